Source: an optimization exercise on an open RTL-to-GDS flow (aim: a short achievable clock period and few clock cycles). Production flows keep margins and buffers that such runs may drop. Only simulation tests tie the RTL to the original design; equivalence was not proved. Runs are listed by start time; runs that overlapped did not see each other's results, and the first one shown may already differ from the original design. Some runs may be left out. An edit can pass the tests and still lose a function that they never use. Power is estimated from default activity; no workload was simulated.

==> flow/design.v <==
module cpu (
    input  wire        clk_i,
    input  wire        rst_ni,
    input  wire [31:0] rdata_i,
    input  wire        irq_i,
    output wire [31:0] addr_o,
    output wire [31:0] wdata_o,
    output wire        we_o
);
  wire [31:0] instruction_w;
  wire        branch_op_w;
  wire [31:0] imm_w;
  wire        ir_en_w;
  wire        pc_add_imm_w;
  wire        cont_pc_en_w;
  wire        pc_sel_alu_w;
  wire        pc_sel_pc_base_w;
  wire        pc_sel_mtvec_w;
  wire        pc_sel_mepc_w;
  wire        rf_we_w;
  wire        sel_addr_w;
  wire        sel_b_w;
  wire        sel_mem_w;
  wire        sel_pc_w;
  wire        sel_imm_w;
  wire        sel_csr_w;
  wire [ 5:0] alu_op_w;
  wire [31:0] ra_w;
  wire [31:0] rb_w;
  wire [31:0] op_b_w;
  wire [31:0] alu_res_w;
  wire [31:0] next_pc_addr_w;
  wire        pc_en_w;
  wire [31:0] alu_mux_imm_w;
  wire [31:0] pc_mux_rdata_w;
  wire        sel_pc_or_mem_w;
  wire [31:0] alu_pc_res_w;
  wire [31:0] final_mux_w;
  wire        csr_we_w;
  wire        csr_set_w;
  wire        csr_clear_w;
  wire        csr_interrupt_w;
  wire        csr_mret_w;
  wire [31:0] csr_rdata_w;
  wire [31:0] mtvec_w;
  wire [31:0] mepc_w;
  wire        ipending_w;
  ir ir_inst (
      .clk_i   (clk_i),
      .enable_i(ir_en_w),
      .d_i     (rdata_i),
      .q_o     (instruction_w)
  );
  controller controller_inst (
      .clk_i           (clk_i),
      .rst_ni          (rst_ni),
      .instruction_i   (instruction_w),
      .ipending_i      (ipending_w),
      .branch_op_o     (branch_op_w),
      .imm_o           (imm_w),
      .ir_en_o         (ir_en_w),
      .pc_add_imm_o    (pc_add_imm_w),
      .pc_en_o         (cont_pc_en_w),
      .pc_sel_alu_o    (pc_sel_alu_w),
      .pc_sel_pc_base_o(pc_sel_pc_base_w),
      .pc_sel_mtvec_o  (pc_sel_mtvec_w),
      .pc_sel_mepc_o   (pc_sel_mepc_w),
      .rf_we_o         (rf_we_w),
      .sel_addr_o      (sel_addr_w),
      .sel_b_o         (sel_b_w),
      .sel_mem_o       (sel_mem_w),
      .sel_pc_o        (sel_pc_w),
      .sel_imm_o       (sel_imm_w),
      .sel_csr_o       (sel_csr_w),
      .we_o            (we_o),
      .alu_op_o        (alu_op_w),
      .csr_write_o     (csr_we_w),
      .csr_set_o       (csr_set_w),
      .csr_clear_o     (csr_clear_w),
      .csr_interrupt_o (csr_interrupt_w),
      .csr_mret_o      (csr_mret_w)
  );
  register_file rf_inst (
      .clk_i   (clk_i),
      .aa_i    (instruction_w[19:15]),
      .ab_i    (instruction_w[24:20]),
      .aw_i    (instruction_w[11:7]),
      .wren_i  (rf_we_w),
      .wrdata_i(final_mux_w),
      .a_o     (ra_w),
      .b_o     (rb_w)
  );
  mux2x32 mux_inst_imm_rb (
      .a_i  (imm_w),
      .b_i  (rb_w),
      .sel_i(sel_b_w),
      .o_o  (op_b_w)
  );
  alu alu_inst (
      .a_i     (ra_w),
      .b_i     (op_b_w),
      .op_i    (alu_op_w),
      .result_o(alu_res_w)
  );
  assign pc_en_w = (branch_op_w && alu_res_w[0]) || cont_pc_en_w;
  pc pc_inst (
      .clk_i        (clk_i),
      .rst_ni       (rst_ni),
      .en_i         (pc_en_w),
      .sel_alu_i    (pc_sel_alu_w),
      .sel_pc_base_i(pc_sel_pc_base_w),
      .sel_mtvec_i  (pc_sel_mtvec_w),
      .sel_mepc_i   (pc_sel_mepc_w),
      .add_imm_i    (pc_add_imm_w),
      .imm_i        (imm_w),
      .alu_i        (alu_res_w),
      .mtvec_i      (mtvec_w),
      .mepc_i       (mepc_w),
      .addr_o       (next_pc_addr_w)
  );
  mux2x32 mux_inst_alu_imm (
      .a_i  (alu_res_w),
      .b_i  (imm_w),
      .sel_i(sel_imm_w),
      .o_o  (alu_mux_imm_w)
  );
  mux2x32 mux_inst_mem_pc (
      .a_i  (next_pc_addr_w),
      .b_i  (rdata_i),
      .sel_i(sel_mem_w),
      .o_o  (pc_mux_rdata_w)
  );
  assign sel_pc_or_mem_w = sel_pc_w || sel_mem_w;
  mux2x32 mux_inst_alu_pc (
      .a_i  (alu_mux_imm_w),
      .b_i  (pc_mux_rdata_w),
      .sel_i(sel_pc_or_mem_w),
      .o_o  (alu_pc_res_w)
  );
  mux2x32 mux_inst_final (
      .a_i  (alu_pc_res_w),
      .b_i  (csr_rdata_w),
      .sel_i(sel_csr_w),
      .o_o  (final_mux_w)
  );
  mux2x32 mux_inst_mem_addr (
      .a_i  (next_pc_addr_w),
      .b_i  (alu_res_w),
      .sel_i(sel_addr_w),
      .o_o  (addr_o)
  );
  wire [31:0] imm_csr_w;
  mux2x32 mux_inst_imm_csr (
      .a_i  (ra_w),
      .b_i  (imm_w),
      .sel_i(sel_imm_w),
      .o_o  (imm_csr_w)
  );
  csr csr_inst (
      .clk_i      (clk_i),
      .rst_ni     (rst_ni),
      .addr_i     (instruction_w[31:20]),
      .wdata_i    (imm_csr_w),
      .irq_i      (irq_i),
      .pc_i       (next_pc_addr_w),
      .write_i    (csr_we_w),
      .set_i      (csr_set_w),
      .clear_i    (csr_clear_w),
      .interrupt_i(csr_interrupt_w),
      .mret_i     (csr_mret_w),
      .rdata_o    (csr_rdata_w),
      .mtvec_o    (mtvec_w),
      .mepc_o     (mepc_w),
      .ipending_o (ipending_w)
  );
  assign wdata_o = rb_w;
endmodule
module controller (
    input wire clk_i,
    input wire rst_ni,
    input wire [31:0] instruction_i,
    input wire ipending_i,
    output reg branch_op_o,
    output reg [31:0] imm_o,
    output reg ir_en_o,
    output reg pc_add_imm_o,
    output reg pc_en_o,
    output reg pc_sel_alu_o,
    output reg pc_sel_pc_base_o,
    output reg pc_sel_mtvec_o,
    output reg pc_sel_mepc_o,
    output reg rf_we_o,
    output reg sel_addr_o,
    output reg sel_b_o,
    output reg sel_mem_o,
    output reg sel_pc_o,
    output reg sel_imm_o,
    output reg sel_csr_o,
    output reg we_o,
    output reg csr_write_o,
    output reg csr_set_o,
    output reg csr_clear_o,
    output reg csr_interrupt_o,
    output reg csr_mret_o,
    output reg [5:0] alu_op_o
);
    reg [3:0]   current_state_r;
    reg [3:0]   next_state_r;
    reg  [1:0]  bits_5_and_4_alu_op_r;
    reg         special_bit_alu_op_r;
    reg  [2:0]  last_3_bits_alu_op_r;
    wire [ 2:0] func3_w;
    wire [ 6:0] func7_w;
    wire [11:0] imm_w;
    wire [ 6:0] op_code_w;
    assign func3_w   = instruction_i[14:12];
    assign func7_w   = instruction_i[31:25];
    assign imm_w     = instruction_i[31:20];
    assign op_code_w = instruction_i[ 6: 0];
    localparam FETCH_1            = 4'b0000;
    localparam FETCH_2            = 4'B0001;
    localparam DECODE             = 4'b0010;
    localparam U_TYPE_S           = 4'b0011;
    localparam R_TYPE_S           = 4'b0100;
    localparam S_TYPE_S           = 4'b0101;
    localparam I_TYPE_S           = 4'b0110;
    localparam BREAK_S            = 4'b0111;
    localparam B_TYPE_S           = 4'b1000;
    localparam J_TYPE_S           = 4'b1001;
    localparam JALR_S             = 4'b1010;
    localparam LOAD_1             = 4'b1011;
    localparam LOAD_2             = 4'b1100;
    localparam CSR_S              = 4'b1101;
    localparam INTERRUPT_RETURN_S = 4'b1110;
    localparam R_TYPE_OP = 7'b0110011;
    localparam I_TYPE_OP = 7'b0010011;
    localparam U_TYPE_OP = 7'b0110111;
    localparam S_TYPE_OP = 7'b0100011;
    localparam LOAD_OP   = 7'b0000011;
    localparam SYSTEM_OP = 7'b1110011;
    localparam B_TYPE_OP = 7'b1100011;
    localparam J_TYPE_OP = 7'b1101111;
    localparam JALR_OP   = 7'b1100111;
    always @(*) begin
        next_state_r = FETCH_1;
        case (current_state_r)
            FETCH_1: next_state_r = FETCH_2;
            FETCH_2: begin
                if (ipending_i) begin
                    next_state_r = FETCH_1;
                end else begin
                    next_state_r = DECODE;
                end
            end
            DECODE: begin
                case (op_code_w)
                    I_TYPE_OP: next_state_r = I_TYPE_S;
                    R_TYPE_OP: next_state_r = R_TYPE_S;
                    U_TYPE_OP: next_state_r = U_TYPE_S;
                    S_TYPE_OP: next_state_r = S_TYPE_S;
                    LOAD_OP:   next_state_r = LOAD_1;
                    SYSTEM_OP:  begin
                        if (imm_w == 1 && func3_w == 3'b0) begin
                            next_state_r = BREAK_S;
                        end else if (imm_w == 12'h302 && func3_w == 3'b0) begin
                            next_state_r = INTERRUPT_RETURN_S;
                        end else begin
                            next_state_r = CSR_S;
                        end
                    end
                    B_TYPE_OP: next_state_r = B_TYPE_S;
                    J_TYPE_OP: next_state_r = J_TYPE_S;
                    JALR_OP:   next_state_r = JALR_S;
                    default:   next_state_r = FETCH_1;
                endcase
            end
            I_TYPE_S: next_state_r = FETCH_2;
            R_TYPE_S: next_state_r = FETCH_2;
            U_TYPE_S: next_state_r = FETCH_2;
            LOAD_1:   next_state_r = LOAD_2;
            LOAD_2:   next_state_r = FETCH_1;
            S_TYPE_S: next_state_r = FETCH_1;
            BREAK_S:  next_state_r = BREAK_S;
            B_TYPE_S: next_state_r = FETCH_1;
            J_TYPE_S: next_state_r = FETCH_1;
            JALR_S:   next_state_r = FETCH_1;
            CSR_S:    next_state_r = FETCH_2;
            INTERRUPT_RETURN_S: next_state_r = FETCH_1;
            default:  next_state_r = FETCH_1;
        endcase
    end
    always @(posedge clk_i) begin
        if (!rst_ni) begin
            current_state_r <= FETCH_1;
        end else begin
            current_state_r <= next_state_r;
        end
    end
    always @(*) begin
        imm_o            = 32'b0;
        branch_op_o      = 1'b0;
        ir_en_o          = 1'b0;
        pc_add_imm_o     = 1'b0;
        pc_en_o          = 1'b0;
        pc_sel_alu_o     = 1'b0;
        pc_sel_pc_base_o = 1'b0;
        rf_we_o          = 1'b0;
        sel_addr_o       = 1'b0;
        sel_b_o          = 1'b0;
        sel_mem_o        = 1'b0;
        sel_pc_o         = 1'b0;
        sel_imm_o        = 1'b0;
        we_o             = 1'b0;
        sel_csr_o        = 1'b0;
        pc_sel_mepc_o    = 1'b0;
        pc_sel_mtvec_o   = 1'b0;
        csr_write_o      = 1'b0;
        csr_set_o        = 1'b0;
        csr_clear_o      = 1'b0;
        csr_interrupt_o  = 1'b0;
        csr_mret_o       = 1'b0;
        case (current_state_r)
            FETCH_1: begin
                we_o = 1'b0;
            end
            FETCH_2: begin
                pc_en_o = 1'b1;
                if (ipending_i) begin
                    csr_interrupt_o = 1'b1;
                    pc_sel_mtvec_o  = 1'b1;
                end else begin
                    ir_en_o = 1'b1;
                end
            end
            I_TYPE_S: begin
                imm_o   = { {20{imm_w[11]}}, imm_w };
                rf_we_o = 1'b1;
            end
            R_TYPE_S: begin
                rf_we_o = 1'b1;
                sel_b_o = 1'b1;
            end
            U_TYPE_S: begin
                imm_o     = instruction_i[31:12] << 12;
                rf_we_o   = 1'b1;
                sel_imm_o = 1'b1;
            end
            LOAD_1: begin
                imm_o = { {20{imm_w[11]}}, imm_w };
                sel_addr_o = 1'b1;
                we_o       = 1'b0;
            end
            LOAD_2: begin
                imm_o = { {20{imm_w[11]}}, imm_w };
                sel_addr_o = 1'b1;
                sel_mem_o  = 1'b1;
                rf_we_o    = 1'b1;
            end
            S_TYPE_S: begin
                imm_o = $signed({
                    {20{instruction_i[31]}},
                    instruction_i[31:25],
                    instruction_i[11: 7]
                });
                we_o       = 1'b1;
                sel_addr_o = 1'b1;
            end
            B_TYPE_S: begin
                imm_o = $signed({
                    {19{instruction_i[31]}},
                    instruction_i[31],
                    instruction_i[7],
                    instruction_i[30:25],
                    instruction_i[11:8],
                    1'b0
                });
                sel_b_o          = 1'b1;
                branch_op_o      = 1'b1;
                pc_add_imm_o     = 1'b1;
                pc_sel_pc_base_o = 1'b1;
            end
            J_TYPE_S: begin
                imm_o = $signed({
                    {11{instruction_i[31]}},
                    instruction_i[31],
                    instruction_i[19:12],
                    instruction_i[20],
                    instruction_i[30:21],
                    1'b0
                });
                rf_we_o          = 1'b1;
                sel_pc_o         = 1'b1;
                pc_en_o          = 1'b1;
                pc_add_imm_o     = 1'b1;
                pc_sel_pc_base_o = 1'b1;
            end
            JALR_S: begin
                imm_o = { {20{imm_w[11]}}, imm_w };
                pc_en_o      = 1'b1;
                pc_sel_alu_o = 1'b1;
                sel_pc_o     = 1'b1;
                rf_we_o      = 1'b1;
            end
            CSR_S: begin
                sel_csr_o = 1'b1;
                rf_we_o   = 1'b1;
                case (func3_w)
                    3'b001, 3'b101: csr_write_o = 1'b1;
                    3'b010, 3'b110: csr_set_o   = 1'b1;
                    3'b011, 3'b111: csr_clear_o = 1'b1;
                    default: begin
                    end
                endcase
                if (func3_w[2]) begin
                    sel_imm_o = 1'b1;
                    imm_o     = { 27'b0, instruction_i[19:15] };
                end else begin
                    sel_imm_o = 1'b0;
                    imm_o     = 32'b0;
                end
            end
            INTERRUPT_RETURN_S: begin
                csr_mret_o    = 1'b1;
                pc_sel_mepc_o = 1'b1;
                pc_en_o       = 1'b1;
            end
            default: begin
                imm_o            = 32'b0;
                branch_op_o      = 1'b0;
                ir_en_o          = 1'b0;
                pc_add_imm_o     = 1'b0;
                pc_en_o          = 1'b0;
                pc_sel_alu_o     = 1'b0;
                pc_sel_pc_base_o = 1'b0;
                rf_we_o          = 1'b0;
                sel_addr_o       = 1'b0;
                sel_b_o          = 1'b0;
                sel_mem_o        = 1'b0;
                sel_pc_o         = 1'b0;
                sel_imm_o        = 1'b0;
                we_o             = 1'b0;
                sel_csr_o        = 1'b0;
                pc_sel_mepc_o    = 1'b0;
                pc_sel_mtvec_o   = 1'b0;
                csr_write_o      = 1'b0;
                csr_set_o        = 1'b0;
                csr_clear_o      = 1'b0;
                csr_interrupt_o  = 1'b0;
                csr_mret_o       = 1'b0;
            end
        endcase
    end
    always @(*) begin
        bits_5_and_4_alu_op_r = 2'b0;
        special_bit_alu_op_r  = 1'b0;
        last_3_bits_alu_op_r  = 3'b0;
        case (op_code_w)
            R_TYPE_OP, I_TYPE_OP: begin
                case (func3_w)
                    3'b000:                 bits_5_and_4_alu_op_r = 2'b00;
                    3'b010, 3'b011:         bits_5_and_4_alu_op_r = 2'b01;
                    3'b100, 3'b110, 3'b111: bits_5_and_4_alu_op_r = 2'b10;
                    3'b001, 3'b101:         bits_5_and_4_alu_op_r = 2'b11;
                    default:                bits_5_and_4_alu_op_r = 2'b00;
                endcase
                if (func3_w == 3'b010 || func3_w == 3'b011) begin
                    last_3_bits_alu_op_r = func3_w << 1;
                end else begin
                    last_3_bits_alu_op_r = func3_w;
                end
                if (op_code_w == I_TYPE_OP && func3_w == 0) begin
                    special_bit_alu_op_r = 1'b0;
                end else if (func7_w == 7'h20) begin
                    special_bit_alu_op_r = 1'b1;
                end else if (bits_5_and_4_alu_op_r == 2'b01) begin
                    special_bit_alu_op_r = 1'b1;
                end else begin
                    special_bit_alu_op_r = 1'b0;
                end
            end
            B_TYPE_OP: begin
                bits_5_and_4_alu_op_r = 2'b01;
                special_bit_alu_op_r  = 1'b1;
                last_3_bits_alu_op_r  = func3_w;
            end
            default: begin
                bits_5_and_4_alu_op_r = 2'b00;
                special_bit_alu_op_r  = 1'b0;
                last_3_bits_alu_op_r  = 3'b000;
            end
        endcase
        alu_op_o = {
            bits_5_and_4_alu_op_r,
            special_bit_alu_op_r,
            last_3_bits_alu_op_r
        };
    end
endmodule
module ir (
    input  wire        clk_i,
    input  wire        enable_i,
    input  wire [31:0] d_i,
    output reg  [31:0] q_o
);
    always @(posedge clk_i) begin
        if (enable_i) begin
            q_o <= d_i;
        end
    end
endmodule
module register_file (
    input  wire        clk_i,
    input  wire [ 4:0] aa_i,
    input  wire [ 4:0] ab_i,
    input  wire [ 4:0] aw_i,
    input  wire        wren_i,
    input  wire [31:0] wrdata_i,
    output wire [31:0] a_o,
    output wire [31:0] b_o
);
  reg [31:0] reg_array_r[32];
  assign a_o = (aa_i == 5'b0) ? 32'b0 : reg_array_r[aa_i];
  assign b_o = (ab_i == 5'b0) ? 32'b0 : reg_array_r[ab_i];
  always @(posedge clk_i) begin
    if (wren_i && aw_i != 5'b0) begin
      reg_array_r[aw_i] <= wrdata_i;
    end
  end
endmodule
module mux2x32 (
    input  wire [31:0] a_i,
    input  wire [31:0] b_i,
    input  wire        sel_i,
    output reg  [31:0] o_o
);
    always @(*) begin
        o_o = 32'b0;
        if (sel_i) begin
            o_o = b_i;
        end else begin
            o_o = a_i;
        end
    end
endmodule
module mux4x32 (
    input  wire [31:0] a_i,
    input  wire [31:0] b_i,
    input  wire [31:0] c_i,
    input  wire [31:0] d_i,
    input  wire [ 1:0] sel_i,
    output wire [31:0] o_o
);
    assign o_o = (sel_i == 2'b00) ? a_i :
                 (sel_i == 2'b01) ? b_i :
                 (sel_i == 2'b10) ? c_i :
                 (sel_i == 2'b11) ? d_i :
                 32'b0;
endmodule
module alu (
    input  wire [31:0] a_i,
    input  wire [31:0] b_i,
    input  wire [ 5:0] op_i,
    output wire [31:0] result_o
);
  wire [31:0] addsub_result_w;
  wire        carry_w;
  wire        zero_w;
  wire        sub_w;
  assign sub_w = op_i[3];
  add_sub add_sub_unit (
      .a_i    (a_i),
      .b_i    (b_i),
      .sub_i  (sub_w),
      .carry_o(carry_w),
      .zero_o (zero_w),
      .r_o    (addsub_result_w)
  );
  wire comp_result_w;
  comparator comp_unit (
      .carry_i  (carry_w),
      .zero_i   (zero_w),
      .a_31_i   (a_i[31]),
      .b_31_i   (b_i[31]),
      .diff_31_i(addsub_result_w[31]),
      .op_i     (op_i[2:0]),
      .r_o      (comp_result_w)
  );
  wire [31:0] logic_result_w;
  logic_unit logic_unit (
      .a_i (a_i),
      .b_i (b_i),
      .op_i(op_i[2:0]),
      .r_o (logic_result_w)
  );
  wire [31:0] shift_result_w;
  wire        arithmetic_shift_w;
  assign arithmetic_shift_w = op_i[3];
  shift_unit shift_unit (
      .a_i         (a_i),
      .b_i         (b_i),
      .op_i        (op_i[2:0]),
      .arithmetic_i(arithmetic_shift_w),
      .r_o         (shift_result_w)
  );
  wire [31:0] comp_result_extended_w;
  assign comp_result_extended_w = {31'b0, comp_result_w};
  mux4x32 result_mux (
      .a_i  (addsub_result_w),
      .b_i  (comp_result_extended_w),
      .c_i  (logic_result_w),
      .d_i  (shift_result_w),
      .sel_i(op_i[5:4]),
      .o_o  (result_o)
  );
endmodule
module add_sub (
    input  wire [31:0] a_i,
    input  wire [31:0] b_i,
    input  wire        sub_i,
    output reg         carry_o,
    output reg         zero_o,
    output reg  [31:0] r_o
);
    wire [31:0] b_xor_w = b_i ^ {32{sub_i}};
    assign {carry_o, r_o} = {1'b0, a_i} + {1'b0, b_xor_w} + {32'b0, sub_i};
    assign zero_o = (r_o == 32'b0);
endmodule
module comparator (
    input  wire       a_31_i,
    input  wire       b_31_i,
    input  wire       diff_31_i,
    input  wire       carry_i,
    input  wire       zero_i,
    input  wire [2:0] op_i,
    output wire       r_o
);
    assign r_o = (op_i == 3'b000) ? zero_i  :
                 (op_i == 3'b001) ? ~zero_i :
                 (op_i == 3'b100) ? (( a_31_i & ~b_31_i) |
                                        ((a_31_i ~^ b_31_i)) &  diff_31_i) :
                 (op_i == 3'b101) ? ((~a_31_i &  b_31_i) |
                                        ((a_31_i ~^ b_31_i)) & ~diff_31_i) :
                 (op_i == 3'b110) ? (~carry_i & ~zero_i) :
                 (op_i == 3'b111) ? ( carry_i |  zero_i) :
                 1'b0;
endmodule
module logic_unit (
    input  wire [31:0] a_i,
    input  wire [31:0] b_i,
    input  wire [ 2:0] op_i,
    output reg [31:0] r_o
);
    assign r_o = (op_i == 3'b100) ? (a_i ^ b_i) :
                 (op_i == 3'b110) ? (a_i | b_i) :
                 (op_i == 3'b111) ? (a_i & b_i) :
                 32'b0;
endmodule
module shift_unit (
    input  wire [31:0] a_i,
    input  wire [31:0] b_i,
    input  wire [ 2:0] op_i,
    input  wire        arithmetic_i,
    output wire [31:0] r_o
);
    assign r_o = (op_i == 3'b001)                  ? (a_i << b_i[4:0]) :
                 (op_i == 3'b101 && ~arithmetic_i) ? (a_i >> b_i[4:0]) :
                 (op_i == 3'b101 &&  arithmetic_i) ? $signed(($signed(a_i) >>> b_i[4:0])) :
                 32'b0;
endmodule
module pc (
    input  wire        clk_i,
    input  wire        rst_ni,
    input  wire        en_i,
    input  wire        sel_alu_i,
    input  wire        sel_pc_base_i,
    input  wire        sel_mtvec_i,
    input  wire        sel_mepc_i,
    input  wire        add_imm_i,
    input  wire [31:0] imm_i,
    input  wire [31:0] alu_i,
    input  wire [31:0] mtvec_i,
    input  wire [31:0] mepc_i,
    output wire [31:0] addr_o
);
    reg [31:0] current_address_r;
    reg [31:0] next_address_r;
    localparam RESET_VALUE        = 32'h80000000;
    localparam MASK_LAST_TWO_BITS = 32'hfffffffc;
    always @(*) begin
        next_address_r = current_address_r;
        if (add_imm_i) begin
            next_address_r = current_address_r + imm_i;
        end else begin
            next_address_r = current_address_r + 4;
        end
    end
    always @(posedge clk_i) begin
        if (!rst_ni) begin
            current_address_r <= RESET_VALUE;
        end else if (en_i) begin
            if (sel_pc_base_i) begin
                current_address_r <= next_address_r - 4;
            end else if (sel_alu_i) begin
                current_address_r <= (alu_i & MASK_LAST_TWO_BITS);
            end else if (sel_mtvec_i) begin
                current_address_r <= (mtvec_i & MASK_LAST_TWO_BITS);
            end else if (sel_mepc_i) begin
                current_address_r <= mepc_i;
            end else begin
                current_address_r <= next_address_r;
            end
        end
    end
    assign addr_o = current_address_r;
endmodule
module csr (
    input  wire        clk_i,
    input  wire        rst_ni,
    input  wire [11:0] addr_i,
    input  wire [31:0] wdata_i,
    input  wire        irq_i,
    input  wire [31:0] pc_i,
    input  wire        write_i,
    input  wire        set_i,
    input  wire        clear_i,
    input  wire        interrupt_i,
    input  wire        mret_i,
    output wire [31:0] rdata_o,
    output wire [31:0] mtvec_o,
    output wire [31:0] mepc_o,
    output wire        ipending_o
);
  reg [31:0] mstatus_r, mie_r, mtvec_r, mepc_r, mcause_r, mip_r;
  reg [31:0] next_mstatus_r;
  reg [31:0] next_mie_r;
  reg [31:0] next_mtvec_r;
  reg [31:0] next_mepc_r;
  reg [31:0] next_mcause_r;
  reg [31:0] next_mip_r;
  localparam MSTATUS_ADDR = 12'h300;
  localparam MIE_ADDR     = 12'h304;
  localparam MTVEC_ADDR   = 12'h305;
  localparam MEPC_ADDR    = 12'h341;
  localparam MCAUSE_ADDR  = 12'h342;
  localparam MIP_ADDR     = 12'h344;
  localparam MSTATUS_MASK = 32'h00001888;
  localparam MIE_MASK     = 32'h00000800;
  localparam MCASUE_MASK  = 32'h80000800;
  localparam MIP_MASK     = 32'h00000800;
  localparam MSTATUS_RST  = 32'h00001800;
  always @(*) begin
    next_mstatus_r = mstatus_r;
    next_mie_r     = mie_r;
    next_mtvec_r   = mtvec_r;
    next_mepc_r    = mepc_r;
    next_mcause_r  = mcause_r;
    next_mip_r     = mip_r;
    if (write_i && !set_i && !clear_i) begin
      case (addr_i)
        MSTATUS_ADDR: begin
          next_mstatus_r = (wdata_i | MSTATUS_RST);
        end
        MIE_ADDR: begin
          next_mie_r = (wdata_i & MIE_MASK);
        end
        MTVEC_ADDR: begin
          next_mtvec_r = wdata_i;
        end
        MEPC_ADDR: begin
          next_mepc_r = wdata_i;
        end
        MCAUSE_ADDR: begin
          next_mcause_r = (wdata_i & MCASUE_MASK);
        end
        MIP_ADDR: begin
          next_mip_r = (wdata_i & MIP_MASK);
        end
        default: begin
        end
      endcase
    end else if (!write_i && set_i && !clear_i) begin
      case (addr_i)
        MSTATUS_ADDR: begin
          next_mstatus_r = ((wdata_i | mstatus_r) & MSTATUS_MASK);
        end
        MIE_ADDR: begin
          next_mie_r = ((wdata_i | mie_r) & MIE_MASK);
        end
        MTVEC_ADDR: begin
          next_mtvec_r = (wdata_i | mtvec_r);
        end
        MEPC_ADDR: begin
          next_mepc_r = (wdata_i | mepc_r);
        end
        MCAUSE_ADDR: begin
          next_mcause_r = ((wdata_i | mcause_r) & MCASUE_MASK);
        end
        MIP_ADDR: begin
          next_mip_r = ((wdata_i | mip_r) & MIP_MASK);
        end
        default: begin
        end
      endcase
    end else if (!write_i && !set_i && clear_i) begin
      case (addr_i)
        MSTATUS_ADDR: begin
          next_mstatus_r = ((mstatus_r & ~wdata_i) & MSTATUS_MASK);
        end
        MIE_ADDR: begin
          next_mie_r = ((mie_r & ~wdata_i) & MIE_MASK);
        end
        MTVEC_ADDR: begin
          next_mtvec_r = (mtvec_r & ~wdata_i);
        end
        MEPC_ADDR: begin
          next_mepc_r = (mepc_r & ~wdata_i);
        end
        MCAUSE_ADDR: begin
          next_mcause_r = ((mcause_r & ~wdata_i) & MCASUE_MASK);
        end
        MIP_ADDR: begin
          next_mip_r = ((mip_r & ~wdata_i) & MIP_MASK);
        end
        default: begin
        end
      endcase
    end
    if (irq_i) begin
      next_mip_r[11] = mstatus_r[3] & mie_r[11];
    end
    if (interrupt_i) begin
      next_mepc_r = pc_i;
      next_mstatus_r[7] = mstatus_r[3];
      next_mstatus_r[3] = 1'b0;
      next_mcause_r[31] = 1'b1;
      next_mcause_r[11] = 1'b1;
      next_mip_r[11]    = 1'b0;
    end
    if (mret_i) begin
      next_mstatus_r[3] = mstatus_r[7];
    end
  end
  always @(posedge clk_i) begin
    if (!rst_ni) begin
      mstatus_r <= MSTATUS_RST;
      mie_r     <= 32'h0;
      mtvec_r   <= 32'h0;
      mepc_r    <= 32'h0;
      mcause_r  <= 32'h0;
      mip_r     <= 32'h0;
    end else begin
      mstatus_r <= next_mstatus_r;
      mie_r     <= next_mie_r;
      mtvec_r   <= next_mtvec_r;
      mepc_r    <= next_mepc_r;
      mcause_r  <= next_mcause_r;
      mip_r     <= next_mip_r;
    end
  end
  assign rdata_o =
    addr_i == MSTATUS_ADDR ? mstatus_r :
    addr_i == MIE_ADDR     ? mie_r :
    addr_i == MTVEC_ADDR   ? mtvec_r :
    addr_i == MEPC_ADDR    ? mepc_r :
    addr_i == MCAUSE_ADDR  ? mcause_r :
    addr_i == MIP_ADDR     ? mip_r :
    32'h0;
  assign mtvec_o = mtvec_r;
  assign mepc_o  = mepc_r;
  assign ipending_o = mip_r != 32'b0;
endmodule
==> flow/run.sh <==
#!/bin/bash
# synth_recipe.tcl (not shown) runs the flow's synth.tcl, then flattens the netlist and writes it again
# the make line also repeats each setting of config.mk as NAME=value (left out here)
make -C /OpenROAD-flow-scripts/flow DESIGN_CONFIG=/design/flow/config.mk WORK_HOME=/design/flow/orfs CLKGATE_MAP_FILE= SYNTH_SCRIPT=/design/flow/synth_recipe.tcl finish
==> flow/config.mk <==
export PLATFORM = sky130hd
export DESIGN_NAME = cpu
export DESIGN_NICKNAME = cpu
export VERILOG_FILES = /design/flow/design.v
export SDC_FILE = /design/flow/constraint.sdc
export NUM_CORES = 4
export LEC_CHECK = 0
export CAP_MARGIN = 20
export CORE_MARGIN = 2
export CORE_UTILIZATION = 40
export PLACE_DENSITY = 0.6
export SLEW_MARGIN = 20
export SYNTH_MEMORY_MAX_BITS = 4096
==> flow/constraint.sdc <==
create_clock -name core_clock -period 11.0 [get_ports {clk_i}]
set_input_delay 2.2000 -clock core_clock [delete_from_list [all_inputs] [get_ports {clk_i}]]
set_output_delay 2.2000 -clock core_clock [all_outputs]
set_load 0.01 [all_outputs]
==> results.json, run 1 <==
{
  "hold_viol": 0,
  "die_w_um": 427,
  "post_cts_buffers": 0,
  "cts_tree": "done",
  "period_minus_slack_ns": 10.72,
  "overflow": 0,
  "netlist_top_cells_area": "edfxtp_1, mux4_2, dfxtp_1, mux2i_1, a21oi_1",
  "synth.ff_latch_count": 1204,
  "clk_pin_slew_ns": 0.06,
  "insertion_delay_ns": 0.79,
  "synth.top_cell.area_share": 0.443,
  "post-route-period-util": 0.975,
  "start_util": 0.402,
  "ant_nets": 0,
  "cts-buffers-inserted": 136,
  "netSwitchingPower_w": 0.00493,
  "cp-start-kind": "flop",
  "internal-power_w": 0.00951,
  "arrival_ns": 8.52,
  "synth_commonest_cells": "edfxtp_1, mux4_2, nor2_1",
  "vdd_drop_max_mv": 0.110,
  "dp.final_hpwl_um": 216000,
  "via_per_inst": 6.89,
  "gp_congestion": 1.07,
  "worst_slack_ns": 0.279,
  "portBuffers": 99,
  "syn_area_per_cell_sq_um": 12.5,
  "finalSetupTns_ns": 0,
  "core_area_sq_mm": 0.178,
  "hold_path_class": "flop to flop",
  "netlist_instances": 5719,
  "async_flop_share": 0,
  "cts.path.max_buffers": 3,
  "finalMaxSlewViolations": 0,
  "synth.distinct_cells": 107,
  "fill_cells": 15900,
  "syn2layout_area_growth_pct": 13.8,
  "dieArea_sq_mm": 0.183,
  "gr-usage-all-layers": 0.338,
  "grt_pass1_wl_um": 433000,
  "yosysMostFrequentCell": "edfxtp_1",
  "worstSetupPathType": "flop to output pin",
  "drt-total-wl_um": 313000,
  "seq_area_frac_synth": 0.484,
  "ys_warn_count": 8,
  "ios": 100,
  "synth-edff-count": 1056,
  "slew_headroom": 0.167,
  "drive_gt1_frac": 0.223,
  "fin_skew_ns": 0.0542,
  "drc_errors": 0,
  "drtIter0Drc": 9178,
  "seqPwrFrac": 0.386,
  "wl_per_cell_um": 37.5,
  "antenna_found_initial": 13,
  "drt_first_pass_iters": 8,
  "path_max_fanout": 32,
  "pre_cts_slack_ns": 1.04,
  "p_comb_frac": 0.301,
  "layout.nets": 6044,
  "required_ns": 8.80,
  "drv_cap": 0,
  "worstMarginPinSlew_ns": 1.24,
  "netSwitchingFraction": 0.341,
  "p_leak_nw": 27.7,
  "grt_pass1_vias": 54700,
  "pwr-share-clk": 0.313,
  "rsz0062_at_grt": "yes",
  "yosysTopAreaCell": "edfxtp_1",
  "setup_violations": 0,
  "ys.flop_type": "edfxtp_1",
  "critPathCaptureType": "output pin",
  "rows": 155,
  "power_per_cell_area_mw_per_mm2": 177,
  "grt_start_max_net_pins": 97,
  "outcome": "finished clean",
  "fmaxAchievable_mhz": 93.3,
  "cts_max_level": 4,
  "die_y_um": 427,
  "cts_sinks": 1204,
  "syn_area_sq_mm": 0.0717,
  "cts_root_buffer": "clkbuf_16",
  "num_vias": 57500
}
[kinds of logic (layout without fill, tap and decap cells)]
family	count (synthesis)	count (layout)	share of synthesized area
mux	857	857	0.222
flops	1204	1204	0.484
fa+ha+maj	133	133	0.0234
other cells	1	43	0.0000523
simple gates	1354	1354	0.0855
buf+inv	574	804	0.0341
xor+xnor	122	122	0.0149
compound gates	1474	1474	0.136
[what timing repair did]
action | in CTS | in global routing
gates resized for setup | 0 | 13
setup endpoints to repair | 0 | 2
hold buffers | 0 | 0
[routing by layer]
| layer | GRT usage | vias to the layer above | wire length, um |
|---|---|---|---|
| li1 | - | 23200 | - |
| met1 | 0.458 | 29400 | 120000 |
| met2 | 0.499 | 4054 | 136000 |
| met3 | 0.0724 | 814 | 34300 |
| met4 | 0.204 | 2 | 22500 |
| met5 | 0 | - | 9 |
[cells in the final DEF (no fill, tap or decap), types with 111 or more instances in the layout]
| cell | instances |
|---|---|
| mux2i_1 | 231 |
| dfxtp_1 | 139 |
| nand2_1 | 442 |
| inv_1 | 113 |
| clkbuf_16 | 140 |
| mux4_2 | 580 |
| nor2_1 | 413 |
| o21ai_0 | 334 |
| edfxtp_1 | 1056 |
| a22oi_1 | 111 |
| ha_1 | 131 |
| buf_4 | 319 |
| a21oi_1 | 347 |
[stage by stage]
step,area (sq um),instances,total power (W),hold WS (ns),utilization
after global routing,81500,8338,0.0148,0.513,0.457
after detailed placement,77100,8093,0.00986,0.476,0.433
after global placement,77100,8091,0.00984,0.460,0.432
final,81600,8346,0.0144,0.484,0.458
after floorplan,71800,5750,0.00789,0.449,-
after CTS,81500,8335,0.0144,0.485,0.457
[worst max-delay path, cell delays in order (launching register included)]
cell and delay [ns]:
dfxtp_4 0.48, buf_12 0.28, buf_12 0.26, mux4_2 0.54, mux4_2 0.47, mux2i_1 0.78
o21ai_0 0.17, o21ai_0 0.21, xnor2_1 0.12, ha_1 0.43, a21o_1 0.22, a21oi_1 0.17
o21ai_0 0.22, or4b_2 0.68, o21ai_0 0.41, buf_4 0.22, xnor2_1 0.17, nor3b_1 0.23
o2111ai_1 0.25, a2111o_1 0.40, o211ai_4 0.15, nor2_1 0.10, nor2_1 0.13, clkdlybuf4s50_1 0.55
[state kept, by name (all words and copies together), names as in the netlist, named ones only]
name and count:
rf_inst.reg_array_r 1024, ir_inst.q_o 32, pc_inst.current_address_r 32, controller_inst.current_state_r 4
csr_inst.mcause_r 2, csr_inst.mstatus_r 31
[path summary, 6_finish.rpt]
path | startpoint | to | slack [ns] | depth (start not counted)
setup / recovery | flop | addr_o[0] | 0.28 | 23
hold / removal | flop | flop | 0.48 | 2
setup reg to reg | flop | rf_inst.reg_array_r[3][0]$_DFFE_PP_ | 2.36 | 23
hold reg to reg | flop | flop | 0.48 | 2
[power by group through the flow]
stage,combinational (W),sequential [W],clock (W)
after global placement,0.00417,0.00567,0
after global routing,0.00445,0.00558,0.00474
after floorplan,0.00229,0.00561,0
final,0.00435,0.00558,0.00452
after detailed placement,0.00419,0.00567,0
after CTS,0.00421,0.00557,0.00457
[cell type report]
class / count / area (sq um) / share of cell area
Antenna cell: 11 / 27.5 / 0.000338
Tap cell: 2355 / 2950 / 0.0361
Clock inverter: 70 / 703 / 0.00862
Sequential cell: 1204 / 34700 / 0.425
Clock buffer: 172 / 3670 / 0.0450
Multi-Input combinational cell: 3972 / 35300 / 0.433
Inverter: 125 / 473 / 0.00580
Timing Repair Buffer: 437 / 3740 / 0.0458
Testbench counts, summed over its fixed seeds: cycles 200,740.
==> inputs of run 2 (changes only) <==
--- a/flow/design.v
+++ b/flow/design.v
@@ -8,171 +8,349 @@
     output wire        we_o
 );
-  wire [31:0] instruction_w;
-  wire        branch_op_w;
-  wire [31:0] imm_w;
-  wire        ir_en_w;
-  wire        pc_add_imm_w;
-  wire        cont_pc_en_w;
-  wire        pc_sel_alu_w;
-  wire        pc_sel_pc_base_w;
-  wire        pc_sel_mtvec_w;
-  wire        pc_sel_mepc_w;
-  wire        rf_we_w;
-  wire        sel_addr_w;
-  wire        sel_b_w;
-  wire        sel_mem_w;
-  wire        sel_pc_w;
-  wire        sel_imm_w;
-  wire        sel_csr_w;
-  wire [ 5:0] alu_op_w;
-  wire [31:0] ra_w;
-  wire [31:0] rb_w;
-  wire [31:0] op_b_w;
-  wire [31:0] alu_res_w;
-  wire [31:0] next_pc_addr_w;
-  wire        pc_en_w;
-  wire [31:0] alu_mux_imm_w;
-  wire [31:0] pc_mux_rdata_w;
-  wire        sel_pc_or_mem_w;
-  wire [31:0] alu_pc_res_w;
-  wire [31:0] final_mux_w;
-  wire        csr_we_w;
-  wire        csr_set_w;
-  wire        csr_clear_w;
-  wire        csr_interrupt_w;
-  wire        csr_mret_w;
-  wire [31:0] csr_rdata_w;
-  wire [31:0] mtvec_w;
-  wire [31:0] mepc_w;
-  wire        ipending_w;
-  ir ir_inst (
-      .clk_i   (clk_i),
-      .enable_i(ir_en_w),
-      .d_i     (rdata_i),
-      .q_o     (instruction_w)
-  );
-  controller controller_inst (
-      .clk_i           (clk_i),
-      .rst_ni          (rst_ni),
-      .instruction_i   (instruction_w),
-      .ipending_i      (ipending_w),
-      .branch_op_o     (branch_op_w),
-      .imm_o           (imm_w),
-      .ir_en_o         (ir_en_w),
-      .pc_add_imm_o    (pc_add_imm_w),
-      .pc_en_o         (cont_pc_en_w),
-      .pc_sel_alu_o    (pc_sel_alu_w),
-      .pc_sel_pc_base_o(pc_sel_pc_base_w),
-      .pc_sel_mtvec_o  (pc_sel_mtvec_w),
-      .pc_sel_mepc_o   (pc_sel_mepc_w),
-      .rf_we_o         (rf_we_w),
-      .sel_addr_o      (sel_addr_w),
-      .sel_b_o         (sel_b_w),
-      .sel_mem_o       (sel_mem_w),
-      .sel_pc_o        (sel_pc_w),
-      .sel_imm_o       (sel_imm_w),
-      .sel_csr_o       (sel_csr_w),
-      .we_o            (we_o),
-      .alu_op_o        (alu_op_w),
-      .csr_write_o     (csr_we_w),
-      .csr_set_o       (csr_set_w),
-      .csr_clear_o     (csr_clear_w),
-      .csr_interrupt_o (csr_interrupt_w),
-      .csr_mret_o      (csr_mret_w)
-  );
-  register_file rf_inst (
-      .clk_i   (clk_i),
-      .aa_i    (instruction_w[19:15]),
-      .ab_i    (instruction_w[24:20]),
-      .aw_i    (instruction_w[11:7]),
-      .wren_i  (rf_we_w),
-      .wrdata_i(final_mux_w),
-      .a_o     (ra_w),
-      .b_o     (rb_w)
-  );
-  mux2x32 mux_inst_imm_rb (
-      .a_i  (imm_w),
-      .b_i  (rb_w),
-      .sel_i(sel_b_w),
-      .o_o  (op_b_w)
-  );
-  alu alu_inst (
-      .a_i     (ra_w),
-      .b_i     (op_b_w),
-      .op_i    (alu_op_w),
-      .result_o(alu_res_w)
-  );
-  assign pc_en_w = (branch_op_w && alu_res_w[0]) || cont_pc_en_w;
-  pc pc_inst (
-      .clk_i        (clk_i),
-      .rst_ni       (rst_ni),
-      .en_i         (pc_en_w),
-      .sel_alu_i    (pc_sel_alu_w),
-      .sel_pc_base_i(pc_sel_pc_base_w),
-      .sel_mtvec_i  (pc_sel_mtvec_w),
-      .sel_mepc_i   (pc_sel_mepc_w),
-      .add_imm_i    (pc_add_imm_w),
-      .imm_i        (imm_w),
-      .alu_i        (alu_res_w),
-      .mtvec_i      (mtvec_w),
-      .mepc_i       (mepc_w),
-      .addr_o       (next_pc_addr_w)
-  );
-  mux2x32 mux_inst_alu_imm (
-      .a_i  (alu_res_w),
-      .b_i  (imm_w),
-      .sel_i(sel_imm_w),
-      .o_o  (alu_mux_imm_w)
-  );
-  mux2x32 mux_inst_mem_pc (
-      .a_i  (next_pc_addr_w),
-      .b_i  (rdata_i),
-      .sel_i(sel_mem_w),
-      .o_o  (pc_mux_rdata_w)
-  );
-  assign sel_pc_or_mem_w = sel_pc_w || sel_mem_w;
-  mux2x32 mux_inst_alu_pc (
-      .a_i  (alu_mux_imm_w),
-      .b_i  (pc_mux_rdata_w),
-      .sel_i(sel_pc_or_mem_w),
-      .o_o  (alu_pc_res_w)
-  );
-  mux2x32 mux_inst_final (
-      .a_i  (alu_pc_res_w),
-      .b_i  (csr_rdata_w),
-      .sel_i(sel_csr_w),
-      .o_o  (final_mux_w)
-  );
-  mux2x32 mux_inst_mem_addr (
-      .a_i  (next_pc_addr_w),
-      .b_i  (alu_res_w),
-      .sel_i(sel_addr_w),
-      .o_o  (addr_o)
-  );
-  wire [31:0] imm_csr_w;
-  mux2x32 mux_inst_imm_csr (
-      .a_i  (ra_w),
-      .b_i  (imm_w),
-      .sel_i(sel_imm_w),
-      .o_o  (imm_csr_w)
-  );
-  csr csr_inst (
-      .clk_i      (clk_i),
-      .rst_ni     (rst_ni),
-      .addr_i     (instruction_w[31:20]),
-      .wdata_i    (imm_csr_w),
-      .irq_i      (irq_i),
-      .pc_i       (next_pc_addr_w),
-      .write_i    (csr_we_w),
-      .set_i      (csr_set_w),
-      .clear_i    (csr_clear_w),
-      .interrupt_i(csr_interrupt_w),
-      .mret_i     (csr_mret_w),
-      .rdata_o    (csr_rdata_w),
-      .mtvec_o    (mtvec_w),
-      .mepc_o     (mepc_w),
-      .ipending_o (ipending_w)
-  );
-  assign wdata_o = rb_w;
+  localparam [31:0] RESET_PC = 32'h80000000;
+  reg  [31:0] addr_q;
+  reg         we_q;
+  reg  [31:0] wdata_q;
+  reg         fetch_q;      
+  reg         load_q;       
+  reg  [ 4:0] m_rd_q;
+  reg  [31:0] fp_q;         
+  reg         halt_q;
+  assign addr_o  = addr_q;
+  assign we_o    = we_q;
+  assign wdata_o = wdata_q;
+  reg         d_v_q;
+  reg  [31:0] d_pc_q;
+  reg         d_pred_q;     
+  reg         m_wen_q;      
+  reg         l_wen_q;      
+  reg  [ 4:0] l_rd_q;
+  reg         wl_v_q;
+  reg  [ 4:0] wl_rd_q;
+  reg  [31:0] ldq;
+  reg         wx_v_q;
+  reg  [ 4:0] wx_rd_q;
+  reg  [31:0] wb_q;         
+  wire [31:0] rfv [0:31];
+  assign rfv[0] = 32'b0;
+  genvar gi;
+  generate
+    for (gi = 1; gi < 32; gi = gi + 1) begin : g_rf
+      reg [31:0] r;
+      always @(posedge clk_i) begin
+        if (wx_v_q && wx_rd_q == gi) r <= wb_q;
+        else if (wl_v_q && wl_rd_q == gi) r <= ldq;
+      end
+      assign rfv[gi] = r;
+    end
+  endgenerate
+  reg  [31:0] mstatus_q, mtvec_q, mepc_q;
+  reg         mie_q, mcause31_q, mcause11_q, mip_q;
+  reg         x_v_q;
+  reg         x_pred_q;
+  reg  [31:0] x_pc_q;
+  reg  [ 4:0] x_rd_q;
+  reg         x_wr_q;        
+  reg         x_ld_q, x_st_q, x_br_q, x_jal_q, x_jalr_q, x_mret_q, x_ebreak_q;
+  reg  [31:0] opa_q, opb_q, sd_q;
+  reg         x_sub_q, x_sra_q;
+  reg         sel_add_q, sel_slt_q, sel_sltu_q, sel_xor_q, sel_or_q, sel_and_q;
+  reg         sel_sll_q, sel_sr_q, sel_csr_q, sel_fix_q;
+  reg  [31:0] fix_q;         
+  reg  [31:0] ximm_q;        
+  reg  [31:0] link_q;        
+  reg  [ 5:0] csr_sel_q;     
+  reg         csr_w_q, csr_s_q, csr_c_q;
+  wire        r_v    = d_v_q;
+  wire [31:0] ir     = rdata_i;
+  wire [31:0] r_pc   = d_pc_q;
+  wire        r_pred = d_pred_q;
+  wire [ 6:0] opc   = ir[6:0];
+  wire [ 4:0] r_rd  = ir[11:7];
+  wire [ 2:0] r_f3  = ir[14:12];
+  wire [ 4:0] r_rs1 = ir[19:15];
+  wire [ 4:0] r_rs2 = ir[24:20];
+  wire [ 6:0] r_f7  = ir[31:25];
+  wire is_op   = opc == 7'b0110011;
+  wire is_opi  = opc == 7'b0010011;
+  wire is_lui  = opc == 7'b0110111;
+  wire is_ld   = opc == 7'b0000011;
+  wire is_st   = opc == 7'b0100011;
+  wire is_br   = opc == 7'b1100011;
+  wire is_jal  = opc == 7'b1101111;
+  wire is_jalr = opc == 7'b1100111;
+  wire is_sys  = opc == 7'b1110011;
+  wire is_ebreak = is_sys && ir[31:20] == 12'h001 && r_f3 == 3'b000;
+  wire is_mret   = is_sys && ir[31:20] == 12'h302 && r_f3 == 3'b000;
+  wire is_csr    = is_sys && !is_ebreak && !is_mret;
+  wire is_alu    = is_op | is_opi;
+  wire use_rs1 = is_alu | is_ld | is_st | is_br | is_jalr | (is_csr & ~r_f3[2]);
+  wire use_rs2 = is_op | is_st | is_br;
+  wire wr_rd   = (is_alu | is_lui | is_ld | is_jal | is_jalr | is_csr) && r_rd != 5'd0;
+  wire [31:0] imm_i = {{20{ir[31]}}, ir[31:20]};
+  wire [31:0] imm_s = {{20{ir[31]}}, ir[31:25], ir[11:7]};
+  wire [31:0] imm_b = {{19{ir[31]}}, ir[31], ir[7], ir[30:25], ir[11:8], 1'b0};
+  wire [31:0] imm_j = {{11{ir[31]}}, ir[31], ir[19:12], ir[20], ir[30:21], 1'b0};
+  wire [31:0] imm_u = {ir[31:12], 12'b0};
+  wire [31:0] rf_a = rfv[r_rs1];
+  wire [31:0] rf_b = rfv[r_rs2];
+  wire wx_a = wx_v_q && wx_rd_q == r_rs1;
+  wire wx_b = wx_v_q && wx_rd_q == r_rs2;
+  wire wl_a = wl_v_q && wl_rd_q == r_rs1;
+  wire wl_b = wl_v_q && wl_rd_q == r_rs2;
+  wire ll_a = l_wen_q && l_rd_q == r_rs1;    
+  wire ll_b = l_wen_q && l_rd_q == r_rs2;
+  wire [31:0] rs1v = wx_a ? wb_q : ll_a ? rdata_i : wl_a ? ldq : rf_a;
+  wire [31:0] rs2v = wx_b ? wb_q : ll_b ? rdata_i : wl_b ? ldq : rf_b;
+  function automatic hz(input [31:0] w, input [4:0] d);
+    reg u1, u2, wr;
+    begin
+      u1 = w[6:0] == 7'b0110011 || w[6:0] == 7'b0010011 || w[6:0] == 7'b0000011 ||
+           w[6:0] == 7'b0100011 || w[6:0] == 7'b1100011 || w[6:0] == 7'b1100111 ||
+           (w[6:0] == 7'b1110011 && !w[14]);
+      u2 = w[6:0] == 7'b0110011 || w[6:0] == 7'b0100011 || w[6:0] == 7'b1100011;
+      wr = w[6:0] == 7'b0110011 || w[6:0] == 7'b0010011 || w[6:0] == 7'b0110111 ||
+           w[6:0] == 7'b0000011 || w[6:0] == 7'b1101111 || w[6:0] == 7'b1100111 ||
+           w[6:0] == 7'b1110011;
+      hz = (u1 && w[19:15] == d) || (u2 && w[24:20] == d);
+    end
+  endfunction
+  wire ldx_v = x_v_q && x_ld_q && x_wr_q;
+  wire stall_d = (ldx_v && hz(rdata_i, x_rd_q)) || (m_wen_q && hz(rdata_i, m_rd_q));
+  wire stall = stall_d;
+  wire x_alu_wr = x_v_q && x_wr_q && !x_ld_q;
+  wire fa = x_alu_wr && x_rd_q == r_rs1;
+  wire fb = x_alu_wr && x_rd_q == r_rs2;
+  wire [31:0] rs1f, rs2f;    
+  wire x_trap = x_v_q && mip_q && !halt_q;
+  wire x_exec = x_v_q && !mip_q && !halt_q;
+  wire [31:0] a  = opa_q;
+  wire [31:0] b  = opb_q;
+  wire [31:0] sd = sd_q;
+  wire [31:0] asum = a + b;               
+  wire [31:0] dif  = a - b;
+  wire [31:0] sum  = x_sub_q ? dif : asum;
+  wire [31:0] tgt_q = x_pc_q + ximm_q;    
+  wire eq  = a == b;
+  wire lts = $signed(a) < $signed(b);
+  wire ltu = a < b;
+  wire [31:0] sll = a << b[4:0];
+  wire [31:0] sr  = $signed({x_sra_q & a[31], a}) >>> b[4:0];
+  wire [31:0] csr_rd = ({32{csr_sel_q[0]}} & mstatus_q) |
+                       ({32{csr_sel_q[1]}} & {20'b0, mie_q, 11'b0}) |
+                       ({32{csr_sel_q[2]}} & mtvec_q) |
+                       ({32{csr_sel_q[3]}} & mepc_q) |
+                       ({32{csr_sel_q[4]}} & {mcause31_q, 19'b0, mcause11_q, 11'b0}) |
+                       ({32{csr_sel_q[5]}} & {20'b0, mip_q, 11'b0});
+  wire [31:0] x_res = ({32{sel_add_q}} & sum) |
+                      {31'b0, (sel_slt_q & lts) | (sel_sltu_q & ltu)} |
+                      ({32{sel_xor_q}} & (a ^ b)) |
+                      ({32{sel_or_q}} & (a | b)) |
+                      ({32{sel_and_q}} & (a & b)) |
+                      ({32{sel_sll_q}} & sll) |
+                      ({32{sel_sr_q}} & sr) |
+                      ({32{sel_csr_q}} & csr_rd) |
+                      ({32{sel_fix_q}} & fix_q);
+  assign rs1f = fa ? x_res : rs1v;
+  assign rs2f = fb ? x_res : rs2v;
+  reg  [5:0] bc_q;    
+  reg        jal_q;
+  wire taken = (bc_q[0] & eq) | (bc_q[1] & !eq) | (bc_q[2] & lts) | (bc_q[3] & !lts) |
+               (bc_q[4] & ltu) | (bc_q[5] & !ltu);
+  wire x_tk     = taken | jal_q;
+  wire x_jr     = x_exec && x_jalr_q;
+  wire x_mr     = x_exec && x_mret_q;
+  wire x_eb     = x_exec && x_ebreak_q;
+  wire red_tk   = x_trap | x_mr | x_jr | (x_exec & !x_pred_q);
+  wire red_nt   = x_trap | x_mr | x_jr | (x_exec & x_pred_q);
+  wire x_redir  = x_tk ? red_tk : red_nt;
+  wire x_flush  = x_redir | x_eb;
+  reg  [31:0] x_tgt_c;
+  always @(*) begin
+    if (x_trap)        x_tgt_c = {mtvec_q[31:2], 2'b00};
+    else if (x_mret_q) x_tgt_c = mepc_q;
+    else               x_tgt_c = {asum[31:2], 2'b00};
+  end
+  wire x_fix = x_trap | x_mret_q | x_jalr_q;
+  wire [31:0] fa_tk = x_fix ? x_tgt_c : tgt_q;
+  wire [31:0] fa_nt = x_fix ? x_tgt_c : link_q;
+  wire x_mem = x_exec && (x_ld_q || x_st_q);
+  wire x_wx  = x_exec && x_wr_q && !x_ld_q;    
+  wire r_issue  = r_v && !stall && !halt_q && !x_flush;
+  wire r_replay = r_v && stall && !halt_q && !x_flush;
+  wire fetch_next = !halt_q && !x_eb && !x_mem;
+  reg  [1:0]  btb_v;
+  reg  [31:0] btb_tag0, btb_tag1, btb_tgt0, btb_tgt1;
+  reg         btb_rr;
+  wire hit0 = btb_v[0] && btb_tag0 == addr_q;
+  wire hit1 = btb_v[1] && btb_tag1 == addr_q;
+  wire btb_hit = fetch_q && (hit0 || hit1);
+  wire [31:0] seq_fa  = !fetch_q ? fp_q : hit0 ? btb_tgt0 : hit1 ? btb_tgt1 : addr_q + 32'd4;
+  wire [31:0] seq2    = r_replay ? d_pc_q : seq_fa;
+  wire [31:0] nfa_tk  = red_tk ? fa_tk : seq2;
+  wire [31:0] nfa_nt  = red_nt ? fa_nt : seq2;
+  wire [31:0] next_fa = x_tk ? nfa_tk : nfa_nt;
+  always @(posedge clk_i) begin
+    if (!rst_ni) begin
+      addr_q   <= RESET_PC;
+      we_q     <= 1'b0;
+      fetch_q  <= 1'b1;
+      load_q   <= 1'b0;
+      halt_q   <= 1'b0;
+      d_v_q    <= 1'b0;
+      m_wen_q  <= 1'b0;
+      l_wen_q  <= 1'b0;
+      wl_v_q   <= 1'b0;
+      wx_v_q   <= 1'b0;
+      x_v_q    <= 1'b0;
+    end else begin
+      we_q    <= x_mem && x_st_q;
+      load_q  <= x_mem && x_ld_q;
+      fetch_q  <= fetch_next;
+      addr_q   <= x_mem ? asum : next_fa;
+      if (x_mem) fp_q <= x_pred_q ? link_q : seq2;
+      if (x_eb) halt_q <= 1'b1;
+      d_v_q <= fetch_q && !x_flush && !r_replay;
+      m_wen_q <= x_mem && x_ld_q && x_wr_q;
+      l_wen_q <= m_wen_q && !(x_wx && x_rd_q == m_rd_q);
+      wl_v_q  <= l_wen_q && !(x_wx && x_rd_q == l_rd_q);
+      wx_v_q <= x_wx;
+      x_v_q <= r_issue;
+    end
+    d_pc_q   <= addr_q;
+    d_pred_q <= btb_hit;
+    if (x_mem) wdata_q <= sd;
+    m_rd_q  <= x_rd_q;
+    l_rd_q  <= m_rd_q;
+    wl_rd_q <= l_rd_q;
+    ldq     <= rdata_i;
+    wx_rd_q <= x_rd_q;
+    if (x_exec && x_wr_q && !x_ld_q) wb_q <= x_res;
+    begin
+      x_pred_q   <= r_pred;
+      x_pc_q     <= r_pc;
+      x_rd_q     <= r_rd;
+      x_wr_q     <= wr_rd;
+      x_ld_q     <= is_ld;
+      x_st_q     <= is_st;
+      x_br_q     <= is_br;
+      x_jal_q    <= is_jal;
+      x_jalr_q   <= is_jalr;
+      x_mret_q   <= is_mret;
+      x_ebreak_q <= is_ebreak;
+      bc_q       <= {6{is_br}} & {r_f3 == 3'b111, r_f3 == 3'b110, r_f3 == 3'b101,
+                                  r_f3 == 3'b100, r_f3 == 3'b001, r_f3 == 3'b000};
+      jal_q      <= is_jal;
+      opa_q      <= (is_csr && r_f3[2]) ? {27'b0, r_rs1} : rs1f;
+      opb_q      <= (is_op | is_br) ? rs2f : is_st ? imm_s : imm_i;
+      sd_q       <= rs2f;
+      x_sub_q    <= is_op && r_f7 == 7'h20;
+      x_sra_q    <= r_f7 == 7'h20;
+      sel_add_q  <= is_alu && r_f3 == 3'b000;
+      sel_slt_q  <= is_alu && r_f3 == 3'b010;
+      sel_sltu_q <= is_alu && r_f3 == 3'b011;
+      sel_xor_q  <= is_alu && r_f3 == 3'b100;
+      sel_or_q   <= is_alu && r_f3 == 3'b110;
+      sel_and_q  <= is_alu && r_f3 == 3'b111;
+      sel_sll_q  <= is_alu && r_f3 == 3'b001;
+      sel_sr_q   <= is_alu && r_f3 == 3'b101;
+      sel_csr_q  <= is_csr;
+      sel_fix_q  <= is_lui | is_jal | is_jalr;
+      fix_q      <= is_lui ? imm_u : r_pc + 32'd4;
+      link_q     <= r_pc + 32'd4;
+      ximm_q     <= is_jal ? imm_j : imm_b;
+      csr_sel_q  <= {ir[31:20] == 12'h344, ir[31:20] == 12'h342, ir[31:20] == 12'h341,
+                     ir[31:20] == 12'h305, ir[31:20] == 12'h304, ir[31:20] == 12'h300};
+      csr_w_q    <= is_csr && r_f3[1:0] == 2'b01;
+      csr_s_q    <= is_csr && r_f3[1:0] == 2'b10;
+      csr_c_q    <= is_csr && r_f3[1:0] == 2'b11;
+    end
+  end
+  reg         ins_q;
+  reg  [31:0] ins_pc_q, ins_tgt_q;
+  always @(posedge clk_i) begin
+    if (!rst_ni) begin
+      ins_q  <= 1'b0;
+      btb_v  <= 2'b00;
+      btb_rr <= 1'b0;
+    end else begin
+      ins_q <= x_exec && x_br_q && taken && !x_pred_q;
+      if (ins_q) begin
+        btb_rr <= ~btb_rr;
+        btb_v[btb_rr] <= 1'b1;
+      end
+    end
+    ins_pc_q  <= x_pc_q;
+    ins_tgt_q <= tgt_q;
+    if (ins_q) begin
+      if (btb_rr) begin btb_tag1 <= ins_pc_q; btb_tgt1 <= ins_tgt_q; end
+      else        begin btb_tag0 <= ins_pc_q; btb_tgt0 <= ins_tgt_q; end
+    end
+  end
+  wire cw = x_exec && csr_w_q;
+  wire cs = x_exec && csr_s_q;
+  wire cc = x_exec && csr_c_q;
+  reg [31:0] n_mstatus, n_mtvec, n_mepc;
+  reg        n_mie, n_mc31, n_mc11, n_mip;
+  always @(*) begin
+    n_mstatus = mstatus_q;
+    n_mtvec   = mtvec_q;
+    n_mepc    = mepc_q;
+    n_mie     = mie_q;
+    n_mc31    = mcause31_q;
+    n_mc11    = mcause11_q;
+    n_mip     = mip_q;
+    if (cw) begin
+      if (csr_sel_q[0]) n_mstatus = a | 32'h00001800;
+      if (csr_sel_q[1]) n_mie = a[11];
+      if (csr_sel_q[2]) n_mtvec = a;
+      if (csr_sel_q[3]) n_mepc = a;
+      if (csr_sel_q[4]) begin n_mc31 = a[31]; n_mc11 = a[11]; end
+      if (csr_sel_q[5]) n_mip = a[11];
+    end else if (cs) begin
+      if (csr_sel_q[0]) n_mstatus = (mstatus_q | a) & 32'h00001888;
+      if (csr_sel_q[1]) n_mie = mie_q | a[11];
+      if (csr_sel_q[2]) n_mtvec = mtvec_q | a;
+      if (csr_sel_q[3]) n_mepc = mepc_q | a;
+      if (csr_sel_q[4]) begin n_mc31 = mcause31_q | a[31]; n_mc11 = mcause11_q | a[11]; end
+      if (csr_sel_q[5]) n_mip = mip_q | a[11];
+    end else if (cc) begin
+      if (csr_sel_q[0]) n_mstatus = (mstatus_q & ~a) & 32'h00001888;
+      if (csr_sel_q[1]) n_mie = mie_q & ~a[11];
+      if (csr_sel_q[2]) n_mtvec = mtvec_q & ~a;
+      if (csr_sel_q[3]) n_mepc = mepc_q & ~a;
+      if (csr_sel_q[4]) begin n_mc31 = mcause31_q & ~a[31]; n_mc11 = mcause11_q & ~a[11]; end
+      if (csr_sel_q[5]) n_mip = mip_q & ~a[11];
+    end
+    if (irq_i) n_mip = mstatus_q[3] & mie_q;
+    if (x_trap) begin
+      n_mepc       = x_pc_q;
+      n_mstatus[7] = mstatus_q[3];
+      n_mstatus[3] = 1'b0;
+      n_mc31       = 1'b1;
+      n_mc11       = 1'b1;
+      n_mip        = 1'b0;
+    end
+    if (x_mr) n_mstatus[3] = mstatus_q[7];
+  end
+  always @(posedge clk_i) begin
+    if (!rst_ni) begin
+      mstatus_q  <= 32'h00001800;
+      mie_q      <= 1'b0;
+      mtvec_q    <= 32'b0;
+      mepc_q     <= 32'b0;
+      mcause31_q <= 1'b0;
+      mcause11_q <= 1'b0;
+      mip_q      <= 1'b0;
+    end else begin
+      mstatus_q  <= n_mstatus;
+      mie_q      <= n_mie;
+      mtvec_q    <= n_mtvec;
+      mepc_q     <= n_mepc;
+      mcause31_q <= n_mc31;
+      mcause11_q <= n_mc11;
+      mip_q      <= n_mip;
+    end
+  end
 endmodule
 module controller (
==> flow/flow/run.sh (new file) <==
#!/bin/bash
set -euo pipefail
bash standard.sh SETUP_SLACK_MARGIN=7.5 TNS_END_PERCENT=100 finish > flow_standard.log 2>&1
==> flow/standard.sh (new file) <==
#!/bin/bash
# synth_recipe.tcl (not shown) runs the flow's synth.tcl, then flattens the netlist and writes it again
# the make line also repeats each setting of config.mk as NAME=value (left out here)
make -C /OpenROAD-flow-scripts/flow DESIGN_CONFIG=/design/flow/config.mk WORK_HOME=/design/flow/orfs CLKGATE_MAP_FILE= SYNTH_SCRIPT=/design/flow/synth_recipe.tcl "${@:-finish}"
--- a/flow/config.mk
+++ b/flow/config.mk
@@ -6,8 +6,12 @@
 export NUM_CORES = 4
 export LEC_CHECK = 0
+export ABC_CLOCK_PERIOD_IN_PS = 3000
 export CAP_MARGIN = 20
+export CELL_PAD_IN_SITES_DETAIL_PLACEMENT = 1
 export CORE_MARGIN = 2
-export CORE_UTILIZATION = 40
-export PLACE_DENSITY = 0.6
+export CORE_UTILIZATION = 30
+export GPL_ROUTABILITY_DRIVEN = 1
+export GPL_TIMING_DRIVEN = 1
+export PLACE_DENSITY = 0.45
 export SLEW_MARGIN = 20
 export SYNTH_MEMORY_MAX_BITS = 4096
removed: flow/run.sh
==> run 2 against run 1 <==
Effect of this change:
- final area rose by 54%
- worst hold slack got worse by 0.15 ns
- critical path type is now primary input to flop
- flip-flop and latch count rose by 537
- sequential share of layout area fell by 5.0 points
- combinational power fell by 28%
- clock skew rose by 0.051 ns
- via count rose by 63%
- non-clock buffer count rose by 880
- cell count rose by 64%
- first-iteration DRC count rose by 71%
==> results.json, run 2 <==
{
  "cts_max_level": 4,
  "clk_pin_slew_ns": 0.06,
  "post-route-period-util": 0.427,
  "ios": 100,
  "grt_pass1_vias": 89400,
  "finalSetupTns_ns": 0,
  "wl_per_cell_um": 47.7,
  "cts_sinks": 1741,
  "die_y_um": 566,
  "critPathMaxStageDelay_ns": 0.79,
  "antenna_found_initial": 51,
  "layout.nets": 9468,
  "critPathCaptureType": "flop",
  "die_w_um": 566,
  "crit_chain": "buf_12, buf_12, buf_4, nand3b_1, buf_4, nor2_4, buf_12, a22oi_2, nand4_1, nor4_4, o211ai_1, o21ai_1, nor2_1, a211oi_2, o31ai_1",
  "start_util": 0.301,
  "drt-total-wl_um": 652000,
  "insertion_delay_ns": 0.99,
  "cts_tree": "done",
  "vdd_drop_max_mv": 0.156,
  "crit_buf_inv": 5,
  "drc_errors": 0,
  "netlist_instances": 8657,
  "grt_pass1_wl_um": 844000,
  "synth.top_cell.area_share": 0.384,
  "gp_congestion": 1.01,
  "slew_headroom": 0.0708,
  "core_area_sq_mm": 0.315,
  "required_ns": 11.78,
  "synth.ff_latch_count": 1741,
  "seq_area_frac_synth": 0.496,
  "yosysTopAreaCell": "edfxtp_1",
  "synth_commonest_cells": "edfxtp_1, mux2_2, clkbuf_1",
  "crit_top_cell": "buf_12",
  "power_per_cell_area_mw_per_mm2": 139,
  "overflow": 0,
  "postCtsHoldBufs": 0,
  "cts-buffers-inserted": 207,
  "grt_start_max_net_pins": 80,
  "path_max_fanout": 25,
  "final_cell_mix": "edfxtp_1, mux2_2, buf_4",
  "outcome": "finished clean",
  "hold_viol": 0,
  "portBuffers": 99,
  "largest-register": "g_rf.r",
  "ant_nets": 0,
  "gr-usage-all-layers": 0.387,
  "period_minus_slack_ns": 4.70,
  "fin_skew_ns": 0.105,
  "cp-start-kind": "primary input",
  "worstSetupPathType": "primary input to flop",
  "fill_cells": 33200,
  "cts_root_buffer": "clkbuf_16",
  "drtIter0Drc": 15700,
  "cp_top_family": "simple AND/OR/NAND/NOR gates",
  "setup_violations": 0,
  "fmaxAchievable_mhz": 213,
  "drt_first_pass_iters": 13,
  "drive_gt1_frac": 0.398,
  "largest_register_ffs": 992,
  "synth-edff-count": 1214,
  "drv_cap": 0,
  "finalMaxSlewViolations": 0,
  "dieArea_sq_mm": 0.321,
  "dp.final_hpwl_um": 363000,
  "p_leak_nw": 44.8,
  "ys_warn_count": 1,
  "rows": 206,
  "critPathSlowestCell": "nor4_4",
  "syn_area_per_cell_sq_um": 11.0,
  "syn2layout_area_growth_pct": 32.5,
  "ys.flop_type": "edfxtp_1",
  "syn_area_sq_mm": 0.0948,
  "via_per_inst": 6.87,
  "worstMarginPinSlew_ns": 1.39,
  "p_total_w": 0.0175,
  "final_common_cell": "edfxtp_1",
  "cts.path.max_buffers": 4,
  "num_vias": 93800,
  "async_flop_share": 0,
  "hold_path_class": "flop to flop",
  "netlist_top_cells_area": "edfxtp_1, mux2_2, dfxtp_1, a22oi_1, clkbuf_1",
  "arrival_ns": 5.48,
  "synth.distinct_cells": 95,
  "rsz0062_at_grt": "yes",
  "yosysMostFrequentCell": "edfxtp_1"
}
[run 2: changes by cell type in the layout (fill, tap and decap cells not counted), sizes merged, moves of 84 or more]
cell,before,now
a22o,11,152
a22oi,121,684
mux2i,237,78
dfxtp,148,527
clkdlybuf4s50,98,14
nand3,85,247
edfxtp,1056,1214
mux2,40,1042
mux4,580,58
nor2,453,545
buf,339,1274
clkbuf,172,277
[run 2: cell families (layout without fill, tap and decap cells)]
family                     after synthesis  count (layout)  share of synthesized area
buffers and inverters                 1038            1838                     0.0417
other                                    0              39                          0
AOI/OAI and AO/OA                     2358            2358                      0.177
adders and majority gates              132             132                     0.0177
and+or+nand+nor                       1968            1977                     0.0990
DFF                                   1741            1741                      0.496
muxes                                 1178            1178                      0.146
xor gates and xnor gates               242             242                     0.0224
[run 2: worst paths after layout]
| kind | from | endpoint | slack (ns) | cells after the start |
|---|---|---|---|---|
| worst max-delay path | rdata_i[23] | opb_q[5]$_DFF_P_ | 6.30 | 15 |
| worst min-delay path | d_pred_q$_DFF_P_ | x_pred_q$_DFF_P_ | 0.33 | 0 |
| worst max register to register | opa_q[7]$_SDFF_PP0_ | addr_q[25]$_SDFF_PN0_ | 6.90 | 16 |
| worst min register to register | d_pred_q$_DFF_P_ | x_pred_q$_DFF_P_ | 0.33 | 0 |
[run 2: metal layers]
metal | vias up | global-route usage | wire length [um]
met5 | - | 0.00595 | 1040
met4 | 39 | 0.354 | 76700
met3 | 3276 | 0.161 | 86400
met2 | 8533 | 0.556 | 267000
met1 | 47200 | 0.435 | 221000
li1 | 34700 | - | -
[run 2: cell type report]
| type | instances | area, sq um | share of cell area |
|---|---|---|---|
| inverter | 145 | 599 | 0.00477 |
| tap | 4160 | 5200 | 0.0414 |
| multi-input combinational | 5887 | 50600 | 0.402 |
| antenna | 39 | 97.6 | 0.000776 |
| timing repair inverter | 2 | 13.8 | 0.000109 |
| clock buffer | 269 | 5750 | 0.0458 |
| sequential | 1741 | 47200 | 0.376 |
| timing repair buffer | 1317 | 15300 | 0.122 |
| clock inverter | 105 | 928 | 0.00739 |
[run 2: timing repair]
| item | CTS | global route |
|---|---|---|
| gates resized for setup | 1609 | 432 |
| cloned | 61 | 8 |
| endpoints found under the setup margin | 871 | 379 |
| buffers inserted | 677 | 169 |
| pin swaps | 401 | 357 |
[run 2: through the flow]
step | setup WS (ns) | cell area (sq um) | hold WS (ns) | cells | utilization
6_report | 6.30 | 126000 | 0.329 | 13700 | 0.399
5_1_grt | 6.43 | 126000 | 0.329 | 13600 | 0.399
4_1_cts | 6.60 | 122000 | 0.328 | 13400 | 0.387
3_5_place_dp | 4.34 | 102000 | 0.315 | 12300 | 0.324
3_3_place_gp | 4.45 | 102000 | 0.314 | 12300 | 0.324
2_1_floorplan | 6.42 | 97800 | 0.310 | 8657 | -
[run 2: power breakdown]
part / switching (W) / total, W / internal (W)
Clock: 0.00306 / 0.00707 / 0.00402
Sequential: 0.000175 / 0.00728 / 0.00711
Combinational: 0.00193 / 0.00314 / 0.00121
Testbench counts for the RTL of run 2, summed over its fixed seeds: cycles 79,092.
==> inputs of run 3 (changes only) <==
--- a/flow/design.v
+++ b/flow/design.v
@@ -93,14 +93,18 @@
   wire [31:0] imm_j = {{11{ir[31]}}, ir[31], ir[19:12], ir[20], ir[30:21], 1'b0};
   wire [31:0] imm_u = {ir[31:12], 12'b0};
-  wire [31:0] rf_a = rfv[r_rs1];
-  wire [31:0] rf_b = rfv[r_rs2];
+  reg  [31:0] rf_a, rf_b;
+  integer k;
+  always @(*) begin
+    rf_a = 32'b0;
+    rf_b = 32'b0;
+    for (k = 1; k < 32; k = k + 1) begin
+      rf_a = rf_a | ({32{r_rs1 == k}} & rfv[k]);
+      rf_b = rf_b | ({32{r_rs2 == k}} & rfv[k]);
+    end
+  end
   wire wx_a = wx_v_q && wx_rd_q == r_rs1;
   wire wx_b = wx_v_q && wx_rd_q == r_rs2;
   wire wl_a = wl_v_q && wl_rd_q == r_rs1;
   wire wl_b = wl_v_q && wl_rd_q == r_rs2;
-  wire ll_a = l_wen_q && l_rd_q == r_rs1;    
-  wire ll_b = l_wen_q && l_rd_q == r_rs2;
-  wire [31:0] rs1v = wx_a ? wb_q : ll_a ? rdata_i : wl_a ? ldq : rf_a;
-  wire [31:0] rs2v = wx_b ? wb_q : ll_b ? rdata_i : wl_b ? ldq : rf_b;
   function automatic hz(input [31:0] w, input [4:0] d);
     reg u1, u2, wr;
@@ -122,5 +126,5 @@
   wire fa = x_alu_wr && x_rd_q == r_rs1;
   wire fb = x_alu_wr && x_rd_q == r_rs2;
-  wire [31:0] rs1f, rs2f;    
+  wire [31:0] opa_n, opb_n, sd_n;    
   wire x_trap = x_v_q && mip_q && !halt_q;
   wire x_exec = x_v_q && !mip_q && !halt_q;
@@ -152,6 +156,21 @@
                       ({32{sel_csr_q}} & csr_rd) |
                       ({32{sel_fix_q}} & fix_q);
-  assign rs1f = fa ? x_res : rs1v;
-  assign rs2f = fb ? x_res : rs2v;
+  wire za    = is_csr && r_f3[2];         
+  wire sa_x  = !za && fa;
+  wire sa_wb = !za && !fa && wx_a;
+  wire sa_wl = !za && !fa && !wx_a && wl_a;
+  wire sa_rf = !za && !fa && !wx_a && !wl_a;
+  assign opa_n = ({32{sa_x}} & x_res) | ({32{sa_wb}} & wb_q) | ({32{sa_wl}} & ldq) |
+                 ({32{za}} & {27'b0, r_rs1}) | ({32{sa_rf}} & rf_a);
+  wire ib    = !(is_op | is_br);          
+  wire sb_x  = fb;
+  wire sb_wb = !fb && wx_b;
+  wire sb_wl = !fb && !wx_b && wl_b;
+  wire sb_rf = !fb && !wx_b && !wl_b;
+  assign sd_n  = ({32{sb_x}} & x_res) | ({32{sb_wb}} & wb_q) | ({32{sb_wl}} & ldq) |
+                 ({32{sb_rf}} & rf_b);
+  assign opb_n = ({32{!ib && sb_x}} & x_res) | ({32{!ib && sb_wb}} & wb_q) |
+                 ({32{!ib && sb_wl}} & ldq) | ({32{!ib && sb_rf}} & rf_b) |
+                 ({32{ib}} & (is_st ? imm_s : imm_i));
   reg  [5:0] bc_q;    
   reg        jal_q;
@@ -178,5 +197,7 @@
   wire x_wx  = x_exec && x_wr_q && !x_ld_q;    
   wire r_issue  = r_v && !stall && !halt_q && !x_flush;
-  wire r_replay = r_v && stall && !halt_q && !x_flush;
+  wire r_stall  = r_v && stall && !halt_q && !x_flush;
+  reg         rp_q;
+  reg  [31:0] rp_pc_q;
   wire fetch_next = !halt_q && !x_eb && !x_mem;
   reg  [1:0]  btb_v;
@@ -187,5 +208,5 @@
   wire btb_hit = fetch_q && (hit0 || hit1);
   wire [31:0] seq_fa  = !fetch_q ? fp_q : hit0 ? btb_tgt0 : hit1 ? btb_tgt1 : addr_q + 32'd4;
-  wire [31:0] seq2    = r_replay ? d_pc_q : seq_fa;
+  wire [31:0] seq2    = rp_q ? rp_pc_q : seq_fa;
   wire [31:0] nfa_tk  = red_tk ? fa_tk : seq2;
   wire [31:0] nfa_nt  = red_nt ? fa_nt : seq2;
@@ -199,4 +220,5 @@
       halt_q   <= 1'b0;
       d_v_q    <= 1'b0;
+      rp_q     <= 1'b0;
       m_wen_q  <= 1'b0;
       l_wen_q  <= 1'b0;
@@ -211,5 +233,6 @@
       if (x_mem) fp_q <= x_pred_q ? link_q : seq2;
       if (x_eb) halt_q <= 1'b1;
-      d_v_q <= fetch_q && !x_flush && !r_replay;
+      d_v_q <= fetch_q && !x_flush && !r_stall && !rp_q;
+      rp_q  <= r_stall;
       m_wen_q <= x_mem && x_ld_q && x_wr_q;
       l_wen_q <= m_wen_q && !(x_wx && x_rd_q == m_rd_q);
@@ -219,4 +242,5 @@
     end
     d_pc_q   <= addr_q;
+    rp_pc_q  <= d_pc_q;
     d_pred_q <= btb_hit;
     if (x_mem) wdata_q <= sd;
@@ -242,7 +266,7 @@
                                   r_f3 == 3'b100, r_f3 == 3'b001, r_f3 == 3'b000};
       jal_q      <= is_jal;
-      opa_q      <= (is_csr && r_f3[2]) ? {27'b0, r_rs1} : rs1f;
-      opb_q      <= (is_op | is_br) ? rs2f : is_st ? imm_s : imm_i;
-      sd_q       <= rs2f;
+      opa_q      <= opa_n;
+      opb_q      <= opb_n;
+      sd_q       <= sd_n;
       x_sub_q    <= is_op && r_f7 == 7'h20;
       x_sra_q    <= r_f7 == 7'h20;
==> run 3 against run 2 <==
Effect of this change:
- flip-flop and latch count is 1 higher
- total power is 3.0% higher
- final area is 2.4% lower
- non-clock buffer count is 120 lower
- maximum frequency is 3.6% higher
- critical path depth is 1 higher
- cell count is 3.0% lower
- combinational power is 4% higher
- clock skew is 0.036 ns lower
- worst hold slack better by 0.013 ns
- clock power is 4.5% higher
- register-to-register slack hardly changed
- largest cell class unchanged
==> results.json, run 3 <==
{
  "drt_first_pass_iters": 11,
  "final_common_cell": "edfxtp_1",
  "largest-register": "g_rf.r",
  "rows": 204,
  "vdd_drop_max_mv": 0.154,
  "use_met3": 0.161,
  "seq_area_frac_synth": 0.504,
  "cts_root_buffer": "clkbuf_16",
  "drv_cap": 0,
  "clk_pin_slew_ns": 0.06,
  "power_per_cell_area_mw_per_mm2": 147,
  "finalMaxSlewViolations": 0,
  "hold_path_class": "flop to flop",
  "cts_sinks": 1742,
  "ys_warn_count": 1,
  "synth.top_cell.area_share": 0.391,
  "p_leak_nw": 43.1,
  "finish.utilization": 0.397,
  "busiest_layer": "met2",
  "wl_per_cell_um": 47.5,
  "cts_max_level": 4,
  "synth.distinct_cells": 111,
  "yosysTopAreaCell": "edfxtp_1",
  "via_per_inst": 6.92,
  "ant_nets": 0,
  "use_met2": 0.538,
  "worstHoldStart": "d_pred_q$_DFF_P_",
  "async_flop_share": 0,
  "antenna_found_initial": 71,
  "gp_congestion": 0.969,
  "worstSetupPathType": "primary input to flop",
  "syn_area_per_cell_sq_um": 11.2,
  "grt_start_max_net_pins": 65,
  "die_w_um": 562,
  "netlist_top_cells_area": "edfxtp_1, mux2_2, dfxtp_1, a22oi_1, clkbuf_1",
  "finalSetupTns_ns": 0,
  "period_minus_slack_ns": 4.54,
  "drt-total-wl_um": 630000,
  "cp-start-kind": "primary input",
  "yosysMostFrequentCell": "edfxtp_1",
  "drc_errors": 0,
  "ios": 100,
  "fmaxAchievable_mhz": 220,
  "outcome": "finished clean",
  "worstMarginPinSlew_ns": 1.40,
  "cts_tree": "done",
  "layout.nets": 9074,
  "synth_commonest_cells": "edfxtp_1, mux2_2, clkbuf_1",
  "start_util": 0.302,
  "arrival_ns": 5.38,
  "setup_violations": 0,
  "drtIter0Drc": 17000,
  "grt_pass1_vias": 86300,
  "gr-usage-all-layers": 0.381,
  "die_y_um": 562,
  "path_max_fanout": 16,
  "syn_area_sq_mm": 0.0933,
  "r2r_setup_slack_ns": 6.90,
  "dieArea_sq_mm": 0.316,
  "worstSetupStartpoint": "rdata_i[20]",
  "dp.final_hpwl_um": 363000,
  "post-route-period-util": 0.413,
  "r2r_start": "opa_q[14]$_DFF_P_",
  "ys.flop_type": "edfxtp_1",
  "synth.ff_latch_count": 1742,
  "overflow": 0,
  "synth-edff-count": 1214,
  "insertion_delay_ns": 0.97,
  "rsz0062_at_grt": "yes",
  "portBuffers": 99,
  "required_ns": 11.84,
  "hold_viol": 0,
  "num_vias": 91800,
  "grtUsageMet1": 0.459,
  "drive_gt1_frac": 0.389,
  "final_cell_mix": "edfxtp_1, mux2_2, buf_4",
  "cts.path.max_buffers": 4,
  "critPathCaptureType": "flop",
  "syn2layout_area_growth_pct": 31.5,
  "grt_pass1_wl_um": 817000,
  "netlist_instances": 8326,
  "core_area_sq_mm": 0.309,
  "cts-buffers-inserted": 208,
  "fin_skew_ns": 0.0698,
  "postCtsHoldBufs": 0,
  "largest_register_ffs": 992,
  "slew_headroom": 0.0698
}
[run 3: cell types whose count changed after synthesis, moves of 36 or more]
| cell | previous run | this run |
|---|---|---|
| nand2_1 | 506 | 444 |
| and3_1 | 113 | 34 |
| clkbuf_1 | 750 | 701 |
| nor4_1 | 76 | 32 |
| mux2i_1 | 76 | 133 |
| nand4_1 | 97 | 133 |
| a221o_1 | 19 | 62 |
| nand3_1 | 246 | 198 |
| o21ai_0 | 340 | 386 |
| nor2_1 | 543 | 500 |
| a22oi_1 | 684 | 631 |
| a21oi_1 | 336 | 279 |
| a21boi_0 | 8 | 76 |
[run 3: final cells by class]
| class | count | area (sq um) |
|---|---|---|
| Inverter | 166 | 704 |
| Timing Repair inverter | 4 | 42.5 |
| Clock buffer | 280 | 5810 |
| Fill cell | 32400 | 186000 |
| Multi-Input combinational cell | 5588 | 48000 |
| Sequential cell | 1742 | 47200 |
| Tap cell | 4120 | 5150 |
| Timing Repair Buffer | 1197 | 14400 |
| Antenna cell | 59 | 148 |
| Clock inverter | 103 | 1170 |
[run 3: what timing repair did]
item / in CTS / in global routing
cloned: 55 / 4
buffers inserted: 552 / 155
setup endpoints to repair: 918 / 482
resized for setup: 1576 / 357
pin swaps: 371 / 275
[run 3: metal layers]
metal / share of wire / routed length, um
met1: 0.36 / 226000
met2: 0.40 / 253000
met3: 0.14 / 90000
met4: 0.096 / 60400
met5: 0.00073 / 462
[run 3: kinds of logic after synthesis]
| kind of cell | count (synthesis) | share of synthesized area |
|---|---|---|
| buf+inv | 1003 | 0.0417 |
| simple gates | 1695 | 0.0862 |
| flops | 1742 | 0.504 |
| xor+xnor | 243 | 0.0228 |
| mux | 1225 | 0.152 |
| compound gates | 2286 | 0.176 |
| fa+ha+maj | 132 | 0.0179 |
[run 3: path summary, 6_finish.rpt]
path | endpoint | cells after the start
worst max register to register | addr_q[6]$_SDFF_PN0_ | 16
worst min-delay path | x_pred_q$_DFF_P_ | 0
worst min register to register | x_pred_q$_DFF_P_ | 0
worst max-delay path | opb_q[16]$_DFF_P_ | 16
[run 3: critical path: stages]
cell      delay, ns
buf_16         0.13
buf_16         0.16
buf_12         0.14
nand2_8        0.07
buf_6          0.14
buf_12         0.11
nor2_4         0.05
buf_8          0.23
a22oi_1        0.19
nand3_1        0.11
nor3_2         0.25
nand3_2        0.19
o211ai_1       0.71
a21oi_1        0.24
a21o_1         0.24
a21o_1         0.17
[run 3: metrics by stage]
step / std cells / cell area, sq um / worst slack, ns / total power, W / hold slack (ns)
4_1_cts: 13000 / 119000 / 6.78 / 0.0177 / 0.339
3_5_place_dp: 12000 / 101000 / 4.01 / 0.00983 / 0.318
3_3_place_gp: 12000 / 100000 / 3.98 / 0.00980 / 0.314
2_1_floorplan: 8326 / 95200 / 6.66 / 0.00877 / 0.310
6_report: 13300 / 123000 / 6.46 / 0.0180 / 0.343
5_1_grt: 13200 / 123000 / 6.52 / 0.0183 / 0.348
[run 3: power breakdown]
group	switching (W)	internal (W)	leakage (nW)
sequential	0.000201	0.00718	15.3
combinational	0.00198	0.00128	24.4
clock	0.00320	0.00419	3.42
Testbench counts for the RTL of run 3, summed over its fixed seeds: cycles 79,157.
==> inputs of run 4 (changes only) <==
--- a/flow/design.v
+++ b/flow/design.v
@@ -26,5 +26,5 @@
   reg         l_wen_q;      
   reg  [ 4:0] l_rd_q;
-  reg         wl_v_q;
+  reg         wl_v_q;       
   reg  [ 4:0] wl_rd_q;
   reg  [31:0] ldq;
@@ -48,5 +48,6 @@
   reg         mie_q, mcause31_q, mcause11_q, mip_q;
   reg         x_v_q;
-  reg         x_pred_q;
+  reg         x_pred_q;      
+  reg         x_btbp_q;      
   reg  [31:0] x_pc_q;
   reg  [ 4:0] x_rd_q;
@@ -105,6 +106,4 @@
   wire wx_a = wx_v_q && wx_rd_q == r_rs1;
   wire wx_b = wx_v_q && wx_rd_q == r_rs2;
-  wire wl_a = wl_v_q && wl_rd_q == r_rs1;
-  wire wl_b = wl_v_q && wl_rd_q == r_rs2;
   function automatic hz(input [31:0] w, input [4:0] d);
     reg u1, u2, wr;
@@ -121,5 +120,6 @@
   endfunction
   wire ldx_v = x_v_q && x_ld_q && x_wr_q;
-  wire stall_d = (ldx_v && hz(rdata_i, x_rd_q)) || (m_wen_q && hz(rdata_i, m_rd_q));
+  wire stall_d = (ldx_v && hz(rdata_i, x_rd_q)) || (m_wen_q && hz(rdata_i, m_rd_q)) ||
+                 (wl_v_q && hz(rdata_i, wl_rd_q));
   wire stall = stall_d;
   wire x_alu_wr = x_v_q && x_wr_q && !x_ld_q;
@@ -159,17 +159,15 @@
   wire sa_x  = !za && fa;
   wire sa_wb = !za && !fa && wx_a;
-  wire sa_wl = !za && !fa && !wx_a && wl_a;
-  wire sa_rf = !za && !fa && !wx_a && !wl_a;
-  assign opa_n = ({32{sa_x}} & x_res) | ({32{sa_wb}} & wb_q) | ({32{sa_wl}} & ldq) |
+  wire sa_rf = !za && !fa && !wx_a;
+  assign opa_n = ({32{sa_x}} & x_res) | ({32{sa_wb}} & wb_q) |
                  ({32{za}} & {27'b0, r_rs1}) | ({32{sa_rf}} & rf_a);
   wire ib    = !(is_op | is_br);          
   wire sb_x  = fb;
   wire sb_wb = !fb && wx_b;
-  wire sb_wl = !fb && !wx_b && wl_b;
-  wire sb_rf = !fb && !wx_b && !wl_b;
-  assign sd_n  = ({32{sb_x}} & x_res) | ({32{sb_wb}} & wb_q) | ({32{sb_wl}} & ldq) |
+  wire sb_rf = !fb && !wx_b;
+  assign sd_n  = ({32{sb_x}} & x_res) | ({32{sb_wb}} & wb_q) |
                  ({32{sb_rf}} & rf_b);
   assign opb_n = ({32{!ib && sb_x}} & x_res) | ({32{!ib && sb_wb}} & wb_q) |
-                 ({32{!ib && sb_wl}} & ldq) | ({32{!ib && sb_rf}} & rf_b) |
+                 ({32{!ib && sb_rf}} & rf_b) |
                  ({32{ib}} & (is_st ? imm_s : imm_i));
   reg  [5:0] bc_q;    
@@ -198,4 +196,17 @@
   wire r_issue  = r_v && !stall && !halt_q && !x_flush;
   wire r_stall  = r_v && stall && !halt_q && !x_flush;
+  wire r_fwd_sel = r_v && !halt_q && (is_jal || (is_br && ir[31] && !r_pred));
+  wire r_fwd     = r_fwd_sel && r_issue;
+  wire [13:0] bt_lo;
+  wire [21:0] jt_lo;
+  ks_add #(13, 4) u_bt (.a(d_pc_q[12:0]), .b(imm_b[12:0]), .cin(1'b0), .s(bt_lo[12:0]), .cout(bt_lo[13]));
+  ks_add #(21, 5) u_jt (.a(d_pc_q[20:0]), .b(imm_j[20:0]), .cin(1'b0), .s(jt_lo[20:0]), .cout(jt_lo[21]));
+  reg  [18:0] pb_inc, pb_dec;
+  reg  [10:0] pj_inc, pj_dec;
+  wire [18:0] pb_hi  = d_pc_q[31:13];
+  wire [10:0] pj_hi  = d_pc_q[31:21];
+  wire [18:0] bt_hi  = (bt_lo[13] == ir[31]) ? pb_hi : bt_lo[13] ? pb_inc : pb_dec;
+  wire [10:0] jt_hi  = (jt_lo[21] == ir[31]) ? pj_hi : jt_lo[21] ? pj_inc : pj_dec;
+  wire [31:0] r_tgt  = ir[3] ? {jt_hi, jt_lo[20:0]} : {bt_hi, bt_lo[12:0]};
   reg         rp_q;
   reg  [31:0] rp_pc_q;
@@ -208,8 +219,7 @@
   wire btb_hit = fetch_q && (hit0 || hit1);
   wire [31:0] seq_fa  = !fetch_q ? fp_q : hit0 ? btb_tgt0 : hit1 ? btb_tgt1 : addr_q + 32'd4;
-  wire [31:0] seq2    = rp_q ? rp_pc_q : seq_fa;
-  wire [31:0] nfa_tk  = red_tk ? fa_tk : seq2;
-  wire [31:0] nfa_nt  = red_nt ? fa_nt : seq2;
-  wire [31:0] next_fa = x_tk ? nfa_tk : nfa_nt;
+  wire [31:0] seq2    = r_fwd_sel ? r_tgt : rp_q ? rp_pc_q : seq_fa;
+  wire [31:0] x_val   = x_mem ? asum : x_tk ? fa_tk : fa_nt;
+  wire        x_ovr   = x_mem | x_redir;
   always @(posedge clk_i) begin
     if (!rst_ni) begin
@@ -222,6 +232,6 @@
       rp_q     <= 1'b0;
       m_wen_q  <= 1'b0;
-      l_wen_q  <= 1'b0;
       wl_v_q   <= 1'b0;
+      l_wen_q  <= 1'b0;
       wx_v_q   <= 1'b0;
       x_v_q    <= 1'b0;
@@ -230,8 +240,8 @@
       load_q  <= x_mem && x_ld_q;
       fetch_q  <= fetch_next;
-      addr_q   <= x_mem ? asum : next_fa;
+      addr_q   <= x_ovr ? x_val : seq2;
       if (x_mem) fp_q <= x_pred_q ? link_q : seq2;
       if (x_eb) halt_q <= 1'b1;
-      d_v_q <= fetch_q && !x_flush && !r_stall && !rp_q;
+      d_v_q <= fetch_q && !x_flush && !r_stall && !rp_q && !r_fwd;
       rp_q  <= r_stall;
       m_wen_q <= x_mem && x_ld_q && x_wr_q;
@@ -242,4 +252,8 @@
     end
     d_pc_q   <= addr_q;
+    pb_inc   <= addr_q[31:13] + 19'd1;
+    pb_dec   <= addr_q[31:13] - 19'd1;
+    pj_inc   <= addr_q[31:21] + 11'd1;
+    pj_dec   <= addr_q[31:21] - 11'd1;
     rp_pc_q  <= d_pc_q;
     d_pred_q <= btb_hit;
@@ -252,5 +266,6 @@
     if (x_exec && x_wr_q && !x_ld_q) wb_q <= x_res;
     begin
-      x_pred_q   <= r_pred;
+      x_pred_q   <= r_pred || is_jal || (is_br && ir[31]);
+      x_btbp_q   <= r_pred;
       x_pc_q     <= r_pc;
       x_rd_q     <= r_rd;
@@ -299,5 +314,5 @@
       btb_rr <= 1'b0;
     end else begin
-      ins_q <= x_exec && x_br_q && taken && !x_pred_q;
+      ins_q <= x_exec && x_br_q && taken && !x_btbp_q;
       if (ins_q) begin
         btb_rr <= ~btb_rr;
@@ -378,4 +393,36 @@
   end
 endmodule
+module ks_add #(
+    parameter W = 32,
+    parameter L = 5      
+) (
+    input  wire [W-1:0] a,
+    input  wire [W-1:0] b,
+    input  wire         cin,
+    output wire [W-1:0] s,
+    output wire         cout
+);
+  wire [W-1:0] g [0:L];
+  wire [W-1:0] p [0:L];
+  wire [W-1:0] p0 = a ^ b;
+  assign g[0] = (a & b) | {{(W-1){1'b0}}, p0[0] & cin};
+  assign p[0] = p0;
+  genvar l, i;
+  generate
+    for (l = 1; l <= L; l = l + 1) begin : g_lvl
+      for (i = 0; i < W; i = i + 1) begin : g_bit
+        if (i >= (1 << (l - 1))) begin : g_op
+          assign g[l][i] = g[l-1][i] | (p[l-1][i] & g[l-1][i-(1<<(l-1))]);
+          assign p[l][i] = p[l-1][i] & p[l-1][i-(1<<(l-1))];
+        end else begin : g_pass
+          assign g[l][i] = g[l-1][i];
+          assign p[l][i] = p[l-1][i];
+        end
+      end
+    end
+  endgenerate
+  assign s    = p0 ^ {g[L][W-2:0], cin};
+  assign cout = g[L][W-1];
+endmodule
 module controller (
     input wire clk_i,
==> run 4 against run 3 <==
Effect of this change:
- setup slack lost 0.15 ns
- wire length grew 4.1%
- clock skew grew 0.017 ns
- area after synthesis grew 3.3%
- maximum frequency shrank 3.1%
- register-to-register slack lost 0.26 ns
- combinational power shrank 7.1%
- total power shrank 1.0%
- core utilization grew 0.72 points
- critical path type unchanged
==> results.json, run 4 <==
{
  "outcome": "finished clean",
  "yosysMostFrequentCell": "edfxtp_1",
  "largest-register": "g_rf.r",
  "ys_warn_count": 3,
  "post-route-period-util": 0.426,
  "drtIter0Drc": 16000,
  "synth.distinct_cells": 95,
  "wl_per_cell_um": 47.2,
  "syn_area_per_cell_sq_um": 11.2,
  "worstSetupPathType": "primary input to flop",
  "portBuffers": 99,
  "num_vias": 94200,
  "ys.flop_type": "edfxtp_1",
  "r2r_start": "opa_q[28]$_DFF_P_",
  "placed_area_sq_mm": 0.105,
  "hold_viol": 0,
  "fin_skew_ns": 0.0865,
  "fmaxAchievable_mhz": 213,
  "final_common_cell": "edfxtp_1",
  "async_flop_share": 0,
  "grt_pass1_wl_um": 846000,
  "rsz0062_at_grt": "yes",
  "reg2reg_to": "addr_q[23]$_SDFF_PN0_",
  "synth-edff-count": 1214,
  "required_ns": 11.78,
  "cp-start-kind": "primary input",
  "worstHoldStart": "l_rd_q[2]$_DFF_P_",
  "critPathMaxStageDelay_ns": 0.60,
  "reg2regPathDepth": 17,
  "crit_chain": "buf_12, buf_12, buf_4, buf_6, buf_8, nand3b_1, buf_6, nor2_4, buf_6, buf_16, a22o_1, a221oi_2, nand4_1, nor3_4, nand2_2, o211ai_1, o21ai_2, o21a_1",
  "netlist_instances": 8623,
  "insertion_delay_ns": 0.97,
  "die_y_um": 571,
  "synth_commonest_cells": "edfxtp_1, mux2_2, clkbuf_1",
  "p_comb_frac": 0.170,
  "power_per_cell_area_mw_per_mm2": 138,
  "internal-power_w": 0.0125,
  "setup_violations": 0,
  "arrival_ns": 5.47,
  "holdWs_ns": 0.364,
  "slew_headroom": 0.0927,
  "cts_tree": "done",
  "p_total_w": 0.0178,
  "netlist_top_cells_area": "edfxtp_1, mux2_2, dfxtp_1, a22oi_1, clkbuf_1",
  "gr-usage-all-layers": 0.384,
  "rows": 208,
  "cts_max_level": 4,
  "netSwitchingFraction": 0.298,
  "critPathCaptureType": "flop",
  "grt_start_max_net_pins": 67,
  "final_cell_mix": "edfxtp_1, mux2_2, buf_4",
  "r2r_setup_slack_ns": 6.64,
  "ios": 100,
  "crit_top_cell": "buf_6",
  "finalSetupTns_ns": 0,
  "pwr-share-clk": 0.410,
  "path_max_fanout": 6,
  "critPathSlowestCell": "nor3_4",
  "hold_path_class": "flop to flop",
  "cts_root_buffer": "clkbuf_16",
  "dp.final_hpwl_um": 370000,
  "period_minus_slack_ns": 4.68,
  "gp_congestion": 0.973,
  "vdd_drop_max_mv": 0.129,
  "p_leak_nw": 45.7,
  "seq_area_frac_synth": 0.500,
  "drive_gt1_frac": 0.412,
  "clk_pin_slew_ns": 0.06,
  "cts_sinks": 1800,
  "crit_buf_inv": 8,
  "grt_pass1_vias": 90300,
  "drt_first_pass_iters": 10,
  "finalMaxSlewViolations": 0,
  "core_area_sq_mm": 0.320,
  "largest_register_ffs": 992,
  "cp_top_family": "simple AND/OR/NAND/NOR gates",
  "die_w_um": 571,
  "start_util": 0.301,
  "stdcell_area_sq_mm": 0.130,
  "worstHoldEndpoint": "wl_rd_q[2]$_DFF_P_",
  "worstMarginPinSlew_ns": 1.36,
  "cts.path.max_buffers": 4,
  "ant_nets": 0,
  "synth.ff_latch_count": 1800,
  "antenna_found_initial": 60,
  "netSwitchingPower_w": 0.00531,
  "dieArea_sq_mm": 0.326,
  "holdPathStages": 0,
  "cts-buffers-inserted": 212,
  "syn2layout_area_growth_pct": 34.3,
  "postCtsHoldBufs": 0,
  "layout.nets": 9558,
  "via_per_inst": 6.78,
  "drc_errors": 0,
  "drt-total-wl_um": 656000,
  "overflow": 0,
  "drv_cap": 0,
  "syn_area_sq_mm": 0.0964,
  "seqPwrFrac": 0.421,
  "yosysTopAreaCell": "edfxtp_1",
  "synth.top_cell.area_share": 0.378
}
## run 4: cell types whose count changed after synthesis, sizes merged, moves of 38 or more
cell    previous run  this run
a21boi            76         6
a21oi            280       364
a221o             62        24
a221oi           156       295
a22o             119       255
a22oi            631       408
dfxtp            528       586
xor2              85       131
## run 4: power groups by stage
| stage | Clock (W) | Combinational (W) | Sequential, W |
|---|---|---|---|
| 6_report | 0.00731 | 0.00303 | 0.00750 |
| 5_1_grt | 0.00753 | 0.00308 | 0.00750 |
| 4_1_cts | 0.00729 | 0.00277 | 0.00749 |
| 3_5_place_dp | 0 | 0.00217 | 0.00767 |
| 3_3_place_gp | 0 | 0.00214 | 0.00767 |
| 2_1_floorplan | 0 | 0.00132 | 0.00752 |
## run 4: worst max-delay path by stage
stage                                    end        start  cells past startpoint  slack, ns
after floorplan           fp_q[29]$_DFFE_PP_  rdata_i[21]                     15       6.18
after global placement     opb_q[21]$_DFF_P_  rdata_i[23]                     11       3.79
after detailed placement   opb_q[23]$_DFF_P_  rdata_i[23]                     12       3.79
after CTS                 fp_q[24]$_DFFE_PP_  rdata_i[21]                     16       6.54
after global routing       opb_q[22]$_DFF_P_  rdata_i[21]                     18       6.36
final                      opb_q[22]$_DFF_P_  rdata_i[21]                     18       6.32
## run 4: logic make-up after synthesis
logic type      share of synthesized area
compound gates                      0.175
xor+xnor                           0.0281
fa+ha+maj                          0.0217
buf+inv                            0.0409
flops                               0.500
mux                                 0.149
simple gates                       0.0853
## run 4: worst reg2reg max path, cell delays in order, from the launching register on
cell	delay, ns
dfxtp_2	0.35
buf_12	0.13
clkinvlp_4	0.17
ha_4	0.28
nor4_4	0.34
nand3_2	0.15
or4_4	0.56
nor3_4	0.29
mux2i_2	0.30
nor2b_4	0.22
nand3_4	0.10
buf_6	0.14
nor2_4	0.14
buf_6	0.12
buf_12	0.16
mux2_2	0.36
a211oi_2	0.34
o31ai_2	0.12
## run 4: per-layer routing
metal / GRT usage / vias up / part of all wire
li1: - / 35000 / -
met1: 0.446 / 47600 / 0.35
met2: 0.564 / 8387 / 0.41
met3: 0.134 / 3144 / 0.12
met4: 0.326 / 29 / 0.11
met5: 0.00764 / - / 0.00058
## run 4: metrics by stage
stage | worst slack [ns] | util | std cells
2_1_floorplan | 6.18 | - | 8623
3_3_place_gp | 3.79 | 0.327 | 12500
3_5_place_dp | 3.79 | 0.327 | 12500
4_1_cts | 6.54 | 0.392 | 13600
5_1_grt | 6.36 | 0.404 | 13900
6_report | 6.32 | 0.404 | 13900
## run 4: cell type report
class,instances,area [sq um]
diodes,42,105
inverters,179,766
clock inverters,102,958
repair buffers,1365,16200
well taps,4305,5390
flip-flops and latches,1800,48400
fillers,33400,191000
clock buffers,293,5950
repair inverters,1,8.76
multi-input cells,5800,51700
## run 4: timing repair
item | 4_1_cts | 5_1_grt
buffers inserted | 652 | 204
setup endpoints to repair | 770 | 453
pin swaps | 444 | 337
resized for setup | 1816 | 377
gates cloned | 54 | 15
Testbench counts for the RTL of run 4, summed over its fixed seeds: cycles 78,086.
==> inputs of run 5 (changes only) <==
--- a/flow/design.v
+++ b/flow/design.v
@@ -26,5 +26,5 @@
   reg         l_wen_q;      
   reg  [ 4:0] l_rd_q;
-  reg         wl_v_q;       
+  reg         wl_v_q;
   reg  [ 4:0] wl_rd_q;
   reg  [31:0] ldq;
@@ -48,6 +48,5 @@
   reg         mie_q, mcause31_q, mcause11_q, mip_q;
   reg         x_v_q;
-  reg         x_pred_q;      
-  reg         x_btbp_q;      
+  reg         x_pred_q;
   reg  [31:0] x_pc_q;
   reg  [ 4:0] x_rd_q;
@@ -196,17 +195,4 @@
   wire r_issue  = r_v && !stall && !halt_q && !x_flush;
   wire r_stall  = r_v && stall && !halt_q && !x_flush;
-  wire r_fwd_sel = r_v && !halt_q && (is_jal || (is_br && ir[31] && !r_pred));
-  wire r_fwd     = r_fwd_sel && r_issue;
-  wire [13:0] bt_lo;
-  wire [21:0] jt_lo;
-  ks_add #(13, 4) u_bt (.a(d_pc_q[12:0]), .b(imm_b[12:0]), .cin(1'b0), .s(bt_lo[12:0]), .cout(bt_lo[13]));
-  ks_add #(21, 5) u_jt (.a(d_pc_q[20:0]), .b(imm_j[20:0]), .cin(1'b0), .s(jt_lo[20:0]), .cout(jt_lo[21]));
-  reg  [18:0] pb_inc, pb_dec;
-  reg  [10:0] pj_inc, pj_dec;
-  wire [18:0] pb_hi  = d_pc_q[31:13];
-  wire [10:0] pj_hi  = d_pc_q[31:21];
-  wire [18:0] bt_hi  = (bt_lo[13] == ir[31]) ? pb_hi : bt_lo[13] ? pb_inc : pb_dec;
-  wire [10:0] jt_hi  = (jt_lo[21] == ir[31]) ? pj_hi : jt_lo[21] ? pj_inc : pj_dec;
-  wire [31:0] r_tgt  = ir[3] ? {jt_hi, jt_lo[20:0]} : {bt_hi, bt_lo[12:0]};
   reg         rp_q;
   reg  [31:0] rp_pc_q;
@@ -219,7 +205,8 @@
   wire btb_hit = fetch_q && (hit0 || hit1);
   wire [31:0] seq_fa  = !fetch_q ? fp_q : hit0 ? btb_tgt0 : hit1 ? btb_tgt1 : addr_q + 32'd4;
-  wire [31:0] seq2    = r_fwd_sel ? r_tgt : rp_q ? rp_pc_q : seq_fa;
-  wire [31:0] x_val   = x_mem ? asum : x_tk ? fa_tk : fa_nt;
-  wire        x_ovr   = x_mem | x_redir;
+  wire [31:0] seq2    = rp_q ? rp_pc_q : seq_fa;
+  wire [31:0] nfa_tk  = red_tk ? fa_tk : seq2;
+  wire [31:0] nfa_nt  = red_nt ? fa_nt : seq2;
+  wire [31:0] next_fa = x_tk ? nfa_tk : nfa_nt;
   always @(posedge clk_i) begin
     if (!rst_ni) begin
@@ -232,6 +219,6 @@
       rp_q     <= 1'b0;
       m_wen_q  <= 1'b0;
-      wl_v_q   <= 1'b0;
       l_wen_q  <= 1'b0;
+      wl_v_q   <= 1'b0;
       wx_v_q   <= 1'b0;
       x_v_q    <= 1'b0;
@@ -240,8 +227,8 @@
       load_q  <= x_mem && x_ld_q;
       fetch_q  <= fetch_next;
-      addr_q   <= x_ovr ? x_val : seq2;
+      addr_q   <= x_mem ? asum : next_fa;
       if (x_mem) fp_q <= x_pred_q ? link_q : seq2;
       if (x_eb) halt_q <= 1'b1;
-      d_v_q <= fetch_q && !x_flush && !r_stall && !rp_q && !r_fwd;
+      d_v_q <= fetch_q && !x_flush && !r_stall && !rp_q;
       rp_q  <= r_stall;
       m_wen_q <= x_mem && x_ld_q && x_wr_q;
@@ -252,8 +239,4 @@
     end
     d_pc_q   <= addr_q;
-    pb_inc   <= addr_q[31:13] + 19'd1;
-    pb_dec   <= addr_q[31:13] - 19'd1;
-    pj_inc   <= addr_q[31:21] + 11'd1;
-    pj_dec   <= addr_q[31:21] - 11'd1;
     rp_pc_q  <= d_pc_q;
     d_pred_q <= btb_hit;
@@ -266,6 +249,5 @@
     if (x_exec && x_wr_q && !x_ld_q) wb_q <= x_res;
     begin
-      x_pred_q   <= r_pred || is_jal || (is_br && ir[31]);
-      x_btbp_q   <= r_pred;
+      x_pred_q   <= r_pred;
       x_pc_q     <= r_pc;
       x_rd_q     <= r_rd;
@@ -314,5 +296,5 @@
       btb_rr <= 1'b0;
     end else begin
-      ins_q <= x_exec && x_br_q && taken && !x_btbp_q;
+      ins_q <= x_exec && x_br_q && taken && !x_pred_q;
       if (ins_q) begin
         btb_rr <= ~btb_rr;
@@ -393,36 +375,4 @@
   end
 endmodule
-module ks_add #(
-    parameter W = 32,
-    parameter L = 5      
-) (
-    input  wire [W-1:0] a,
-    input  wire [W-1:0] b,
-    input  wire         cin,
-    output wire [W-1:0] s,
-    output wire         cout
-);
-  wire [W-1:0] g [0:L];
-  wire [W-1:0] p [0:L];
-  wire [W-1:0] p0 = a ^ b;
-  assign g[0] = (a & b) | {{(W-1){1'b0}}, p0[0] & cin};
-  assign p[0] = p0;
-  genvar l, i;
-  generate
-    for (l = 1; l <= L; l = l + 1) begin : g_lvl
-      for (i = 0; i < W; i = i + 1) begin : g_bit
-        if (i >= (1 << (l - 1))) begin : g_op
-          assign g[l][i] = g[l-1][i] | (p[l-1][i] & g[l-1][i-(1<<(l-1))]);
-          assign p[l][i] = p[l-1][i] & p[l-1][i-(1<<(l-1))];
-        end else begin : g_pass
-          assign g[l][i] = g[l-1][i];
-          assign p[l][i] = p[l-1][i];
-        end
-      end
-    end
-  endgenerate
-  assign s    = p0 ^ {g[L][W-2:0], cin};
-  assign cout = g[L][W-1];
-endmodule
 module controller (
     input wire clk_i,
==> run 5 against run 4 <==
Effect of this change:
- still clean on timing, DRC and antenna
- cell count decreased by 6.9%
- setup slack improved by 0.30 ns
- non-clock buffer count fell by 266
- maximum frequency up 6.8%
- total power rose by 0.30%
- synthesized cell count is 6.2% lower
- clock power is 1% higher
- wire length is 3.9% lower
- largest power group unchanged
==> results.json, run 5 <==
{
  "grt_pass1_wl_um": 805000,
  "fill_cells": 31900,
  "worstMarginPinSlew_ns": 1.34,
  "critPathCaptureType": "flop",
  "synth_commonest_cells": "edfxtp_1, mux2_2, clkbuf_1",
  "overflow": 0,
  "syn2layout_area_growth_pct": 30.6,
  "setup_violations": 0,
  "antenna_found_initial": 74,
  "syn_area_per_cell_sq_um": 11.4,
  "core_area_sq_mm": 0.306,
  "netlist_top_cells_area": "edfxtp_1, mux2_2, dfxtp_1, a22oi_1, clkbuf_1",
  "worstSetupPathType": "flop to flop",
  "drive_gt1_frac": 0.390,
  "num_vias": 88800,
  "cts_max_level": 4,
  "cts.path.max_buffers": 4,
  "yosysTopAreaCell": "edfxtp_1",
  "worstHoldStart": "d_pred_q$_DFF_P_",
  "final_common_cell": "edfxtp_1",
  "syn_area_sq_mm": 0.0921,
  "synth-edff-count": 1214,
  "largest-register": "g_rf.r",
  "hold_viol": 0,
  "cp-start-kind": "flop",
  "insertion_delay_ns": 1.00,
  "ys_warn_count": 1,
  "grt_start_max_net_pins": 68,
  "cts_sinks": 1742,
  "top_layer": "met5",
  "finalSetupTns_ns": 0,
  "portBuffers": 99,
  "clk_pin_slew_ns": 0.06,
  "dieArea_sq_mm": 0.311,
  "via_per_inst": 6.87,
  "crit_chain": "inv_2, ha_4, or4_4, nor3_4, and2_4, and4_4, mux2_4, and4b_4, o21ba_4, buf_6, buf_4, nor2_4, o221ai_2, o221ai_1, a221oi_1",
  "rows": 203,
  "p_leak_nw": 41.9,
  "gp_congestion": 0.965,
  "yosysMostFrequentCell": "edfxtp_1",
  "arrival_ns": 5.19,
  "path_max_fanout": 4,
  "gr-usage-all-layers": 0.385,
  "cts_tree": "done",
  "ant_nets": 0,
  "cp_top_family": "simple AND/OR/NAND/NOR gates",
  "drt-total-wl_um": 630000,
  "r2r_start": "opa_q[19]$_DFF_P_",
  "dp.final_hpwl_um": 366000,
  "finalMaxSlewViolations": 0,
  "holdPathStages": 0,
  "r2r_setup_slack_ns": 6.61,
  "start_util": 0.301,
  "reg2regPathDepth": 15,
  "synth.top_cell.area_share": 0.396,
  "slew_headroom": 0.109,
  "dr_wl_met3_um": 86400,
  "seq_area_frac_synth": 0.511,
  "ios": 100,
  "postCtsHoldBufs": 0,
  "outcome": "finished clean",
  "required_ns": 11.80,
  "power_per_cell_area_mw_per_mm2": 149,
  "drt_first_pass_iters": 9,
  "post-route-period-util": 0.399,
  "vdd_drop_max_mv": 0.119,
  "met1_length_um": 242000,
  "drc_errors": 0,
  "async_flop_share": 0,
  "final_cell_mix": "edfxtp_1, mux2_2, buf_4",
  "critPathSlowestCell": "or4_4",
  "grt_pass1_vias": 83200,
  "drtIter0Drc": 15600,
  "wl_met2_um": 250000,
  "hold_path_class": "flop to flop",
  "wl_per_cell_um": 48.8,
  "crit_buf_inv": 3,
  "fmaxAchievable_mhz": 228,
  "largest_register_ffs": 992,
  "worstSetupStartpoint": "opa_q[19]$_DFF_P_",
  "drv_cap": 0,
  "synth.distinct_cells": 96,
  "fin_skew_ns": 0.125,
  "rsz0062_at_grt": "yes",
  "die_w_um": 558,
  "cts-buffers-inserted": 214,
  "ys.flop_type": "edfxtp_1",
  "synth.ff_latch_count": 1742,
  "period_minus_slack_ns": 4.39,
  "finish.utilization": 0.393,
  "cp.depth": 15,
  "netlist_instances": 8089,
  "critPathMaxStageDelay_ns": 0.50,
  "cts_root_buffer": "clkbuf_16",
  "die_y_um": 558,
  "layout.nets": 8750
}
## run 5: where the power goes
group          internal (W)  total, W  leakage, nW  switching (W)
Sequential          0.00720   0.00749         15.3       0.000294
Combinational       0.00118   0.00300         23.1        0.00182
Clock               0.00425   0.00741         3.47        0.00316
Total                0.0126    0.0179         41.9        0.00527
## run 5: logic make-up after synthesis
kind of cell / Yosys count / share of synthesized area
muxes: 1205 / 0.152
adders and majority gates: 132 / 0.0182
and+or+nand+nor: 1585 / 0.0810
xor gates and xnor gates: 243 / 0.0231
buffers and inverters: 968 / 0.0404
DFF: 1742 / 0.511
AOI/OAI and AO/OA: 2214 / 0.174
## run 5: final timing paths
| kind | endpoint |
|---|---|
| max | addr_q[30]$_SDFF_PN0_ |
| min | x_pred_q$_DFF_P_ |
| max reg2reg | addr_q[30]$_SDFF_PN0_ |
| min reg2reg | x_pred_q$_DFF_P_ |
## run 5: what timing repair did
action | in CTS | in global routing
gates cloned | 47 | 15
setup buffers | 493 | 135
endpoints found under the setup margin | 878 | 433
pin swaps | 350 | 266
resized for setup | 1388 | 267
## run 5: through the flow
stage                     total power [W]  cells  cell area (sq um)  hold WS [ns]  setup slack, ns
after floorplan                   0.00880   8089              94900         0.310             6.87
after global placement            0.00980  11800              99500         0.319             4.09
after detailed placement          0.00982  11800              99600         0.315             4.26
after CTS                          0.0176  12700             117000         0.334             6.74
after global routing               0.0182  12900             120000         0.345             6.63
final                              0.0179  12900             120000         0.330             6.61
## run 5: layout make-up
class | count | area, sq um | share of cell area
clock inverter | 104 | 1140 | 0.00945
antenna | 64 | 160 | 0.00133
clock buffer | 290 | 5960 | 0.0496
sequential | 1742 | 47300 | 0.393
multi-input combinational | 5384 | 46800 | 0.390
timing repair buffer | 1099 | 13200 | 0.110
inverter | 142 | 573 | 0.00477
tap | 4100 | 5130 | 0.0427
## run 5: per-layer routing
metal  global-route usage  vias to the layer above
met3                0.157                     2486
met1                0.493                    45700
met2                0.530                     7939
li1                     -                    32600
met4                0.247                       44
met5               0.0176                        -
Testbench counts for the RTL of run 5, summed over its fixed seeds: cycles 79,646.

-- afterwards: timing with drivers on the ports --
The flow's constraints put no driver on any port. The routed layouts listed below were extracted and timed again, unchanged, in two steps. Step 1 assumes that a clkbuf_16 drives the clock port and a buf_2 every other input. Step 2, shift: input delay + t, output delay - t, t = (earliest + latest rising clock arrival at the registers) / 2. This alone moves slack from input paths to output paths. Slacks: ideal / step 1 / step 2; pairs: ideal / step 1.
| run | t, ns | setup slack, ns | slew at the worst register clock pin (ns) | pins driven straight from the clock port |
|---|---|---|---|---|
| run 1 | 0.847 | 0.279 / 0.198 / 1.046 | 0.09 / 0.09 | 1 |
| run 2 | 1.031 | 6.300 / 6.328 / 5.297 | 0.08 / 0.08 | 1 |
| run 3 | 1.044 | 6.462 / 6.244 / 5.200 | 0.08 / 0.08 | 1 |
| run 4 | 1.040 | 6.315 / 6.367 / 5.327 | 0.08 / 0.08 | 1 |
| run 5 | 1.045 | 6.613 / 6.613 / 5.651 | 0.07 / 0.07 | 1 |
After both steps setup and hold are still met in every run listed. For run 3, which loses most, drivers alone change the setup slack by -0.218 ns; drivers and shift together by -1.262 ns.
